Context: an optimization exercise on an open-source flow, tuned for a short achievable clock period and few clock cycles. The choices shown serve that exercise and are no tape-out recipe.
In this exercise RTL edits were held to simulation tests only and were not proved equivalent to the original.
The runs stand in the order in which they began. Some may have run side by side, so a run need not build on the results above it, and the first need not be the original design.
The series may have gaps, and a smaller design here may also do less where the tests do not look.
Power is estimated from default activity; no workload was simulated.

<file path="design/flow/config.mk">
export PLATFORM = sky130hd
export DESIGN_NAME = Top
export DESIGN_NICKNAME = Top
export VERILOG_FILES = /design/flow/design.v
export SDC_FILE = /design/flow/constraint.sdc
export NUM_CORES = 8
export LEC_CHECK = 0
export CAP_MARGIN = 20
export CORE_MARGIN = 2
export CORE_UTILIZATION = 40
export SETUP_SLACK_MARGIN = 0.2
export SLEW_MARGIN = 20
</file>
<file path="design/flow/run.sh">
#!/bin/bash
# synth_recipe.tcl (not shown) runs the flow's synth.tcl, then flattens the netlist and writes it again
# the make line also repeats each setting of config.mk as NAME=value (left out here)
make -C /OpenROAD-flow-scripts/flow DESIGN_CONFIG=/design/flow/config.mk WORK_HOME=/design/flow/orfs CLKGATE_MAP_FILE= SYNTH_SCRIPT=/design/flow/synth_recipe.tcl finish
</file>
<file path="design/flow/design.v">
module Pc(
  input         clock,
  input         reset,
  input  [63:0] io_in,
  output [63:0] io_out,
  output [63:0] io_pc4
);
  reg [63:0] reg_;  
  assign io_out = reg_;  
  assign io_pc4 = $signed(reg_) + 64'sh4;  
  always @(posedge clock) begin
    if (reset) begin  
      reg_ <= 64'sh0;  
    end else begin
      reg_ <= io_in;  
    end
  end
endmodule
module RegFiles(
  input         clock,
  input         reset,
  input         io_reg_write,
  input  [4:0]  io_rs1,
  input  [4:0]  io_rs2,
  input  [4:0]  io_rd,
  input  [63:0] io_w_data,
  output [63:0] io_r_data1,
  output [63:0] io_r_data2
);
  reg [63:0] registers_0;  
  reg [63:0] registers_1;  
  reg [63:0] registers_2;  
  reg [63:0] registers_3;  
  reg [63:0] registers_4;  
  reg [63:0] registers_5;  
  reg [63:0] registers_6;  
  reg [63:0] registers_7;  
  reg [63:0] registers_8;  
  reg [63:0] registers_9;  
  reg [63:0] registers_10;  
  reg [63:0] registers_11;  
  reg [63:0] registers_12;  
  reg [63:0] registers_13;  
  reg [63:0] registers_14;  
  reg [63:0] registers_15;  
  reg [63:0] registers_16;  
  reg [63:0] registers_17;  
  reg [63:0] registers_18;  
  reg [63:0] registers_19;  
  reg [63:0] registers_20;  
  reg [63:0] registers_21;  
  reg [63:0] registers_22;  
  reg [63:0] registers_23;  
  reg [63:0] registers_24;  
  reg [63:0] registers_25;  
  reg [63:0] registers_26;  
  reg [63:0] registers_27;  
  reg [63:0] registers_28;  
  reg [63:0] registers_29;  
  reg [63:0] registers_30;  
  reg [63:0] registers_31;  
  wire [63:0] _GEN_1 = 5'h1 == io_rs1 ? $signed(registers_1) : $signed(registers_0);  
  wire [63:0] _GEN_2 = 5'h2 == io_rs1 ? $signed(registers_2) : $signed(_GEN_1);  
  wire [63:0] _GEN_3 = 5'h3 == io_rs1 ? $signed(registers_3) : $signed(_GEN_2);  
  wire [63:0] _GEN_4 = 5'h4 == io_rs1 ? $signed(registers_4) : $signed(_GEN_3);  
  wire [63:0] _GEN_5 = 5'h5 == io_rs1 ? $signed(registers_5) : $signed(_GEN_4);  
  wire [63:0] _GEN_6 = 5'h6 == io_rs1 ? $signed(registers_6) : $signed(_GEN_5);  
  wire [63:0] _GEN_7 = 5'h7 == io_rs1 ? $signed(registers_7) : $signed(_GEN_6);  
  wire [63:0] _GEN_8 = 5'h8 == io_rs1 ? $signed(registers_8) : $signed(_GEN_7);  
  wire [63:0] _GEN_9 = 5'h9 == io_rs1 ? $signed(registers_9) : $signed(_GEN_8);  
  wire [63:0] _GEN_10 = 5'ha == io_rs1 ? $signed(registers_10) : $signed(_GEN_9);  
  wire [63:0] _GEN_11 = 5'hb == io_rs1 ? $signed(registers_11) : $signed(_GEN_10);  
  wire [63:0] _GEN_12 = 5'hc == io_rs1 ? $signed(registers_12) : $signed(_GEN_11);  
  wire [63:0] _GEN_13 = 5'hd == io_rs1 ? $signed(registers_13) : $signed(_GEN_12);  
  wire [63:0] _GEN_14 = 5'he == io_rs1 ? $signed(registers_14) : $signed(_GEN_13);  
  wire [63:0] _GEN_15 = 5'hf == io_rs1 ? $signed(registers_15) : $signed(_GEN_14);  
  wire [63:0] _GEN_16 = 5'h10 == io_rs1 ? $signed(registers_16) : $signed(_GEN_15);  
  wire [63:0] _GEN_17 = 5'h11 == io_rs1 ? $signed(registers_17) : $signed(_GEN_16);  
  wire [63:0] _GEN_18 = 5'h12 == io_rs1 ? $signed(registers_18) : $signed(_GEN_17);  
  wire [63:0] _GEN_19 = 5'h13 == io_rs1 ? $signed(registers_19) : $signed(_GEN_18);  
  wire [63:0] _GEN_20 = 5'h14 == io_rs1 ? $signed(registers_20) : $signed(_GEN_19);  
  wire [63:0] _GEN_21 = 5'h15 == io_rs1 ? $signed(registers_21) : $signed(_GEN_20);  
  wire [63:0] _GEN_22 = 5'h16 == io_rs1 ? $signed(registers_22) : $signed(_GEN_21);  
  wire [63:0] _GEN_23 = 5'h17 == io_rs1 ? $signed(registers_23) : $signed(_GEN_22);  
  wire [63:0] _GEN_24 = 5'h18 == io_rs1 ? $signed(registers_24) : $signed(_GEN_23);  
  wire [63:0] _GEN_25 = 5'h19 == io_rs1 ? $signed(registers_25) : $signed(_GEN_24);  
  wire [63:0] _GEN_26 = 5'h1a == io_rs1 ? $signed(registers_26) : $signed(_GEN_25);  
  wire [63:0] _GEN_27 = 5'h1b == io_rs1 ? $signed(registers_27) : $signed(_GEN_26);  
  wire [63:0] _GEN_28 = 5'h1c == io_rs1 ? $signed(registers_28) : $signed(_GEN_27);  
  wire [63:0] _GEN_29 = 5'h1d == io_rs1 ? $signed(registers_29) : $signed(_GEN_28);  
  wire [63:0] _GEN_30 = 5'h1e == io_rs1 ? $signed(registers_30) : $signed(_GEN_29);  
  wire [63:0] _GEN_33 = 5'h1 == io_rs2 ? $signed(registers_1) : $signed(registers_0);  
  wire [63:0] _GEN_34 = 5'h2 == io_rs2 ? $signed(registers_2) : $signed(_GEN_33);  
  wire [63:0] _GEN_35 = 5'h3 == io_rs2 ? $signed(registers_3) : $signed(_GEN_34);  
  wire [63:0] _GEN_36 = 5'h4 == io_rs2 ? $signed(registers_4) : $signed(_GEN_35);  
  wire [63:0] _GEN_37 = 5'h5 == io_rs2 ? $signed(registers_5) : $signed(_GEN_36);  
  wire [63:0] _GEN_38 = 5'h6 == io_rs2 ? $signed(registers_6) : $signed(_GEN_37);  
  wire [63:0] _GEN_39 = 5'h7 == io_rs2 ? $signed(registers_7) : $signed(_GEN_38);  
  wire [63:0] _GEN_40 = 5'h8 == io_rs2 ? $signed(registers_8) : $signed(_GEN_39);  
  wire [63:0] _GEN_41 = 5'h9 == io_rs2 ? $signed(registers_9) : $signed(_GEN_40);  
  wire [63:0] _GEN_42 = 5'ha == io_rs2 ? $signed(registers_10) : $signed(_GEN_41);  
  wire [63:0] _GEN_43 = 5'hb == io_rs2 ? $signed(registers_11) : $signed(_GEN_42);  
  wire [63:0] _GEN_44 = 5'hc == io_rs2 ? $signed(registers_12) : $signed(_GEN_43);  
  wire [63:0] _GEN_45 = 5'hd == io_rs2 ? $signed(registers_13) : $signed(_GEN_44);  
  wire [63:0] _GEN_46 = 5'he == io_rs2 ? $signed(registers_14) : $signed(_GEN_45);  
  wire [63:0] _GEN_47 = 5'hf == io_rs2 ? $signed(registers_15) : $signed(_GEN_46);  
  wire [63:0] _GEN_48 = 5'h10 == io_rs2 ? $signed(registers_16) : $signed(_GEN_47);  
  wire [63:0] _GEN_49 = 5'h11 == io_rs2 ? $signed(registers_17) : $signed(_GEN_48);  
  wire [63:0] _GEN_50 = 5'h12 == io_rs2 ? $signed(registers_18) : $signed(_GEN_49);  
  wire [63:0] _GEN_51 = 5'h13 == io_rs2 ? $signed(registers_19) : $signed(_GEN_50);  
  wire [63:0] _GEN_52 = 5'h14 == io_rs2 ? $signed(registers_20) : $signed(_GEN_51);  
  wire [63:0] _GEN_53 = 5'h15 == io_rs2 ? $signed(registers_21) : $signed(_GEN_52);  
  wire [63:0] _GEN_54 = 5'h16 == io_rs2 ? $signed(registers_22) : $signed(_GEN_53);  
  wire [63:0] _GEN_55 = 5'h17 == io_rs2 ? $signed(registers_23) : $signed(_GEN_54);  
  wire [63:0] _GEN_56 = 5'h18 == io_rs2 ? $signed(registers_24) : $signed(_GEN_55);  
  wire [63:0] _GEN_57 = 5'h19 == io_rs2 ? $signed(registers_25) : $signed(_GEN_56);  
  wire [63:0] _GEN_58 = 5'h1a == io_rs2 ? $signed(registers_26) : $signed(_GEN_57);  
  wire [63:0] _GEN_59 = 5'h1b == io_rs2 ? $signed(registers_27) : $signed(_GEN_58);  
  wire [63:0] _GEN_60 = 5'h1c == io_rs2 ? $signed(registers_28) : $signed(_GEN_59);  
  wire [63:0] _GEN_61 = 5'h1d == io_rs2 ? $signed(registers_29) : $signed(_GEN_60);  
  wire [63:0] _GEN_62 = 5'h1e == io_rs2 ? $signed(registers_30) : $signed(_GEN_61);  
  assign io_r_data1 = 5'h1f == io_rs1 ? $signed(registers_31) : $signed(_GEN_30);  
  assign io_r_data2 = 5'h1f == io_rs2 ? $signed(registers_31) : $signed(_GEN_62);  
  always @(posedge clock) begin
    if (reset) begin  
      registers_0 <= 64'sh0;  
    end else if (io_reg_write) begin  
      if (io_rd != 5'h0) begin  
        if (5'h0 == io_rd) begin  
          registers_0 <= io_w_data;  
        end else begin
          registers_0 <= 64'sh0;  
        end
      end else begin
        registers_0 <= 64'sh0;  
      end
    end else begin
      registers_0 <= 64'sh0;  
    end
    if (reset) begin  
      registers_1 <= 64'sh0;  
    end else if (io_reg_write) begin  
      if (io_rd != 5'h0) begin  
        if (5'h1 == io_rd) begin  
          registers_1 <= io_w_data;  
        end
      end
    end
    if (reset) begin  
      registers_2 <= 64'sh0;  
    end else if (io_reg_write) begin  
      if (io_rd != 5'h0) begin  
        if (5'h2 == io_rd) begin  
          registers_2 <= io_w_data;  
        end
      end
    end
    if (reset) begin  
      registers_3 <= 64'sh0;  
    end else if (io_reg_write) begin  
      if (io_rd != 5'h0) begin  
        if (5'h3 == io_rd) begin  
          registers_3 <= io_w_data;  
        end
      end
    end
    if (reset) begin  
      registers_4 <= 64'sh0;  
    end else if (io_reg_write) begin  
      if (io_rd != 5'h0) begin  
        if (5'h4 == io_rd) begin  
          registers_4 <= io_w_data;  
        end
      end
    end
    if (reset) begin  
      registers_5 <= 64'sh0;  
    end else if (io_reg_write) begin  
      if (io_rd != 5'h0) begin  
        if (5'h5 == io_rd) begin  
          registers_5 <= io_w_data;  
        end
      end
    end
    if (reset) begin  
      registers_6 <= 64'sh0;  
    end else if (io_reg_write) begin  
      if (io_rd != 5'h0) begin  
        if (5'h6 == io_rd) begin  
          registers_6 <= io_w_data;  
        end
      end
    end
    if (reset) begin  
      registers_7 <= 64'sh0;  
    end else if (io_reg_write) begin  
      if (io_rd != 5'h0) begin  
        if (5'h7 == io_rd) begin  
          registers_7 <= io_w_data;  
        end
      end
    end
    if (reset) begin  
      registers_8 <= 64'sh0;  
    end else if (io_reg_write) begin  
      if (io_rd != 5'h0) begin  
        if (5'h8 == io_rd) begin  
          registers_8 <= io_w_data;  
        end
      end
    end
    if (reset) begin  
      registers_9 <= 64'sh0;  
    end else if (io_reg_write) begin  
      if (io_rd != 5'h0) begin  
        if (5'h9 == io_rd) begin  
          registers_9 <= io_w_data;  
        end
      end
    end
    if (reset) begin  
      registers_10 <= 64'sh0;  
    end else if (io_reg_write) begin  
      if (io_rd != 5'h0) begin  
        if (5'ha == io_rd) begin  
          registers_10 <= io_w_data;  
        end
      end
    end
    if (reset) begin  
      registers_11 <= 64'sh0;  
    end else if (io_reg_write) begin  
      if (io_rd != 5'h0) begin  
        if (5'hb == io_rd) begin  
          registers_11 <= io_w_data;  
        end
      end
    end
    if (reset) begin  
      registers_12 <= 64'sh0;  
    end else if (io_reg_write) begin  
      if (io_rd != 5'h0) begin  
        if (5'hc == io_rd) begin  
          registers_12 <= io_w_data;  
        end
      end
    end
    if (reset) begin  
      registers_13 <= 64'sh0;  
    end else if (io_reg_write) begin  
      if (io_rd != 5'h0) begin  
        if (5'hd == io_rd) begin  
          registers_13 <= io_w_data;  
        end
      end
    end
    if (reset) begin  
      registers_14 <= 64'sh0;  
    end else if (io_reg_write) begin  
      if (io_rd != 5'h0) begin  
        if (5'he == io_rd) begin  
          registers_14 <= io_w_data;  
        end
      end
    end
    if (reset) begin  
      registers_15 <= 64'sh0;  
    end else if (io_reg_write) begin  
      if (io_rd != 5'h0) begin  
        if (5'hf == io_rd) begin  
          registers_15 <= io_w_data;  
        end
      end
    end
    if (reset) begin  
      registers_16 <= 64'sh0;  
    end else if (io_reg_write) begin  
      if (io_rd != 5'h0) begin  
        if (5'h10 == io_rd) begin  
          registers_16 <= io_w_data;  
        end
      end
    end
    if (reset) begin  
      registers_17 <= 64'sh0;  
    end else if (io_reg_write) begin  
      if (io_rd != 5'h0) begin  
        if (5'h11 == io_rd) begin  
          registers_17 <= io_w_data;  
        end
      end
    end
    if (reset) begin  
      registers_18 <= 64'sh0;  
    end else if (io_reg_write) begin  
      if (io_rd != 5'h0) begin  
        if (5'h12 == io_rd) begin  
          registers_18 <= io_w_data;  
        end
      end
    end
    if (reset) begin  
      registers_19 <= 64'sh0;  
    end else if (io_reg_write) begin  
      if (io_rd != 5'h0) begin  
        if (5'h13 == io_rd) begin  
          registers_19 <= io_w_data;  
        end
      end
    end
    if (reset) begin  
      registers_20 <= 64'sh0;  
    end else if (io_reg_write) begin  
      if (io_rd != 5'h0) begin  
        if (5'h14 == io_rd) begin  
          registers_20 <= io_w_data;  
        end
      end
    end
    if (reset) begin  
      registers_21 <= 64'sh0;  
    end else if (io_reg_write) begin  
      if (io_rd != 5'h0) begin  
        if (5'h15 == io_rd) begin  
          registers_21 <= io_w_data;  
        end
      end
    end
    if (reset) begin  
      registers_22 <= 64'sh0;  
    end else if (io_reg_write) begin  
      if (io_rd != 5'h0) begin  
        if (5'h16 == io_rd) begin  
          registers_22 <= io_w_data;  
        end
      end
    end
    if (reset) begin  
      registers_23 <= 64'sh0;  
    end else if (io_reg_write) begin  
      if (io_rd != 5'h0) begin  
        if (5'h17 == io_rd) begin  
          registers_23 <= io_w_data;  
        end
      end
    end
    if (reset) begin  
      registers_24 <= 64'sh0;  
    end else if (io_reg_write) begin  
      if (io_rd != 5'h0) begin  
        if (5'h18 == io_rd) begin  
          registers_24 <= io_w_data;  
        end
      end
    end
    if (reset) begin  
      registers_25 <= 64'sh0;  
    end else if (io_reg_write) begin  
      if (io_rd != 5'h0) begin  
        if (5'h19 == io_rd) begin  
          registers_25 <= io_w_data;  
        end
      end
    end
    if (reset) begin  
      registers_26 <= 64'sh0;  
    end else if (io_reg_write) begin  
      if (io_rd != 5'h0) begin  
        if (5'h1a == io_rd) begin  
          registers_26 <= io_w_data;  
        end
      end
    end
    if (reset) begin  
      registers_27 <= 64'sh0;  
    end else if (io_reg_write) begin  
      if (io_rd != 5'h0) begin  
        if (5'h1b == io_rd) begin  
          registers_27 <= io_w_data;  
        end
      end
    end
    if (reset) begin  
      registers_28 <= 64'sh0;  
    end else if (io_reg_write) begin  
      if (io_rd != 5'h0) begin  
        if (5'h1c == io_rd) begin  
          registers_28 <= io_w_data;  
        end
      end
    end
    if (reset) begin  
      registers_29 <= 64'sh0;  
    end else if (io_reg_write) begin  
      if (io_rd != 5'h0) begin  
        if (5'h1d == io_rd) begin  
          registers_29 <= io_w_data;  
        end
      end
    end
    if (reset) begin  
      registers_30 <= 64'sh0;  
    end else if (io_reg_write) begin  
      if (io_rd != 5'h0) begin  
        if (5'h1e == io_rd) begin  
          registers_30 <= io_w_data;  
        end
      end
    end
    if (reset) begin  
      registers_31 <= 64'sh0;  
    end else if (io_reg_write) begin  
      if (io_rd != 5'h0) begin  
        if (5'h1f == io_rd) begin  
          registers_31 <= io_w_data;  
        end
      end
    end
  end
endmodule
module Alu(
  input  [63:0] io_oper_a,
  input  [63:0] io_oper_b,
  input  [4:0]  io_alu_ctrl,
  output [63:0] io_result,
  output        io_zero
);
  wire [63:0] _res_T_1 = $signed(io_oper_a) & $signed(io_oper_b);  
  wire [63:0] _res_T_3 = $signed(io_oper_a) | $signed(io_oper_b);  
  wire [63:0] _res_T_6 = $signed(io_oper_a) + $signed(io_oper_b);  
  wire [63:0] _res_T_9 = $signed(io_oper_a) - $signed(io_oper_b);  
  wire [63:0] _GEN_0 = 5'h6 == io_alu_ctrl ? $signed(_res_T_9) : $signed(64'sh0);  
  wire [63:0] _GEN_1 = 5'h2 == io_alu_ctrl ? $signed(_res_T_6) : $signed(_GEN_0);  
  wire [63:0] _GEN_2 = 5'h1 == io_alu_ctrl ? $signed(_res_T_3) : $signed(_GEN_1);  
  wire [63:0] res = 5'h0 == io_alu_ctrl ? $signed(_res_T_1) : $signed(_GEN_2);  
  assign io_result = 5'h0 == io_alu_ctrl ? $signed(_res_T_1) : $signed(_GEN_2);  
  assign io_zero = $signed(res) == 64'sh0;  
endmodule
module AluCtrl(
  input  [1:0] io_alu_op,
  input  [2:0] io_fun3,
  input        io_fun7,
  output [3:0] io_alu_ctrl
);
  wire [3:0] _io_alu_ctrl_T = {1'h0,io_fun7,2'h2};  
  wire [3:0] _GEN_0 = 3'h0 == io_fun3 ? _io_alu_ctrl_T : 4'h0;  
  wire [3:0] _GEN_1 = 3'h6 == io_fun3 ? 4'h1 : _GEN_0;  
  wire [3:0] _GEN_2 = 3'h7 == io_fun3 ? 4'h0 : _GEN_1;  
  wire [3:0] _GEN_3 = 2'h2 == io_alu_op ? _GEN_2 : 4'h0;  
  wire [3:0] _GEN_4 = 2'h1 == io_alu_op ? 4'h6 : _GEN_3;  
  assign io_alu_ctrl = 2'h0 == io_alu_op ? 4'h2 : _GEN_4;  
endmodule
module Ctrl(
  input  [31:0] io_inst,
  output        io_alu_src,
  output        io_mem_to_reg,
  output        io_reg_write,
  output        io_mem_read,
  output        io_mem_write,
  output        io_branch,
  output [1:0]  io_alu_op
);
  wire [6:0] opcode = io_inst[6:0];  
  wire  _io_alu_src_T_1 = ~io_inst[6];  
  wire  _io_mem_to_reg_T_4 = _io_alu_src_T_1 & ~io_inst[5];  
  wire  _io_mem_to_reg_T_6 = ~io_inst[4];  
  wire  _io_reg_write_T_5 = io_inst[5] & _io_mem_to_reg_T_6;  
  wire  alu_op0 = io_inst[6] & io_inst[5] & _io_mem_to_reg_T_6;  
  wire  alu_op1 = _io_alu_src_T_1 & io_inst[4];  
  assign io_alu_src = ~io_inst[6] & ~(io_inst[5] & io_inst[4]);  
  assign io_mem_to_reg = _io_alu_src_T_1 & ~io_inst[5] & ~io_inst[4];  
  assign io_reg_write = _io_alu_src_T_1 & ~(io_inst[5] & _io_mem_to_reg_T_6);  
  assign io_mem_read = _io_mem_to_reg_T_4 & _io_mem_to_reg_T_6;  
  assign io_mem_write = _io_alu_src_T_1 & _io_reg_write_T_5;  
  assign io_branch = opcode[6];  
  assign io_alu_op = {alu_op1,alu_op0};  
endmodule
module ImmGen(
  input  [31:0] io_instruction,
  output [63:0] io_i_imm,
  output [63:0] io_s_imm,
  output [63:0] io_b_imm,
  output [63:0] io_u_imm,
  output [63:0] io_j_imm
);
  wire [11:0] i_imm_12 = io_instruction[31:20];  
  wire [51:0] _i_imm_32_T_2 = i_imm_12[11] ? 52'hfffffffffffff : 52'h0;  
  wire [4:0] s_lower_half = io_instruction[11:7];  
  wire [6:0] s_upper_half = io_instruction[31:25];  
  wire [11:0] s_imm_12 = {s_upper_half,s_lower_half};  
  wire [51:0] _s_imm_64_T_2 = s_imm_12[11] ? 52'hfffffffffffff : 52'h0;  
  wire [3:0] sb_lower_half = io_instruction[11:8];  
  wire [5:0] sb_upper_half = io_instruction[30:25];  
  wire  sb_11thbit = io_instruction[7];  
  wire  sb_12thbit = io_instruction[31];  
  wire [12:0] sb_imm_13 = {sb_12thbit,sb_11thbit,sb_upper_half,sb_lower_half,1'h0};  
  wire [50:0] _sb_imm_64_T_2 = sb_imm_13[12] ? 51'h7ffffffffffff : 51'h0;  
  wire [19:0] u_imm_20 = io_instruction[31:12];  
  wire [43:0] _u_imm_64_T_2 = u_imm_20[19] ? 44'hfffffffffff : 44'h0;  
  wire [63:0] u_imm_64 = {_u_imm_64_T_2,u_imm_20};  
  wire [75:0] _GEN_0 = {u_imm_64, 12'h0};  
  wire [78:0] _io_u_imm_T = {{3'd0}, _GEN_0};  
  wire [9:0] uj_lower_half = io_instruction[30:21];  
  wire  uj_11thbit = io_instruction[20];  
  wire [7:0] uj_upper_half = io_instruction[19:12];  
  wire [20:0] uj_imm_21 = {sb_12thbit,uj_upper_half,uj_11thbit,uj_lower_half,1'h0};  
  wire [42:0] _uj_imm_64_T_2 = uj_imm_21[20] ? 43'h7ffffffffff : 43'h0;  
  assign io_i_imm = {_i_imm_32_T_2,i_imm_12};  
  assign io_s_imm = {_s_imm_64_T_2,s_upper_half,s_lower_half};  
  assign io_b_imm = {_sb_imm_64_T_2,sb_12thbit,sb_11thbit,sb_upper_half,sb_lower_half,1'h0};  
  assign io_u_imm = _io_u_imm_T[63:0];  
  assign io_j_imm = {_uj_imm_64_T_2,sb_12thbit,uj_upper_half,uj_11thbit,uj_lower_half,1'h0};  
endmodule
module Top(
  input         clock,
  input         reset,
  output [9:0]  imem_addr,
  input  [31:0] imem_inst,
  output [9:0]  dmem_addr,
  output [63:0] dmem_wdata,
  output        dmem_we,
  input  [63:0] dmem_rdata
);
  wire  pc_clock;  
  wire  pc_reset;  
  wire [63:0] pc_io_in;  
  wire [63:0] pc_io_out;  
  wire [63:0] pc_io_pc4;  
  wire [9:0] imem_io_address;  
  wire [31:0] imem_io_inst;  
  wire  reg_files_clock;  
  wire  reg_files_reset;  
  wire  reg_files_io_reg_write;  
  wire [4:0] reg_files_io_rs1;  
  wire [4:0] reg_files_io_rs2;  
  wire [4:0] reg_files_io_rd;  
  wire [63:0] reg_files_io_w_data;  
  wire [63:0] reg_files_io_r_data1;  
  wire [63:0] reg_files_io_r_data2;  
  wire [63:0] alu_io_oper_a;  
  wire [63:0] alu_io_oper_b;  
  wire [4:0] alu_io_alu_ctrl;  
  wire [63:0] alu_io_result;  
  wire  alu_io_zero;  
  wire [1:0] alu_ctrl_io_alu_op;  
  wire [2:0] alu_ctrl_io_fun3;  
  wire  alu_ctrl_io_fun7;  
  wire [3:0] alu_ctrl_io_alu_ctrl;  
  wire [31:0] ctrl_io_inst;  
  wire  ctrl_io_alu_src;  
  wire  ctrl_io_mem_to_reg;  
  wire  ctrl_io_reg_write;  
  wire  ctrl_io_mem_read;  
  wire  ctrl_io_mem_write;  
  wire  ctrl_io_branch;  
  wire [1:0] ctrl_io_alu_op;  
  wire [31:0] imm_gen_io_instruction;  
  wire [63:0] imm_gen_io_i_imm;  
  wire [63:0] imm_gen_io_s_imm;  
  wire [63:0] imm_gen_io_b_imm;  
  wire [63:0] imm_gen_io_u_imm;  
  wire [63:0] imm_gen_io_j_imm;  
  wire  dmem_io_mem_write;  
  wire  dmem_io_mem_read;  
  wire [9:0] dmem_io_address;  
  wire [63:0] dmem_io_write_data;  
  wire [63:0] dmem_io_read_data;  
  wire [63:0] _GEN_0 = imem_io_inst[6:0] == 7'h37 ? $signed(imm_gen_io_u_imm) : $signed(64'sh0);  
  wire [63:0] _GEN_1 = imem_io_inst[6:0] == 7'h17 ? $signed(imm_gen_io_u_imm) : $signed(_GEN_0);  
  wire [63:0] _GEN_2 = imem_io_inst[6:0] == 7'h6f ? $signed(imm_gen_io_j_imm) : $signed(_GEN_1);  
  wire [63:0] _GEN_3 = imem_io_inst[6:0] == 7'h63 ? $signed(imm_gen_io_b_imm) : $signed(_GEN_2);  
  wire [63:0] _GEN_4 = imem_io_inst[6:0] == 7'h23 ? $signed(imm_gen_io_s_imm) : $signed(_GEN_3);  
  wire [63:0] _GEN_5 = imem_io_inst[6:0] == 7'h13 ? $signed(imm_gen_io_i_imm) : $signed(_GEN_4);  
  wire [63:0] imm = imem_io_inst[6:0] == 7'h3 ? $signed(imm_gen_io_i_imm) : $signed(_GEN_5);  
  wire [63:0] _pc_io_in_T_2 = $signed(pc_io_out) + $signed(imm);  
  Pc pc (  
    .clock(pc_clock),
    .reset(pc_reset),
    .io_in(pc_io_in),
    .io_out(pc_io_out),
    .io_pc4(pc_io_pc4)
  );
  RegFiles reg_files (  
    .clock(reg_files_clock),
    .reset(reg_files_reset),
    .io_reg_write(reg_files_io_reg_write),
    .io_rs1(reg_files_io_rs1),
    .io_rs2(reg_files_io_rs2),
    .io_rd(reg_files_io_rd),
    .io_w_data(reg_files_io_w_data),
    .io_r_data1(reg_files_io_r_data1),
    .io_r_data2(reg_files_io_r_data2)
  );
  Alu alu (  
    .io_oper_a(alu_io_oper_a),
    .io_oper_b(alu_io_oper_b),
    .io_alu_ctrl(alu_io_alu_ctrl),
    .io_result(alu_io_result),
    .io_zero(alu_io_zero)
  );
  AluCtrl alu_ctrl (  
    .io_alu_op(alu_ctrl_io_alu_op),
    .io_fun3(alu_ctrl_io_fun3),
    .io_fun7(alu_ctrl_io_fun7),
    .io_alu_ctrl(alu_ctrl_io_alu_ctrl)
  );
  Ctrl ctrl (  
    .io_inst(ctrl_io_inst),
    .io_alu_src(ctrl_io_alu_src),
    .io_mem_to_reg(ctrl_io_mem_to_reg),
    .io_reg_write(ctrl_io_reg_write),
    .io_mem_read(ctrl_io_mem_read),
    .io_mem_write(ctrl_io_mem_write),
    .io_branch(ctrl_io_branch),
    .io_alu_op(ctrl_io_alu_op)
  );
  ImmGen imm_gen (  
    .io_instruction(imm_gen_io_instruction),
    .io_i_imm(imm_gen_io_i_imm),
    .io_s_imm(imm_gen_io_s_imm),
    .io_b_imm(imm_gen_io_b_imm),
    .io_u_imm(imm_gen_io_u_imm),
    .io_j_imm(imm_gen_io_j_imm)
  );
  assign imem_addr = imem_io_address;
  assign imem_io_inst = imem_inst;
  assign dmem_addr = dmem_io_address;
  assign dmem_wdata = dmem_io_write_data;
  assign dmem_we = dmem_io_mem_write & ~dmem_io_mem_read;  
  assign dmem_io_read_data = dmem_rdata;
  assign pc_clock = clock;
  assign pc_reset = reset;
  assign pc_io_in = alu_io_zero & ctrl_io_branch ? $signed(_pc_io_in_T_2) : $signed(pc_io_pc4);  
  assign imem_io_address = pc_io_out[11:2];  
  assign reg_files_clock = clock;
  assign reg_files_reset = reset;
  assign reg_files_io_reg_write = ctrl_io_reg_write;  
  assign reg_files_io_rs1 = imem_io_inst[19:15];  
  assign reg_files_io_rs2 = imem_io_inst[24:20];  
  assign reg_files_io_rd = imem_io_inst[11:7];  
  assign reg_files_io_w_data = ctrl_io_mem_to_reg ? $signed(dmem_io_read_data) : $signed(alu_io_result);  
  assign alu_io_oper_a = reg_files_io_r_data1;  
  assign alu_io_oper_b = ctrl_io_alu_src ? $signed(imm) : $signed(reg_files_io_r_data2);  
  assign alu_io_alu_ctrl = {{1'd0}, alu_ctrl_io_alu_ctrl};  
  assign alu_ctrl_io_alu_op = ctrl_io_alu_op;  
  assign alu_ctrl_io_fun3 = imem_io_inst[14:12];  
  assign alu_ctrl_io_fun7 = imem_io_inst[30];  
  assign ctrl_io_inst = imem_io_inst;  
  assign imm_gen_io_instruction = imem_io_inst;  
  assign dmem_io_mem_write = ctrl_io_mem_write;  
  assign dmem_io_mem_read = ctrl_io_mem_read;  
  assign dmem_io_address = alu_io_result[11:2];  
  assign dmem_io_write_data = reg_files_io_r_data2;  
endmodule
</file>
<file path="design/flow/constraint.sdc">
create_clock -name core_clock -period 11.0 [get_ports {clock}]
set_input_delay 2.2000 -clock core_clock [delete_from_list [all_inputs] [get_ports {clock}]]
set_output_delay 2.2000 -clock core_clock [all_outputs]
set_load 0.01 [all_outputs]
</file>
==> results of run 1 <==
## worst register-to-register path, delay by kind of cell (launching register included)
| family | cells | cell delay [ns] |
|---|---|---|
| compound gates | 19 | 4.23 |
| xor+xnor | 1 | 0.20 |
| fa+ha+maj | 2 | 0.40 |
| buf+inv | 12 | 1.71 |
| flops | 1 | 0.40 |
| mux | 2 | 0.39 |
| simple gates | 6 | 1.05 |
## worst min path at each step
stage,from,to,depth (start not counted)
floorplan,reg_files.registers_28[14],reg_files.registers_28[14],2
global placement,reg_files.registers_28[14],reg_files.registers_28[14],2
detailed placement,reg_files.registers_28[14],reg_files.registers_28[14],2
CTS,reg_files.registers_28[21],reg_files.registers_28[21],2
global route,reg_files.registers_28[33],reg_files.registers_28[33],2
finish,reg_files.registers_28[14],reg_files.registers_28[14],2
## routing by layer
metal  global-route usage (%)  vias to the layer above  wire [microns]
li1                         -                    55300               -
met1                     43.2                    56200          199000
met2                     50.1                     5749          213000
met3                     4.40                     1152           39800
met4                     15.3                        4           25900
met5                        0                        -              26
## kinds of logic after synthesis
logic type,Yosys count
xor gates and xnor gates,59
other,1
buffers and inverters,1783
AOI/OAI and AO/OA,5435
adders and majority gates,206
and+or+nand+nor,5310
muxes,353
DFF,2060
## where the power goes
part	total [uW]	switching (uW)	internal [uW]	leakage, uW
Combinational	6320	3930	2390	0.0298
Sequential	7610	65.0	7540	0.0166
Clock	7720	3240	4480	0.00366
## per-stage QoR
stage / std cells / TNS [ns]
after global routing: 19500 / 0
final: 19500 / 0
after floorplan: 15300 / 0
after CTS: 19400 / 0
after global placement: 19000 / -168.18
after detailed placement: 19000 / -161.60
## layout make-up
class                   instances  area [sq um]
flip-flops and latches       2060         41200
repair buffers               1656         14500
well taps                    3705          4640
clock buffers                 342          6720
fillers                     27500        142000
inverters                     203           762
diodes                          5          12.5
clock inverters                62           661
multi-input cells           11400         65800
## layout by cell type (no fill, tap or decap), drive strengths merged, types with 18 or more instances in the layout
| cell | n |
|---|---|
| a211oi | 1099 |
| a21o | 86 |
| a21oi | 1955 |
| a221oi | 208 |
| a222oi | 64 |
| a22o | 193 |
| a22oi | 333 |
| a31oi | 79 |
| and2 | 25 |
| buf | 1480 |
| clkbuf | 346 |
| clkdlybuf4s50 | 166 |
| clkinv | 42 |
| conb | 64 |
| dfxtp | 2060 |
| ha | 203 |
| inv | 206 |
| mux2 | 73 |
| mux2i | 277 |
| nand2 | 2488 |
| nand2b | 48 |
| nand3 | 186 |
| nand4 | 82 |
| nor2 | 2060 |
| nor2b | 46 |
| nor3 | 210 |
| nor4 | 80 |
| o211ai | 90 |
| o21a | 22 |
| o21ai | 502 |
| o21bai | 34 |
| o221ai | 88 |
| o22ai | 456 |
| o31ai | 19 |
| o32a | 63 |
| or3 | 18 |
| xnor2 | 47 |
## repair_timing
item / CTS / global route
buffers inserted: 12 / 6
endpoints found under the setup margin: 52 / 145
hold endpoints to repair: 0 / 0
pin swaps: 28 / 66
gates resized for setup: 69 / 130
cloned: 1 / 2
==> results.yml, run 1 <==
clock_network:
  cts_hold_buffers: 0
  cts_tree: "yes"
  numCtsBuffers: 224
  clock_latency_ns: 0.92
  clkSinkCount: 2060
  cts-root-buf: "clkbuf_16"
  htreeDepth: 4
  cts_max_path_buffers: 4
  clkTransAtPathRegs_ns: 0.06
timing:
  final.period_utilization_pct: 96.8
  setup_viol: 0
  min_period_ns: 10.65
  holdWs_ns: 0.466
  worst_slew_pin_slew_ns: 1.16
  clock.fmax_ghz: 0.0939
  maxSlewViolCount: 0
  fin_skew_ns: 0.0733
  rsz0062_at_grt: "true"
  slew-limit-headroom_pct: 23.0
  setup_ws_ns: 0.348
  hold_viol: 0
synthesis:
  yosysTopAreaCellShare_pct: 37.0
  synth_compound_area_share_pct: 31.6
  synth-simple-area-share_pct: 19.3
  avgSynthCellArea_sq_um: 7.32
  netlist_instances: 15200
  synth_adder_area_share_pct: 2.33
  seq_area_frac_synth_pct: 37.0
  ys_seq_elements: 2060
  synth.area.mux_share_pct: 3.29
  yosys_warnings: 2
  synth_edf_count: 0
  ys_types: 92
  synth.largest_area_cell: "dfxtp_1"
  synthFlopType: "dfxtp_1"
  synth_area_leaders: "dfxtp_1 (37%), a21oi_1 (8.8%), nand2_1 (8.4%), a211oi_1 (7.4%), nor2_1 (6.9%)"
  synth_top_family_by_area: "compound AO/OA/AOI/OAI gates"
  netlist_area_sq_um: 111000
  synth_common_cells: "nand2_1 (2488), dfxtp_1 (2060), nor2_1 (2058)"
  synth_most_common_cell: "nand2_1"
  synthXorXnorAreaFrac_pct: 0.464
  ys_async_sr_fraction_pct: 0
setup_path:
  r2r-end: "pc.reg_[2]"
  cp_max_fo: 19
  worstPathRequired_ns: 11.85
  cp-end-kind: "flop"
  cp_slowest_stage_delay_ns: 0.60
  worst-r2r-cell-count: 42
  worstPathArrival_ns: 11.51
  cp-start-kind: "input pin"
  startpoint: "imem_inst[23]"
  critPathTopFamily: "compound AO/OA/AOI/OAI gates"
  critPathMostFrequentCell: "buf_4"
  cp_num_buf_inv: 10
  cp_slowest_cell: "or4_1"
  critPathKind: "input pin to flop"
  cp-endpoint: "pc.reg_[2]"
  r2r_setup_slack_ns: 2.60
  r2r-start: "reg_files.registers_1[0]"
  cp.depth: 39
detailed_routing:
  first_pass_iters: 9
  wl_per_cell_microns: 24.5
  drtIter0Drc: 14500
  viasPerCell: 6.09
  vias: 118000
  drc_errors: 0
  wl_microns: 478000
  ant_nets: 0
layout:
  area_growth_pct: 20.6
  layout.nets: 15900
  drive_gt1_share_pct: 14.4
  stdcell_area_sq_um: 134000
  fin_util_pct: 48.5
place:
  dp_slack_ns: -1.34
  placed_area_sq_um: 126000
  io_buffers: 182
  post-dp-hpwl_microns: 333000
  gp_congestion: 0.967
floorplan:
  dieWidth_microns: 532
  initial_utilization_pct: 40.2
  die_h_microns: 532
  boundaryPins: 183
  rows: 193
  die_area_sq_um: 283000
  core_sq_um: 277000
global_route:
  grt_pass1_wl_microns: 709000
  grt_pass1_vias: 109000
  grt_usage_pct: 32.0
  globalRoute.totalOverflow: 0
  grt_max_degree: 201
  antenna_found_initial: 15
power:
  leakagePower_uw: 0.0501
  p_total_uw: 21700
  p_per_area_nw_per_um2: 161
  vdd_drop_max_mv: 0.165
flow_run:
  maxCapViolCount: 0
min_path:
  min_path_type: "flop to flop"
run_status:
  status: "complete, no violations"
Testbench counts, summed over its fixed seeds: cycles 23,908.
==> run 2: changes to the inputs <==
==> design/flow/design.v (replaced) <==
module Top(
  input         clock,
  input         reset,
  output [9:0]  imem_addr,
  input  [31:0] imem_inst,
  output [9:0]  dmem_addr,
  output [63:0] dmem_wdata,
  output        dmem_we,
  input  [63:0] dmem_rdata
);
  parameter LW = 6;                  
  parameter AHEAD = 40;
  localparam NW = 1 << LW;
  reg  [9:0]  ipa;             
  reg         fill_v;
  reg  [9:0]  fill_a;
  reg  [31:0] fill_d;
  reg  [9:0]  hi;              
  reg  [46:0] ib [0:NW-1];       
  reg  [NW-1:0] ibv;             
  assign imem_addr = ipa;
  reg  [9:0]  fpc;             
  reg  [9:0]  fpc1;            
  reg         rmis;
  reg  [9:0]  rnpc, rnpc1;
  reg         rdred;
  reg  [9:0]  rdtg, rdtg1;
  wire [9:0]  fad  = fpc;
  wire [9:0]  fad1 = fpc1;
  reg         dv0, dv1;
  reg  [31:0] di0, di1;
  reg  [9:0]  dp0, dp1;
  reg         dpt0, dpt1;        
  reg  [9:0]  dtg0, dtg1;
  reg         ev0, ev1;
  reg         ewen0, ewen1, eld0, eld1, est0, est1, ebr0, ebr1, ept0, ept1;
  reg         esub0, esub1, eand0, eand1, eor0, eor1;
  reg         eq0b1;              
  reg  [4:0]  erd0, erd1;
  reg  [63:0] ea0, ea1, eb0, eb1;
  reg  [11:0] eimm0, eimm1;
  reg  [4:0]  fa0, fa1, fb0, fb1;      
  reg         fbld0, fbld1;            
  reg  [9:0]  etg0, etg1, epc10, epc11;
  reg  [9:0]  etg0p, etg1p, epc10p, epc11p;    
  reg         m_we;
  reg  [9:0]  m_addr;
  reg  [63:0] m_wdata;
  reg         mwen0, mwen1, mld0, mld1;
  reg  [4:0]  mrd0, mrd1;
  reg  [63:0] mres0, mres1;
  reg         wwen0, wwen1;
  reg  [4:0]  wrd0, wrd1;
  reg  [63:0] wres0, wres1;
  parameter SBN = 4;
  reg  [9:0]  sba [0:SBN-1];
  reg  [63:0] sbd [0:SBN-1];
  reg  [3:0]  sbn;             
  reg  [2:0]  mcnt;            
  assign dmem_addr  = m_addr;
  assign dmem_wdata = m_wdata;
  assign dmem_we    = m_we;
  wire [63:0] rf [0:31];
  assign rf[0] = 64'd0;
  genvar gi;
  generate
    for (gi = 1; gi < 32; gi = gi + 1) begin : RF
      reg [63:0] r;
      always @(posedge clock) begin
        if (reset) r <= 64'd0;
        else if (wwen1 && wrd1 == gi) r <= wres1;
        else if (wwen0 && wrd0 == gi) r <= wres0;
      end
      assign rf[gi] = r;
    end
  endgenerate
  reg  [31:1] zf;
  wire wz0 = (wres0 == 64'd0), wz1 = (wres1 == 64'd0);
  wire mz0 = (mres0 == 64'd0), mz1 = (mres1 == 64'd0);
  function [63:0] rdreg(input [4:0] a);
    rdreg = (wwen1 && wrd1 == a) ? wres1 :
            (wwen0 && wrd0 == a) ? wres0 : rf[a];
  endfunction
  wire [46:0] r0e = ib[fad[LW-1:0]];
  wire [46:0] r1e = ib[fad1[LW-1:0]];
  wire       r0v  = ibv[fad[LW-1:0]]  & (r0e[46:43] == fad[9:LW]);
  wire       r1v  = ibv[fad1[LW-1:0]] & (r1e[46:43] == fad1[9:LW]);
  wire [31:0] r0  = r0e[31:0],  r1  = r1e[31:0];
  wire [9:0]  r0t = r0e[41:32], r1t = r1e[41:32];
  wire        r0p = r0e[42],    r1p = r1e[42];
  wire        fl_pt  = fill_d[6] & (fill_d[31] | (fill_d[19:15] == fill_d[24:20]));
  wire [9:0]  fl_tgt = fill_a + {fill_d[7], fill_d[30:25], fill_d[11:9]};
  wire [4:0] rd0 = di0[11:7],  rd1 = di1[11:7];
  wire [4:0] s10 = di0[19:15], s11 = di1[19:15];
  wire [4:0] s20 = di0[24:20], s21 = di1[24:20];
  wire br0 = di0[6], br1 = di1[6];
  wire isr0  = ~di0[6] &  di0[5] &  di0[4], isr1  = ~di1[6] &  di1[5] &  di1[4];
  wire ori0  = ~di0[6] & ~di0[5] &  di0[4], ori1  = ~di1[6] & ~di1[5] &  di1[4];
  wire lw0   = ~di0[6] & ~di0[5] & ~di0[4], lw1   = ~di1[6] & ~di1[5] & ~di1[4];
  wire sw0   = ~di0[6] &  di0[5] & ~di0[4], sw1   = ~di1[6] &  di1[5] & ~di1[4];
  wire wr0   = (isr0 | ori0 | lw0) & (rd0 != 5'd0);
  wire wr1   = (isr1 | ori1 | lw1) & (rd1 != 5'd0);
  wire u20   = isr0 | sw0 | br0,  u21 = isr1 | sw1 | br1;
  wire mem0  = lw0 | sw0,         mem1 = lw1 | sw1;
  function ldhit(input [4:0] a, input v1, input l1, input w1, input [4:0] r1,
                 input v0, input l0, input w0, input [4:0] r0);
    ldhit = (v1 & l1 & w1 & (r1 == a)) | (v0 & l0 & w0 & (r0 == a) & ~(v1 & w1 & (r1 == a)));
  endfunction
  wire haz0 = ldhit(s10, ev1, eld1, ewen1, erd1, ev0, eld0, ewen0, erd0) | (u20 & ~sw0 & ldhit(s20, ev1, eld1, ewen1, erd1, ev0, eld0, ewen0, erd0));
  wire haz1 = ldhit(s11, ev1, eld1, ewen1, erd1, ev0, eld0, ewen0, erd0) | (u21 & ~sw1 & ldhit(s21, ev1, eld1, ewen1, erd1, ev0, eld0, ewen0, erd0));
  wire sub0  = isr0 & di0[30] & (di0[14:12] == 3'b000);
  wire bz1   = br1 & (((s11 == rd0) & (s21 == 5'd0)) | ((s11 == 5'd0) & (s21 == rd0)));
  wire sbq1d = sub0 & (rd0 != 5'd0) & bz1;
  wire dep10 = wr0 & ((s11 == rd0) | (u21 & (s21 == rd0))) & ~sbq1d;
  function [4:0] fsel(input [4:0] a);
    reg hm1, hm0, hw1, hw0;
    begin
      hm1 = ev1 & ewen1 & (erd1 == a);
      hm0 = ev0 & ewen0 & (erd0 == a);
      hw1 = mwen1 & (mrd1 == a);
      hw0 = mwen0 & (mrd0 == a);
      fsel[0] = hm1;
      fsel[1] = ~hm1 & hm0;
      fsel[2] = ~hm1 & ~hm0 & hw1;
      fsel[3] = ~hm1 & ~hm0 & ~hw1 & hw0;
      fsel[4] = ~hm1 & ~hm0 & ~hw1 & ~hw0;
    end
  endfunction
  function fldsel(input [4:0] a);    
    fldsel = (ev1 & ewen1 & (erd1 == a)) ? eld1 : (ev0 & ewen0 & (erd0 == a) & eld0);
  endfunction
  wire [63:0] A0, B0, A1, B1, res0, res1;
  wire        eq0, eq1;
  ExFwd fw0 (.fa(fa0), .fb(fb0), .ra(ea0), .rb(eb0), .m1(mres1), .m0(mres0),
             .w1(wres1), .w0(wres0), .a(A0), .b(B0));
  ExFwd fw1 (.fa(fa1), .fb(fb1), .ra(ea1), .rb(eb1), .m1(mres1), .m0(mres0),
             .w1(wres1), .w0(wres0), .a(A1), .b(B1));
  wire [63:0] sum0, sum1;
  KsAdd add0 (.a(A0), .b(B0), .sub(esub0), .s(sum0));
  KsAdd add1 (.a(A1), .b(B1), .sub(esub1), .s(sum1));
  EqCmp cmp0 (.a(A0), .b(B0), .eq(eq0));
  EqCmp cmp1 (.a(A1), .b(B1), .eq(eq1));
  assign res0 = eand0 ? (A0 & B0) : eor0 ? (A0 | B0) : sum0;
  assign res1 = eand1 ? (A1 & B1) : eor1 ? (A1 | B1) : sum1;
  wire xv0 = ev0 & ~rmis, xv1 = ev1 & ~rmis & ~rdred;
  wire mis0 = xv0 & ebr0 & (eq0 != ept0);
  wire eq1b = eq0b1 ? eq0 : eq1;
  wire mis1 = xv1 & ebr1 & (eq1b != ept1) & ~mis0;
  wire emis = mis0 | mis1;
  wire [9:0] enpc  = mis0 ? (eq0 ? etg0 : epc10) : (eq1b ? etg1 : epc11);
  wire [9:0] enpc1 = mis0 ? (eq0 ? etg0p : epc10p) : (eq1b ? etg1p : epc11p);
  wire [11:0] ad0 = A0[11:0] + eimm0;
  wire [11:0] ad1 = A1[11:0] + eimm1;
  reg         mhit;
  reg  [63:0] mhd;
  integer k;
  always @(*) begin
    mhit = 1'b0;
    mhd  = 64'd0;
    for (k = 0; k < SBN; k = k + 1)
      if (k < mcnt && sba[k] == m_addr) begin
        mhit = 1'b1;
        mhd  = sbd[k];
      end
  end
  wire [63:0] ldv = mhit ? mhd : dmem_rdata;
  wire [63:0] sd0 = fbld0 ? ldv : B0;
  wire [63:0] sd1 = fbld1 ? ldv : B1;
  wire        eld  = (xv0 & eld0) | (xv1 & eld1);
  wire [9:0]  lda  = eld0 ? ad0[11:2] : ad1[11:2];
  wire [4:0] sbe    = sbn + {4'd0, ev0 & est0} + {4'd0, ev1 & est1};
  wire       sbok1  = sbe <= SBN - 1;
  wire       sbok2  = sbe <= SBN - 2;
  wire iss0n = dv0 & ~haz0 & (~sw0 | sbok1);
  wire iss1n = iss0n & dv1 & ~haz1 & ~dep10 & ~(lw0 & lw1) & ~(br0 & sw1) &
               (~sw1 | (sw0 ? sbok2 : sbok1));
  wire iss0 = iss0n & ~rmis & ~rdred;
  wire iss1 = iss1n & ~rmis & ~rdred;
  wire keep0n = dv0 & ~iss0n;
  function kz(input [4:0] a,
              input e1, input [4:0] r1, input s1, input q1,
              input e0, input [4:0] r0, input s0, input q0,
              input m1, input [4:0] n1, input l1, input z1,
              input m0, input [4:0] n0, input l0, input z0,
              input x1, input [4:0] t1, input y1,
              input x0, input [4:0] t0, input y0,
              input [31:1] zz);
    if (a == 5'd0)               kz = 1'b1;
    else if (e1 && r1 == a)      kz = 1'b0;      
    else if (e0 && r0 == a)      kz = 1'b0;
    else if (m1 && n1 == a)      kz = ~l1 & z1;
    else if (m0 && n0 == a)      kz = ~l0 & z0;
    else if (x1 && t1 == a)      kz = y1;
    else if (x0 && t0 == a)      kz = y0;
    else                         kz = zz[a];
  endfunction
  wire kz1 = kz(s10, ev1 & ewen1, erd1, esub1, eq1, ev0 & ewen0, erd0, esub0, eq0,
                mwen1, mrd1, mld1, mz1, mwen0, mrd0, mld0, mz0,
                wwen1, wrd1, wz1, wwen0, wrd0, wz0, zf);
  wire kz2 = kz(s20, ev1 & ewen1, erd1, esub1, eq1, ev0 & ewen0, erd0, esub0, eq0,
                mwen1, mrd1, mld1, mz1, mwen0, mrd0, mld0, mz0,
                wwen1, wrd1, wz1, wwen0, wrd0, wz0, zf);
  wire zp0  = br0 & kz1 & kz2;
  wire dred = iss0 & ~dpt0 & zp0;
  wire keep1n = dv1 & iss0n & ~iss1n;
  wire keep0 = dv0 & ~iss0 & ~rmis & ~rdred;          
  wire keep1 = dv1 & iss0 & ~iss1 & ~rmis & ~rdred;     
  wire [9:0] ahead    = ipa - fpc;
  wire [9:0] need     = fpc - hi;
  wire [9:0] inflight = ipa - hi;
  wire       restart  = ~rmis & ~r0v & (need > inflight + 10'd2);
  wire       pf_go    = (ahead < AHEAD) | ahead[9];
  always @(posedge clock) begin
    if (reset) begin
      ipa <= 10'd0; fill_v <= 1'b0; hi <= 10'd0; ibv <= {NW{1'b0}};
      fpc <= 10'd0; fpc1 <= 10'd1;
      rmis <= 1'b0;
      rdred <= 1'b0;
      dv0 <= 1'b0; dv1 <= 1'b0;
      ev0 <= 1'b0; ev1 <= 1'b0;
      zf <= {31{1'b1}};
      ewen0 <= 1'b0; ewen1 <= 1'b0; eld0 <= 1'b0; eld1 <= 1'b0;
      est0 <= 1'b0; est1 <= 1'b0; ebr0 <= 1'b0; ebr1 <= 1'b0;
      m_we <= 1'b0; mwen0 <= 1'b0; mwen1 <= 1'b0; mld0 <= 1'b0; mld1 <= 1'b0;
      sbn <= 5'd0;
      wwen0 <= 1'b0; wwen1 <= 1'b0;
    end else begin
      if (fill_v) ibv[fill_a[LW-1:0]] <= 1'b1;
      if (fill_v & ~restart) hi <= fill_a + 10'd1;
      if (restart) begin
        ipa <= fpc; fill_v <= 1'b0; hi <= fpc;
      end else if (pf_go) begin
        ipa <= ipa + 10'd1; fill_v <= 1'b1;
      end else begin
        fill_v <= 1'b0;
      end
      rmis <= emis;
      rdred <= dred;
      if (rmis) begin
        dv0 <= 1'b0; dv1 <= 1'b0;
        fpc <= rnpc; fpc1 <= rnpc1;
      end else if (rdred) begin
        dv0 <= 1'b0; dv1 <= 1'b0;
        fpc <= rdtg; fpc1 <= rdtg1;
      end else if (keep0) begin
        if (~dv1 & r0v) begin
          dv1 <= 1'b1;
          fpc <= r0p ? r0t : fad1; fpc1 <= (r0p ? r0t : fad1) + 10'd1;
        end
      end else if (keep1) begin
        dv0 <= 1'b1;
        dv1 <= r0v;
        if (r0v) begin fpc <= r0p ? r0t : fad1; fpc1 <= (r0p ? r0t : fad1) + 10'd1; end
      end else begin
        dv0 <= r0v;
        dv1 <= r0v & ~r0p & r1v;
        if (r0v & r0p) begin fpc <= r0t; fpc1 <= r0t + 10'd1; end
        else if (r0v & r1v) begin fpc <= r1p ? r1t : fad + 10'd2; fpc1 <= (r1p ? r1t : fad + 10'd2) + 10'd1; end
        else if (r0v) begin fpc <= fad1; fpc1 <= fad1 + 10'd1; end
        else begin fpc <= fad; fpc1 <= fad1; end
      end
      ev0 <= iss0; ev1 <= iss1;
      ewen0 <= iss0 & wr0;  ewen1 <= iss1 & wr1;
      eld0  <= iss0 & lw0;  eld1  <= iss1 & lw1;
      est0  <= iss0 & sw0;  est1  <= iss1 & sw1;
      ebr0  <= iss0 & br0;  ebr1  <= iss1 & br1;
      m_we    <= ~eld & (sbn != 5'd0);
      sbn     <= sbn - {4'd0, sbdq} + {4'd0, sbq0} + {4'd0, sbq1};
      mwen0   <= xv0 & ewen0;
      mwen1   <= xv1 & ewen1 & ~mis0;
      mld0    <= xv0 & eld0;
      mld1    <= xv1 & eld1 & ~mis0;
      begin : zfu
        integer i;
        for (i = 1; i < 32; i = i + 1)
          if (wwen1 && wrd1 == i) zf[i] <= wz1;
          else if (wwen0 && wrd0 == i) zf[i] <= wz0;
      end
      wwen0 <= mwen0; wwen1 <= mwen1;
    end
  end
  wire       sbq0 = xv0 & est0;
  wire       sbq1w = xv1 & est1;
  wire       sbq1 = sbq1w;
  wire       sbdq = ~eld & (sbn != 5'd0);
  wire [4:0] sbn1 = sbn - {4'd0, sbdq};           
  wire [4:0] sbn2 = sbq0 ? sbn1 + 5'd1 : sbn1;
  always @(posedge clock) begin
    if (fill_v)
      ib[fill_a[LW-1:0]] <= {fill_a[9:LW], fl_pt, fl_tgt, fill_d};
    fill_a <= ipa;
    fill_d <= imem_inst;
    if (keep0n) begin
      if (~dv1) begin di1 <= r0; dp1 <= fad; dpt1 <= r0p; dtg1 <= r0t; end
    end else if (keep1n) begin
      di0 <= di1; dp0 <= dp1; dpt0 <= dpt1; dtg0 <= dtg1;
      di1 <= r0;  dp1 <= fad; dpt1 <= r0p;  dtg1 <= r0t;
    end else begin
      di0 <= r0;  dp0 <= fad;  dpt0 <= r0p; dtg0 <= r0t;
      di1 <= r1;  dp1 <= fad1; dpt1 <= r1p; dtg1 <= r1t;
    end
    rnpc  <= enpc; rnpc1 <= enpc1;
    rdtg  <= dtg0; rdtg1 <= dtg0 + 10'd1;
    ept0  <= dpt0 | zp0;  ept1  <= dpt1;
    esub0 <= isr0 & di0[30] & (di0[14:12] == 3'b000);
    esub1 <= isr1 & di1[30] & (di1[14:12] == 3'b000);
    eq0b1 <= sbq1d;
    eand0 <= isr0 & (di0[14:12] == 3'b111);
    eand1 <= isr1 & (di1[14:12] == 3'b111);
    eor0  <= ori0 | (isr0 & (di0[14:12] == 3'b110));
    eor1  <= ori1 | (isr1 & (di1[14:12] == 3'b110));
    erd0  <= rd0; erd1 <= rd1;
    ea0   <= rdreg(s10);
    ea1   <= rdreg(s11);
    eb0   <= ori0 ? {{52{di0[31]}}, di0[31:20]} : rdreg(s20);
    eb1   <= ori1 ? {{52{di1[31]}}, di1[31:20]} : rdreg(s21);
    eimm0 <= sw0 ? {di0[31:25], di0[11:7]} : di0[31:20];
    eimm1 <= sw1 ? {di1[31:25], di1[11:7]} : di1[31:20];
    fa0   <= fsel(s10);
    fa1   <= fsel(s11);
    fb0   <= ori0 ? 5'b10000 : fsel(s20);
    fb1   <= ori1 ? 5'b10000 : fsel(s21);
    fbld0 <= fldsel(s20);
    fbld1 <= fldsel(s21);
    etg0  <= dtg0; etg1 <= dtg1;
    epc10 <= dp0 + 10'd1; epc11 <= dp1 + 10'd1;
    etg0p <= dtg0 + 10'd1; etg1p <= dtg1 + 10'd1;
    epc10p <= dp0 + 10'd2; epc11p <= dp1 + 10'd2;
    m_addr  <= eld ? lda : sba[0];
    m_wdata <= sbd[0];
    mcnt    <= sbn[2:0] + {2'd0, eld1 & est0};
    begin : sbw
      integer j;
      for (j = 0; j < SBN; j = j + 1) begin
        if (sbq0 && j == sbn1) begin
          sba[j] <= ad0[11:2]; sbd[j] <= sd0;
        end else if (sbq1w && j == sbn2) begin
          sba[j] <= ad1[11:2]; sbd[j] <= sd1;
        end else if (sbdq && j < SBN - 1) begin
          sba[j] <= sba[j + 1]; sbd[j] <= sbd[j + 1];
        end
      end
    end
    mrd0    <= erd0; mrd1 <= erd1;
    mres0   <= res0; mres1 <= res1;
    wrd0  <= mrd0;  wrd1  <= mrd1;
    wres0 <= mld0 ? ldv : mres0;
    wres1 <= mld1 ? ldv : mres1;
  end
endmodule
module KsAdd(
  input  [63:0] a,
  input  [63:0] b,
  input         sub,
  output [63:0] s
);
  wire [63:0] bb = b ^ {64{sub}};
  wire [63:0] g0 = a & bb;
  wire [63:0] p0 = a ^ bb;
  wire [63:0] g [0:6];
  wire [63:0] p [0:6];
  assign g[0] = {g0[63:1], g0[0] | (p0[0] & sub)};
  assign p[0] = p0;
  genvar l, i;
  generate
    for (l = 0; l < 6; l = l + 1) begin : L
      for (i = 0; i < 64; i = i + 1) begin : B
        if (i >= (1 << l)) begin : M
          assign g[l+1][i] = g[l][i] | (p[l][i] & g[l][i - (1 << l)]);
          assign p[l+1][i] = p[l][i] & p[l][i - (1 << l)];
        end else begin : T
          assign g[l+1][i] = g[l][i];
          assign p[l+1][i] = p[l][i];
        end
      end
    end
  endgenerate
  assign s = p0 ^ {g[6][62:0], sub};
endmodule
module ExFwd(
  input  [4:0]  fa,
  input  [4:0]  fb,
  input  [63:0] ra,
  input  [63:0] rb,
  input  [63:0] m1,
  input  [63:0] m0,
  input  [63:0] w1,
  input  [63:0] w0,
  output [63:0] a,
  output [63:0] b
);
  assign a = ({64{fa[0]}} & m1) | ({64{fa[1]}} & m0) | ({64{fa[2]}} & w1) |
             ({64{fa[3]}} & w0) | ({64{fa[4]}} & ra);
  assign b = ({64{fb[0]}} & m1) | ({64{fb[1]}} & m0) | ({64{fb[2]}} & w1) |
             ({64{fb[3]}} & w0) | ({64{fb[4]}} & rb);
endmodule
module EqCmp(
  input  [63:0] a,
  input  [63:0] b,
  output        eq
);
  assign eq = (a == b);
endmodule
==> design/flow/flow/run.sh (new file) <==
#!/bin/bash
# Layout flow: the standard synthesis unchanged, then the standard ORFS
# steps with a larger setup-slack margin for the timing repair (the clock,
# its period and the I/O constraints are the design's, as in constraint.sdc).
set -uo pipefail
REPAIR_MARGIN=7.5
sed -e "s/SETUP_SLACK_MARGIN=[^ ]*/SETUP_SLACK_MARGIN=${REPAIR_MARGIN}/" standard.sh > layout_standard.sh
bash standard.sh synth > synth_make.log 2>&1 || { echo "synthesis failed"; exit 1; }
bash layout_standard.sh finish > layout_make.log 2>&1 || { echo "layout failed"; exit 1; }
test -f out/final.def || { echo "no final.def"; exit 1; }
==> design/flow/standard.sh (new file) <==
#!/bin/bash
# synth_recipe.tcl (not shown) runs the flow's synth.tcl, then flattens the netlist and writes it again
# the make line also repeats each setting of config.mk as NAME=value (left out here)
make -C /OpenROAD-flow-scripts/flow DESIGN_CONFIG=/design/flow/config.mk WORK_HOME=/design/flow/orfs CLKGATE_MAP_FILE= SYNTH_SCRIPT=/design/flow/synth_recipe.tcl "${@:-finish}"
==> design/flow/config.mk (replaced) <==
export PLATFORM = sky130hd
export DESIGN_NAME = Top
export DESIGN_NICKNAME = Top
export VERILOG_FILES = /design/flow/design.v
export SDC_FILE = /design/flow/constraint.sdc
export NUM_CORES = 8
export LEC_CHECK = 0
export ABC_CLOCK_PERIOD_IN_PS = 1000
export CAP_MARGIN = 30
export CORE_MARGIN = 2
export CORE_UTILIZATION = 30
export SETUP_SLACK_MARGIN = 5
export SLEW_MARGIN = 30
export SYNTH_HIERARCHICAL = 1
export SYNTH_MEMORY_MAX_BITS = 16384
export SYNTH_MINIMUM_KEEP_SIZE = 0
removed: design/flow/run.sh
==> results.yml, run 2 <==
floorplan:
  rows: 390
  initial_utilization_pct: 30.0
  dieWidth_microns: 1070
  boundaryPins: 183
  die_h_microns: 1070
clock_network:
  cts_max_path_buffers: 5
  cts-root-buf: "clkbuf_16"
  htreeDepth: 6
  numCtsBuffers: 659
  cts_hold_buffers: 0
  clkSinkCount: 6115
global_route:
  grt_usage_pct: 41.8
  globalRoute.totalOverflow: 1
  grt_max_degree: 208
synthesis:
  synthFlopType: "edfxtp_1"
  ys_types: 103
  synth.largest_area_cell: "edfxtp_1"
  synth_edf_count: 3146
  netlist_instances: 30800
  seq_area_frac_synth_pct: 45.5
  ys_seq_elements: 6115
  avgSynthCellArea_sq_um: 11.0
  synth_most_common_cell: "nor2_1"
  yosysTopAreaCellShare_pct: 27.9
  synth_area_leaders: "edfxtp_1 (28%), dfxtp_1 (18%), mux4_2 (11%), mux2i_1 (6.8%), a211oi_1 (4.5%)"
  yosys_warnings: 10
  ys_async_sr_fraction_pct: 0
  netlist_area_sq_um: 338000
  synth_common_cells: "nor2_1 (3208), edfxtp_1 (3146), dfxtp_1 (2969)"
run_status:
  status: "stopped before the end"
  error_message: "[ERROR GRT-0232] Routing congestion too high. Check the congestion heatmap in the GUI."
  stop_stage: "global routing"
place:
  placed_area_sq_um: 359000
  post-dp-hpwl_microns: 1220000
  io_buffers: 178
  gp_congestion: 1.12
run 2: power groups by stage:
stage	registers [uW]	logic, uW	clock network (uW)
after floorplan	26600	4470	0
after global placement	27000	8270	0
after detailed placement	27000	8350	0
after CTS	26500	11100	23300
run 2: modules after synthesis, one instance, submodules excluded:
module | area (sq um) | copies in the design
EqCmp | 698 | 2
ExFwd | 3220 | 2
KsAdd | 4490 | 2
Top | 321000 | 1
run 2: worst max path at each step:
stage | end | slack [ns] | cells after the start
after CTS | fpc1[9] | 6.39 | 17
after detailed placement | flop | 4.52 | 16
after global placement | di1[16] | 4.02 | 9
after floorplan | fpc1[8] | 6.54 | 11
run 2: metal layers:
layer | GRT overflow | global-route usage, %
met2 | 0 | 49.5
met4 | 0 | 35.7
met1 | 1 | 43.9
met5 | 0 | 24.9
met3 | 0 | 34.5
run 2: logic make-up after synthesis:
family          synth area share [%]
compound gates                  20.9
simple gates                    8.55
flops                           45.5
mux                             18.1
buf+inv                         4.20
xor+xnor                        1.79
fa+ha+maj                      0.944
run 2: per-stage QoR:
stage,worst slack (ns),instances
CTS,6.39,46400
detailed placement,4.52,43700
global placement,4.02,43700
floorplan,6.54,30800
run 2: timing repair:
item / 4_1_cts
setup endpoints to repair: 4352
gates cloned: 295
buffers inserted: 1179
gates resized for setup: 3905
pin swaps: 1037
Testbench counts for the RTL of run 2, summed over its fixed seeds: cycles 17,334.
==> run 3: changes to the inputs <==
--- a/design/flow/design.v
+++ b/design/flow/design.v
@@ -24,6 +24,7 @@
   reg         rmis;
   reg  [9:0]  rnpc, rnpc1;
   reg         rdred;
+  reg         rkill1;            
   reg  [9:0]  rdtg, rdtg1;
   wire [9:0]  fad  = fpc;
   wire [9:0]  fad1 = fpc1;
@@ -77,6 +78,9 @@
   reg  [31:1] zf;
   wire wz0 = (wres0 == 64'd0), wz1 = (wres1 == 64'd0);
   wire mz0 = (mres0 == 64'd0), mz1 = (mres1 == 64'd0);
+  reg  [31:1] of;
+  wire wo0 = (wres0 == 64'd1), wo1 = (wres1 == 64'd1);
+  wire mo0 = (mres0 == 64'd1), mo1 = (mres1 == 64'd1);
   function [63:0] rdreg(input [4:0] a);
     rdreg = (wwen1 && wrd1 == a) ? wres1 :
             (wwen0 && wrd0 == a) ? wres0 : rf[a];
@@ -142,7 +146,7 @@
   EqCmp cmp1 (.a(A1), .b(B1), .eq(eq1));
   assign res0 = eand0 ? (A0 & B0) : eor0 ? (A0 | B0) : sum0;
   assign res1 = eand1 ? (A1 & B1) : eor1 ? (A1 | B1) : sum1;
-  wire xv0 = ev0 & ~rmis, xv1 = ev1 & ~rmis & ~rdred;
+  wire xv0 = ev0 & ~rmis, xv1 = ev1 & ~rmis & ~rkill1;
   wire mis0 = xv0 & ebr0 & (eq0 != ept0);
   wire eq1b = eq0b1 ? eq0 : eq1;
   wire mis1 = xv1 & ebr1 & (eq1b != ept1) & ~mis0;
@@ -200,8 +204,19 @@
   wire kz2 = kz(s20, ev1 & ewen1, erd1, esub1, eq1, ev0 & ewen0, erd0, esub0, eq0,
                 mwen1, mrd1, mld1, mz1, mwen0, mrd0, mld0, mz0,
                 wwen1, wrd1, wz1, wwen0, wrd0, wz0, zf);
+  wire ko1 = (s10 != 5'd0) &
+             kz(s10, ev1 & ewen1, erd1, esub1, eq1, ev0 & ewen0, erd0, esub0, eq0,
+                mwen1, mrd1, mld1, mo1, mwen0, mrd0, mld0, mo0,
+                wwen1, wrd1, wo1, wwen0, wrd0, wo0, of);
+  wire ko2 = (s20 != 5'd0) &
+             kz(s20, ev1 & ewen1, erd1, esub1, eq1, ev0 & ewen0, erd0, esub0, eq0,
+                mwen1, mrd1, mld1, mo1, mwen0, mrd0, mld0, mo0,
+                wwen1, wrd1, wo1, wwen0, wrd0, wo0, of);
   wire zp0  = br0 & kz1 & kz2;
-  wire dred = iss0 & ~dpt0 & zp0;
+  wire zp1  = sbq1d & ((kz1 & kz2) | (ko1 & ko2));
+  wire dred0 = iss0 & ~dpt0 & zp0;
+  wire dred1 = iss1 & ~dpt1 & zp1;
+  wire dred = dred0 | dred1;
   wire keep1n = dv1 & iss0n & ~iss1n;
   wire keep0 = dv0 & ~iss0 & ~rmis & ~rdred;          
   wire keep1 = dv1 & iss0 & ~iss1 & ~rmis & ~rdred;     
@@ -216,6 +231,8 @@
       fpc <= 10'd0; fpc1 <= 10'd1;
       rmis <= 1'b0;
       rdred <= 1'b0;
+      rkill1 <= 1'b0;
+      of <= {31{1'b0}};
       dv0 <= 1'b0; dv1 <= 1'b0;
       ev0 <= 1'b0; ev1 <= 1'b0;
       zf <= {31{1'b1}};
@@ -236,6 +253,7 @@
       end
       rmis <= emis;
       rdred <= dred;
+      rkill1 <= dred0;
       if (rmis) begin
         dv0 <= 1'b0; dv1 <= 1'b0;
         fpc <= rnpc; fpc1 <= rnpc1;
@@ -273,8 +291,8 @@
       begin : zfu
         integer i;
         for (i = 1; i < 32; i = i + 1)
-          if (wwen1 && wrd1 == i) zf[i] <= wz1;
-          else if (wwen0 && wrd0 == i) zf[i] <= wz0;
+          if (wwen1 && wrd1 == i) begin zf[i] <= wz1; of[i] <= wo1; end
+          else if (wwen0 && wrd0 == i) begin zf[i] <= wz0; of[i] <= wo0; end
       end
       wwen0 <= mwen0; wwen1 <= mwen1;
     end
@@ -300,8 +318,8 @@
       di1 <= r1;  dp1 <= fad1; dpt1 <= r1p; dtg1 <= r1t;
     end
     rnpc  <= enpc; rnpc1 <= enpc1;
-    rdtg  <= dtg0; rdtg1 <= dtg0 + 10'd1;
-    ept0  <= dpt0 | zp0;  ept1  <= dpt1;
+    rdtg  <= dred0 ? dtg0 : dtg1; rdtg1 <= (dred0 ? dtg0 : dtg1) + 10'd1;
+    ept0  <= dpt0 | zp0;  ept1  <= dpt1 | zp1;
     esub0 <= isr0 & di0[30] & (di0[14:12] == 3'b000);
     esub1 <= isr1 & di1[30] & (di1[14:12] == 3'b000);
     eq0b1 <= sbq1d;
--- a/design/flow/flow/run.sh
+++ b/design/flow/flow/run.sh
@@ -3,7 +3,7 @@
 # steps with a larger setup-slack margin for the timing repair (the clock,
 # its period and the I/O constraints are the design's, as in constraint.sdc).
 set -uo pipefail
-REPAIR_MARGIN=7.5
+REPAIR_MARGIN=6.5
 sed -e "s/SETUP_SLACK_MARGIN=[^ ]*/SETUP_SLACK_MARGIN=${REPAIR_MARGIN}/" standard.sh > layout_standard.sh
 bash standard.sh synth > synth_make.log 2>&1 || { echo "synthesis failed"; exit 1; }
 bash layout_standard.sh finish > layout_make.log 2>&1 || { echo "layout failed"; exit 1; }
--- a/design/flow/config.mk
+++ b/design/flow/config.mk
@@ -7,8 +7,11 @@
 export LEC_CHECK = 0
 export ABC_CLOCK_PERIOD_IN_PS = 1000
 export CAP_MARGIN = 30
+export CELL_PAD_IN_SITES_DETAIL_PLACEMENT = 1
+export CELL_PAD_IN_SITES_GLOBAL_PLACEMENT = 2
 export CORE_MARGIN = 2
 export CORE_UTILIZATION = 30
+export PLACE_DENSITY = 0.5
 export SETUP_SLACK_MARGIN = 5
 export SLEW_MARGIN = 30
 export SYNTH_HIERARCHICAL = 1
==> results.yml, run 3 <==
layout:
  fin_util_pct: 36.1
  drive_gt1_share_pct: 20.2
  final_common_cell: "nand2_1"
  area_growth_pct: 20.0
  final_cell_mix: "nand2_1 (4497), edfxtp_1 (3146), nor2_1 (2984), dfxtp_1 (2774), a311oi_1 (1797)"
  layout.nets: 33000
  largest_reg_flops: 2752
  fillerInstances: 123000
floorplan:
  core_sq_um: 1130000
  rows: 391
  boundaryPins: 183
  dieWidth_microns: 1070
  initial_utilization_pct: 30.1
  die_h_microns: 1070
  die_area_sq_um: 1140000
timing:
  worst_slew_pin_slew_ns: 1.37
  rsz0062_at_grt: "true"
  clock.fmax_ghz: 0.178
  final.period_utilization_pct: 51.0
  setup_tns_ns: 0
  slew-limit-headroom_pct: 8.51
  maxSlewViolCount: 0
  setup_viol: 0
  hold_viol: 0
  min_period_ns: 5.61
  fin_skew_ns: 0.111
min_path:
  min_path_type: "flop to flop"
setup_path:
  critPathKind: "flop to flop"
  cp-end-kind: "flop"
  r2r_setup_slack_ns: 5.39
  worstPathRequired_ns: 12.13
  cp_max_fo: 40
  startpoint: "wres0[54]"
  cp-endpoint: "rdtg1[4]"
  r2r-start: "wres0[54]"
  cp-start-kind: "flop"
  worst-r2r-cell-count: 19
  r2r-end: "rdtg1[4]"
  worstPathArrival_ns: 6.74
power:
  internal_power_uw: 44000
  switching_power_uw: 21100
  leakagePower_uw: 0.137
  p_total_uw: 65100
  combPwrFrac_pct: 17.3
  pwr-share-clk_pct: 41.5
  swShare_pct: 32.4
  vdd_drop_max_mv: 0.207
  p_per_area_nw_per_um2: 159
  seqPwrFrac_pct: 41.2
flow_run:
  maxCapViolCount: 0
detailed_routing:
  ant_nets: 9
  first_pass_iters: 14
  vias: 375000
  drc_errors: 0
  wl_microns: 2870000
  viasPerCell: 7.54
  drtIter0Drc: 73200
  wl_per_cell_microns: 57.8
place:
  gp_congestion: 0.983
  io_buffers: 178
  post-dp-hpwl_microns: 1700000
synthesis:
  synth_common_cells: "nand2_1 (4721), nor2_1 (3217), edfxtp_1 (3146)"
  synth.largest_area_cell: "edfxtp_1"
  ys_seq_elements: 6167
  ys_types: 96
  yosysTopAreaCellShare_pct: 27.7
  ys_async_sr_fraction_pct: 0
  netlist_instances: 33200
  synthFlopType: "edfxtp_1"
  seq_area_frac_synth_pct: 45.5
  synth_most_common_cell: "nand2_1"
  synth_area_leaders: "edfxtp_1 (28%), dfxtp_1 (18%), mux4_2 (11%), nand2_1 (5.2%), a311oi_1 (4.6%)"
  synth_edf_count: 3146
  avgSynthCellArea_sq_um: 10.3
  netlist_area_sq_um: 340000
  yosys_warnings: 10
clock_network:
  numCtsBuffers: 778
  clkTransAtPathRegs_ns: 0.06
  clock_latency_ns: 1.29
  cts_max_path_buffers: 5
  cts-root-buf: "clkbuf_16"
  cts_tree: "yes"
  htreeDepth: 6
  clkSinkCount: 6167
run_status:
  status: "finished with violations"
  so_faults: "antenna violations"
global_route:
  antenna_found_initial: 541
  grt_max_degree: 156
  grt_usage_pct: 48.2
  grt_pass1_vias: 333000
  grt_pass1_wl_microns: 3630000
  globalRoute.totalOverflow: 0
[run 3: how the worst min path moves through the flow]
stage / start / end / slack, ns / cells past startpoint
2_1_floorplan: erd0[3] / mrd0[3] / 0.33 / 0
3_3_place_gp: sbd[0][32] / m_wdata[32] / 0.36 / 0
3_5_place_dp: sbd[0][31] / m_wdata[31] / 0.36 / 0
4_1_cts: sbd[0][22] / m_wdata[22] / 0.37 / 0
5_1_grt: sbd[0][52] / m_wdata[52] / 0.38 / 0
6_report: sbd[0][22] / m_wdata[22] / 0.37 / 0
[run 3: power by group through the flow]
stage	logic, uW	registers (uW)	clock network [uW]
2_1_floorplan	4310	26900	0
3_3_place_gp	9500	27200	0
3_5_place_dp	9550	27300	0
4_1_cts	10400	26800	27100
5_1_grt	11200	26900	27900
6_report	11300	26800	27000
[run 3: timing repair]
item,4_1_cts,5_1_grt
cloned,68,23
pin swaps,271,351
resized for setup,1200,675
setup buffers,361,218
hold buffers,0,0
endpoints found under the setup margin,1549,749
[run 3: final cells by class]
| type | instances | area, sq um | area share, % |
|---|---|---|---|
| Multi-Input combinational cell | 23200 | 179000 | 43.8 |
| Sequential cell | 6167 | 155000 | 38.1 |
| Timing Repair Buffer | 2299 | 25800 | 6.32 |
| Clock buffer | 1084 | 22000 | 5.39 |
| Tap cell | 15100 | 18900 | 4.63 |
| Clock inverter | 338 | 3570 | 0.874 |
| Antenna cell | 1302 | 3260 | 0.798 |
| Inverter | 148 | 656 | 0.161 |
[run 3: cells by family (layout without fill, tap and decap cells)]
group,after synthesis,in the layout,share of synthesized area (%)
DFF,6167,6167,45.5
muxes,2378,2378,13.4
buffers and inverters,3784,3869,4.47
AOI/OAI and AO/OA,9407,9408,21.0
adders and majority gates,252,252,0.941
and+or+nand+nor,10500,10500,12.9
other,0,1302,0
xor gates and xnor gates,713,713,1.83
[run 3: metal layers]
layer  global-route usage [%]  wire length, microns  vias to the layer above
met5                    0.277                  1160                        -
met4                     40.3                311000                       96
met3                     18.6                341000                    13000
met2                     67.1               1170000                    37800
met1                     58.4               1050000                   194000
li1                         -                     -                   130000
[run 3: per-stage QoR]
stage / hold WS (ns) / std cells / area (sq um) / setup slack (ns)
2_1_floorplan: 0.329 / 33200 / 341000 / 6.32
3_3_place_gp: 0.355 / 46200 / 362000 / 4.23
3_5_place_dp: 0.357 / 46300 / 364000 / 4.30
4_1_cts: 0.371 / 48100 / 399000 / 5.62
5_1_grt: 0.380 / 49000 / 407000 / 5.49
6_report: 0.367 / 49700 / 408000 / 5.39
[run 3: modules after synthesis (local to each module, per instance)]
module,cells,times used
KsAdd,646,2
ExFwd,454,2
EqCmp,85,2
Top,30800,1
[run 3: critical path, cell delays in order (launching register included)]
cell and delay, ns:
dfxtp_2 0.30, buf_4 0.32, nor4_1 0.43, nand4_1 0.49
nor4_4 0.78, buf_6 0.27, nand2b_4 0.09, buf_12 0.13
nand2b_4 0.14, o311ai_4 0.09, buf_6 0.18, nand3_2 0.08
a22o_4 0.28, or2_4 0.29, nor4bb_4 0.35, buf_12 0.18
mux2_4 0.32, ha_4 0.18, mux4_2 0.41, and3_4 0.15
Testbench counts for the RTL of run 3, summed over its fixed seeds: cycles 17,239.

[re-timing with driven ports]
How much do the figures lean on ideal ports? The routed layouts below were timed once more, with nothing changed but the port constraints.
Step 1 (the two cells are an assumption about what drives the block):
set clk [get_ports {clock}]
set_driving_cell -lib_cell sky130_fd_sc_hd__clkbuf_16 $clk
set_driving_cell -lib_cell sky130_fd_sc_hd__buf_2 [delete_from_list [all_inputs] $clk]
Step 2, shift: input delay + t, output delay - t, t = (earliest + latest rising clock arrival at the registers) / 2. This alone moves slack from input paths to output paths.
Three values: no drivers, after step 1, after step 2; two values: the first two.
run | t (ns) | setup slack, ns | worst setup path after step 2 | slew at the worst register clock pin (ns) | worst data-port slew with drivers (ns)
run 1 | 0.978 | 0.348 / 0.321 / -0.578 | input to register | 0.07 / 0.07 | 0.20
run 3 | 1.423 | 5.392 / 5.392 / 5.392 | register to register | 0.08 / 0.08 | 0.35
With both steps, setup timing fails in run 1, where it was met with ideal ports. For run 1, which loses most, drivers alone change the setup slack by -0.027 ns; drivers and shift together by -0.926 ns.
